Source: an optimization exercise on an open RTL-to-GDS flow (aim: small area, a short achievable clock period and few clock cycles per item). Production flows keep margins and buffers that such runs may drop. Function was checked by simulation only, so behaviour that the tests miss may differ from the original. Order is by start time. A run may have started before the one above it ended, and the first run may already hold edits. The series may have gaps, and a smaller design here may also do less where the tests do not look.

### flow/design.v
module measureClifford(
    input wire i_clk,
    input wire i_rst_n,
    input wire [1 : 0] i_basis_0,
    input wire [1 : 0] i_basis_1,
    input wire [1 : 0] i_basis_2,
    input wire [1 : 0] i_basis_3,
    input wire [1 : 0] i_basis_4,
    input wire [1 : 0] i_result_0,
    input wire [1 : 0] i_result_1,
    input wire [1 : 0] i_result_2,
    input wire [1 : 0] i_result_3,
    input wire [1 : 0] i_result_4,
    output wire [5+1 : 0] o_value,
    output wire o_ready
);
    reg [0 : 2*5] tableau [0 : 2*5-1];
    reg [0 : 2*5] nxt_tableau [0 : 2*5-1];
    reg [1 : 0] basis [0 : 5-1];
    reg [1 : 0] nxt_basis [0 : 5-1];
    reg [1 : 0] result [0 : 5-1];
    reg [2 : 0] state, nxt_state;
    reg [$clog2(5)-1 : 0] cnt2, nxt_cnt2;
    reg [$clog2(5)-1 : 0] cnt3, nxt_cnt3;
    reg [$clog2(5)-1 : 0] cnt2_j, nxt_cnt2_j;
    reg [$clog2(5) : 0] first_row_idx, nxt_first_row_idx;
    reg [0 : 2*5] first_row, nxt_first_row;
    reg [0 : 2*5] ancilla, nxt_ancilla;
    reg [0 : 2*5] row1_1, row2_1;
    reg [0 : 2*5] row1_2, row2_2;
    reg [5+1 : 0] value, nxt_value;
    reg ready, nxt_ready;
    integer i, j;
    integer ib, it, jt, ip;
    wire [0 : 5-1] wire_0 [0 : 2*5-1];
    wire [0 : 2*5] new_row_1, new_row_2;
    wire [0 : 2*5] obs_row;
    wire [0 : 5-1] wire_1 [0 : 2*5-1];
    wire [0 : 2*5-1] IsCommute;
    function automatic row_bit(input [0 : 2*5] row, input [$clog2(5)-1 : 0] idx);
        integer k;
        begin
            row_bit = 1'b0;
            for(k=0;k<5;k=k+1) if(idx == k) row_bit = row[k];
        end
    endfunction
    row_sum u_row_sum_1(
        .row1(row1_1),
        .row2(row2_1),
        .new_row(new_row_1)
    );
    row_sum u_row_sum_2(
        .row1(row1_2),
        .row2(row2_2),
        .new_row(new_row_2)
    );
    generate
        genvar gi, gj;
        for(gi=0;gi<2*5;gi=gi+1) begin : gen_wire_0
            for(gj=0;gj<5;gj=gj+1) begin : gen_inner_wire_0
                assign wire_0[gi][gj] = (basis[gj][1]) ? ((basis[gj][0]) ? tableau[gi][gj] : (tableau[gi][gj+5] & tableau[gi][gj])) : 1'b0;
            end
        end
    endgenerate
    assign o_value = (ready) ? value : 0;
    assign o_ready = ready;
    generate
        for(gi=0;gi<5;gi=gi+1) begin : gen_obs_row
            assign obs_row[gi] = basis[gi][1];
            assign obs_row[gi+5] = basis[gi][0];
        end
        assign obs_row[2*5] = 0;
    endgenerate
    generate
        for(gi=0;gi<2*5;gi=gi+1) begin : gen_wire_1
            for(gj=0;gj<5;gj=gj+1) begin : gen_inner_wire_0
                assign wire_1[gi][gj] = (obs_row[gj] & tableau[gi][gj+5]) ^ (obs_row[gj+5] & tableau[gi][gj]);
            end
        end
    endgenerate
    generate
        for(gi=0;gi<2*5;gi=gi+1) begin : gen_iscommute
            assign IsCommute[gi] = 1 ^ (^wire_1[gi]);
        end
    endgenerate
    always @(posedge i_clk or negedge i_rst_n) begin
        if(!i_rst_n) begin
            tableau[0] <= 11'b00000100000;
            tableau[1] <= 11'b01000000000;
            tableau[2] <= 11'b00000001000;
            tableau[3] <= 11'b01010000000;
            tableau[4] <= 11'b00001000000;
            tableau[5] <= 11'b10000000000;
            tableau[6] <= 11'b00000011100;
            tableau[7] <= 11'b01100000000;
            tableau[8] <= 11'b00001000101;
            tableau[9] <= 11'b01010000011;
            state <= 0;
            for(i = 0;i < 5;i = i+1) begin
                basis[i] <= 2'b00;
                result[i] <= 2'b00;
            end
            value <= 0;
            ready <= 0;
            cnt2 <= 0;
            cnt2_j <= 0;
            cnt3 <= 0;
            first_row_idx <= 0;
            ancilla <= {11{1'b0}};
            first_row <= {11{1'b0}};
        end else begin
            state <= nxt_state;
            if(state == 0) begin
                basis[0] <= i_basis_0;
                basis[1] <= i_basis_1;
                basis[2] <= i_basis_2;
                basis[3] <= i_basis_3;
                basis[4] <= i_basis_4;
                result[0] <= i_result_0;
                result[1] <= i_result_1;
                result[2] <= i_result_2;
                result[3] <= i_result_3;
                result[4] <= i_result_4;
                value <= 2**5;
            end
            else begin
                for(i=0;i<5;i=i+1) begin
                    basis[i] <= nxt_basis[i];
                end
                value <= nxt_value;
            end
            for(i=0;i<2*5;i=i+1) begin
                tableau[i] <= nxt_tableau[i];
            end
            cnt2 <= nxt_cnt2;
            cnt2_j <= nxt_cnt2_j;
            first_row_idx <= nxt_first_row_idx;
            first_row <= nxt_first_row;
            ready <= nxt_ready;
            ancilla <= nxt_ancilla;
            cnt3 <= nxt_cnt3;
            ready <= nxt_ready;
        end
    end
    always @(*) begin
        if(state==0) begin
            nxt_state = 1;
            nxt_cnt2 = 0;
            nxt_cnt2_j = 0;
            nxt_cnt3 = 0;
            nxt_ready = ready;
        end
        else if(state == 1) begin
            nxt_state = 2;
            nxt_cnt2 = 0;
            nxt_cnt2_j = 0;
            nxt_cnt3 = 0;
            nxt_ready = ready;
        end
        else if(state == 2) begin
            nxt_cnt3 = 0;
            if(!result[cnt2][1]) begin
                if(cnt2 == 5-1) begin
                    nxt_state = 3;
                    nxt_cnt2 = 0;
                    nxt_cnt2_j = 0;
                    nxt_ready = ready;
                end
                else begin
                    nxt_cnt2 = cnt2 + 1;
                    nxt_cnt2_j = 0;
                    nxt_ready = ready;
                    nxt_state = state;
                end
            end
            else begin
                if(cnt2_j >= 5) begin
                    if(cnt2_j == 5 && first_row_idx == 0 && nxt_ancilla[2*5] != result[cnt2][0]) begin
                        nxt_state = 4;
                        nxt_ready = 1;
                        nxt_cnt2 = 0;
                        nxt_cnt2_j = 0;
                    end
                    else if(cnt2 == 5-1) begin
                        nxt_state = 3;
                        nxt_cnt2 = 0;
                        nxt_cnt2_j = 0;
                        nxt_ready = ready;
                    end
                    else begin
                        nxt_cnt2_j = 0;
                        nxt_cnt2 = cnt2 + 1;
                        nxt_ready = ready;
                        nxt_state = state;
                    end
                end
                else begin
                    nxt_cnt2_j = cnt2_j + 1;
                    nxt_cnt2 = cnt2;
                    nxt_state = state;
                    nxt_ready = ready;
                end
            end
        end
        else if(state == 3) begin
            nxt_cnt2 = 0;
            nxt_cnt2_j = 0;
            if(&IsCommute[5:2*5-1] == 0) begin
                nxt_state = 4;
                nxt_ready = 1;
                nxt_cnt3 = 0;
            end
            else begin
                if(cnt3 == 5) begin
                    nxt_state = 4;
                    nxt_ready = 1;
                    nxt_cnt3 = 0;
                end
                else begin
                    nxt_state = state;
                    nxt_ready = 0;
                    nxt_cnt3 = cnt3 + 1;
                end
            end
        end
        else begin
            nxt_state = 0;
            nxt_cnt2 = 0;
            nxt_cnt2_j = 0;
            nxt_cnt3 = 0;
            nxt_ready = 0;
        end
    end
    always @(*) begin
        for(ib = 0;ib<5;ib=ib+1) begin
            nxt_basis[ib] = basis[ib];
        end
        if(state == 1) begin
            for(ib = 0;ib<5;ib=ib+1) begin
                if(basis[ib] >= 2'b10) begin
                    nxt_basis[ib] = 2'b01;
                end
                else nxt_basis[ib] = basis[ib];
            end
        end
        else if(state == 2) begin
            if(cnt2_j == 0 && result[cnt2][1]) nxt_basis[cnt2] = 2'b00;
            else nxt_basis[cnt2] = basis[cnt2];
        end
        else begin
            for(ib = 0;ib<5;ib=ib+1) begin
                nxt_basis[ib] = basis[ib];
            end
        end
    end
    always @(*) begin
        jt = 0;
        for(it=0;it<2*5;it=it+1) nxt_tableau[it] = tableau[it];
        if(state == 1) begin
            nxt_ancilla = 0;
            for(it=0;it<2*5;it=it+1) begin
                for(jt=0;jt<5;jt=jt+1) begin
                    nxt_tableau[it][jt] = (basis[jt][1]) ? ((basis[jt][0]) ? (tableau[it][jt+5] ^ tableau[it][jt]) : tableau[it][jt+5]) : tableau[it][jt];
                    nxt_tableau[it][jt+5] = (basis[jt][1]) ? tableau[it][jt] : tableau[it][jt+5];
                end
                nxt_tableau[it][2*5] = tableau[it][2*5] ^ (^wire_0[it]);
            end
        end
        else if(state == 2) begin
            if(cnt2_j != 0 && first_row_idx != 0) begin
                nxt_ancilla = 0;
                if(cnt2_j-1 == first_row_idx-5) begin
                    nxt_tableau[cnt2_j-1] = new_row_1;
                    nxt_tableau[cnt2_j-1+5] = {11{1'b0}};
                    for(jt=0;jt<5;jt=jt+1) if(jt == cnt2) nxt_tableau[cnt2_j-1+5][jt+5] = 1'b1;
                    nxt_tableau[cnt2_j-1+5][2*5] = result[cnt2][0];
                end
                else begin
                    if(row_bit(tableau[cnt2_j-1], cnt2)) nxt_tableau[cnt2_j-1] = new_row_1;
                    else nxt_tableau[cnt2_j-1] = tableau[cnt2_j-1];
                    if(row_bit(tableau[cnt2_j-1+5], cnt2)) nxt_tableau[cnt2_j-1+5] = new_row_2;
                    else nxt_tableau[cnt2_j-1+5] = tableau[cnt2_j-1+5];
                end
            end
            else if(cnt2_j != 0 && first_row_idx == 0) begin
                if(row_bit(tableau[cnt2_j-1], cnt2)) begin
                    nxt_ancilla = new_row_1;
                end
                else begin
                    nxt_ancilla = ancilla;
                end
            end
            else begin
                for(it=0;it<2*5;it=it+1) begin
                    nxt_tableau[it] = tableau[it];
                end
                nxt_ancilla = {11{1'b0}};
            end
        end
        else if(state == 3) begin
            if(cnt3 == 0) begin
                nxt_ancilla = {11{1'b0}};
            end
            else begin
                if(IsCommute[cnt3-1] == 0) nxt_ancilla = new_row_1;
                else nxt_ancilla = ancilla;
            end
        end
        else nxt_ancilla = ancilla;
    end
    always @(*) begin
        ip = 0;
        nxt_first_row_idx = first_row_idx;
        nxt_first_row = first_row;
        if(state == 2 && cnt2_j == 0 && result[cnt2][1]) begin
            nxt_first_row_idx = 0;
            nxt_value = value;
            for(ip=2*5-1;ip>=5;ip=ip-1) begin
                if(row_bit(tableau[ip], cnt2)) begin
                    nxt_first_row_idx = ip;
                    nxt_value = value >>> 1;
                end
            end
            nxt_first_row = tableau[nxt_first_row_idx];
        end
        else if(state == 2 && cnt2_j == 5 && first_row_idx == 0 && nxt_ancilla[2*5] != result[cnt2][0]) nxt_value = 0;
        else if(state == 3 && &IsCommute[5:2*5-1] == 0) nxt_value = 0;
        else if(state == 3 && cnt3 == 5) begin
            if(nxt_ancilla[2*5]) nxt_value = value * -1;
            else nxt_value = value;
        end
        else nxt_value = value;
    end
    always @(*) begin
        row1_2 = {11{1'b0}};
        row2_2 = {11{1'b0}};
        if(state == 2) begin
            if(first_row_idx != 0 && cnt2_j != 0) begin
                if(cnt2_j-1 == first_row_idx-5) begin
                    row1_1 = {11{1'b0}};
                    row2_1 = first_row;
                    row1_2 = {11{1'b0}};
                    row2_2 = {11{1'b0}};
                end
                else begin
                    row1_1 = first_row;
                    row2_1 = tableau[cnt2_j-1];
                    row1_2 = first_row;
                    row2_2 = tableau[cnt2_j-1+5];
                end
            end
            else if(first_row_idx == 0 && cnt2_j != 0) begin
                row1_1 = tableau[cnt2_j-1+5];
                row2_1 = ancilla;
            end
            else begin
                row1_1 = {11{1'b0}};
                row2_1 = {11{1'b0}};
            end
        end
        else if(state == 3) begin
            if(cnt3 != 0) begin
                row1_1 = tableau[cnt3-1+5];
                row2_1 = ancilla;
            end
            else begin
                row1_1 = {11{1'b0}};
                row2_1 = {11{1'b0}};
            end
        end
        else begin
            row1_1 = {11{1'b0}};
            row2_1 = {11{1'b0}};
        end
    end
endmodule
module row_sum(
    input wire [0 : 2*5] row1,
    input wire [0 : 2*5] row2,
    output reg [0 : 2*5] new_row
);
    wire [1 : 0] phase_i [0 : 5-1];
    wire [0 : 2*5-1] front_row;
    reg [1 : 0] sum;
    reg last_bit;
    integer i;
    generate
        genvar gi;
        for(gi=0;gi<5;gi=gi+1) begin : phase_assign
            assign phase_i[gi] = (row1[gi] & ~row1[gi+5] & row2[gi] & row2[gi+5]) ? 2'b01 :
                                    (row1[gi] & row1[gi+5] & ~row2[gi] & row2[gi+5]) ? 2'b01 :
                                    (~row1[gi] & row1[gi+5] & row2[gi] & ~row2[gi+5]) ? 2'b01 :
                                    (row1[gi] & ~row1[gi+5] & ~row2[gi] & row2[gi+5]) ? 2'b11 :
                                    (~row1[gi] & row1[gi+5] & row2[gi] & row2[gi+5]) ? 2'b11 :
                                    (row1[gi] & row1[gi+5] & row2[gi] & ~row2[gi+5]) ? 2'b11 :
                                    2'b00;
        end
    endgenerate
    assign front_row = row1[0:2*5-1] ^ row2[0:2*5-1];
    always @(*) begin
        sum = 0;
        for(i=0;i<5;i=i+1) begin
            sum = (sum + phase_i[i]) % 4;
        end
        last_bit = row1[2*5] ^ row2[2*5] ^ sum[1];
        new_row = {front_row, last_bit};
    end
endmodule
### flow/run.sh
#!/bin/bash
# synth_recipe.tcl (not shown) runs the flow's synth.tcl, then flattens the netlist and writes it again
# the make line also repeats each setting of config.mk as NAME=value (left out here)
make -C /OpenROAD-flow-scripts/flow DESIGN_CONFIG=/design/flow/config.mk WORK_HOME=/design/flow/orfs CLKGATE_MAP_FILE= SYNTH_SCRIPT=/design/flow/synth_recipe.tcl finish
### flow/config.mk
export PLATFORM = sky130hd
export DESIGN_NAME = measureClifford
export DESIGN_NICKNAME = measureClifford
export VERILOG_FILES = /design/flow/design.v
export SDC_FILE = /design/flow/constraint.sdc
export NUM_CORES = 4
export LEC_CHECK = 0
export CAP_MARGIN = 20
export CORE_MARGIN = 2
export CORE_UTILIZATION = 40
export SLEW_MARGIN = 20
### flow/constraint.sdc
create_clock -name core_clock -period 10.0 [get_ports {i_clk}]
set_input_delay 2.0000 -clock core_clock [delete_from_list [all_inputs] [get_ports {i_clk}]]
set_output_delay 2.0000 -clock core_clock [all_outputs]
set_load 0.01 [all_outputs]
==> results of run 1 <==
per-stage QoR:
stage | hold WS [ps] | area, sq um | worst slack (ps) | cells | util
floorplan | 449 | 20600 | 3530 | 2798 | -
global placement | 471 | 21500 | 1700 | 3341 | 0.420
detailed placement | 477 | 21500 | 1630 | 3343 | 0.421
CTS | 498 | 22100 | 1540 | 3375 | 0.433
global route | 525 | 22200 | 1020 | 3376 | 0.434
finish | 500 | 22200 | 1310 | 3377 | 0.434
flip-flops by register name, indices dropped and copies added, names as in the netlist:
register,cells
ancilla,11
basis,10
cnt2,3
cnt2_j,3
cnt3,3
first_row,11
first_row_idx,4
ready,1
result,10
state,3
tableau,110
value,7
layout by cell type (no fill, tap or decap), types with 22 or more instances in the layout:
cell             Yosys  final
clkdlybuf4s50_1      0     28
o21ai_0            284    284
and2_1              36     36
o31ai_1             31     30
a21oi_1            158    152
xnor2_1            126    126
a211oi_1            65     65
xor2_1              44     44
o211ai_1            27     27
dfrtp_1            157    157
nor3_1              30     30
a22oi_1             66     66
a222oi_1            44     44
ha_1                88     86
mux2i_1             62     61
inv_1              107    107
buf_4                6     94
nand3_1             56     56
nand2_1            496    495
a221oi_1            27     27
and3_1              22     22
nor2_1             171    170
a221o_1             29     29
o22ai_1             32     32
final timing paths:
kind | startpoint | end | slack, ps | depth (start not counted)
max | cnt2_j[0] | tableau[7][10] | 1310 | 21
min | ancilla[6] | ancilla[6] | 500 | 2
max reg2reg | cnt2_j[0] | tableau[7][10] | 1310 | 21
min reg2reg | ancilla[6] | ancilla[6] | 500 | 2
max in group asynchronous | i_rst_n | tableau[0][4] | 7230 | 2
min in group asynchronous | i_rst_n | tableau[3][8] | 1450 | 1
kinds of logic after synthesis:
logic type / count (synthesis) / synth area share
flops: 176 / 0.215
simple gates: 903 / 0.192
mux: 88 / 0.0455
buf+inv: 366 / 0.0705
xor+xnor: 184 / 0.0874
compound gates: 984 / 0.327
fa+ha+maj: 97 / 0.0623
area by class of cell:
cell class                      instances  area, sq um  share of cell area
Clock buffer                           17          425              0.0192
Antenna cell                            1         2.50            0.000113
Tap cell                              680          851              0.0384
Timing Repair Buffer                  124         1030              0.0464
Inverter                              108          405              0.0183
Clock inverter                         15          210             0.00949
Sequential cell                       176         4430               0.200
Multi-Input combinational cell       2256        14800               0.668
worst min-delay path, stage by stage (launching register included):
cell and delay, ps:
dfrtp_1 350, nand2_1 50, o21ai_0 60
routing by layer:
layer | GRT usage | up-vias | share of wire
met5 | 0 | - | 0.000091
met4 | 0.229 | 2 | 0.064
met3 | 0.0936 | 318 | 0.10
met2 | 0.621 | 1325 | 0.43
met1 | 0.535 | 11000 | 0.41
li1 | - | 9967 | -
==> out/qor.csv, run 1 <==
stage,metric,value,unit
detailed_routing,drt_first_iter_violations,3338,
detailed_routing,via_count,22600,
cts,clock_path_buffers,2,
cts,cts_hold_buffers,0,
setup_path,critPathTopFamily,compound AO/OA/AOI/OAI gates,
floorplanning,fp.dieH,231,microns
cts,cts_setup_buffers,0,
yosys,synth_ff_type,dfrtp_1,
cts,cts_made_buffers,17,
cts,cts.sinks,176,
cts,cts_resized,0,
finish,final_nets,2802,
setup_path,crit_required,10410,ps
timing,min_period_over_period,0.869,
global_route,grt.total_usage,0.409,
floorplanning,core-area,51100,sq um
setup_path,cp_num_buf_inv,3,
timing,tightest_slew,1250,ps
cts,cts_tree,done,
yosys,syn-num-nets,2917,
yosys,synth_seq_cells,176,
cts,cts_root_buffer,clkbuf_16,
detailed_routing,wl_per_cell,32.5,microns
yosys,synth-seq-area-share,0.215,
floorplanning,rows,83,
yosys,syn_inst,2798,
yosys,synth_top_area_frac,0.191,
placement,io_buffers,29,
detailed_routing,via_per_inst,6.68,
floorplanning,fp.dieW,231,microns
yosys,yosys_warnings,7,
yosys,synth_top_area_cell,dfrtp_1,
timing,hold_viol,0,
setup_path,endpoint_kind,flop,
setup_path,crit_chain,"inv_1, ha_1, buf_4, mux2i_1, and2_1, a221oi_1, nand2_1, a222oi_1, nand2b_1, xnor2_1, fa_1, inv_1, fa_1, ha_1, nor4b_1, a311oi_1, xor2_1, xor3_1, a21oi_2, o221ai_1, a32o_1",
timing,max_clock_freq,0.115,GHz
timing,rsz0062_at_grt,no,
finish,fillers,5223,
timing,min_period,8690,ps
global_route,grt_pass1_wl,156,mm
hold_path,hp-class,reg2reg,
yosys,yosysMostFrequentCell,nand2_1,
cts,clock_latency,530,ps
global_route,antenna_found_initial,4,
finish,drive_gt1_frac,0.0853,
yosys,yosys-top-cells-count,"nand2_1, o21ai_0, clkbuf_1",
cts,htree_levels,4,
floorplanning,pin_count,30,
detailed_routing,drcViolationCount,0,
setup_path,startpoint_type,flop,
yosys,async_reset_ff_frac,1.00,
setup_path,cp_slowest_cell,a21oi_2,
placement,place_hpwl,83.5,mm
detailed_routing,ant_nets,0,
flow_run,drv_cap,0,
timing,finalSetupViolations,0,
timing,skew,24.6,ps
setup_path,cp.arrival,9090,ps
detailed_routing,dr.pass1.iters,8,
yosys,synth_edf_count,0,
timing,fin_setup_tns,0,ps
yosys,synth_area_per_cell,7.35,sq um
global_route,grt_pass1_vias,20900,
yosys,netlist_area,20600,sq um
floorplanning,die_area,53300,sq um
timing,maxSlewViolCount,0,
timing,max_slew_margin,0.168,
setup_path,cp_max_fo,25,
cts,clkTransAtPathRegs,70,ps
yosys,synthTopCellsByArea,"dfrtp_1, nand2_1, o21ai_0",
detailed_routing,wirelength,110,mm
placement,gp_congestion,1.07,
yosys,synth_cell_types,102,
global_route,overflow,0,
run_status,outcome,"complete, no violations",
setup_path,critPathMaxStageDelay,860,ps
setup_path,worstSetupPathType,reg2reg,
global_route,grt_max_degree,66,
floorplanning,start_util,0.403,
finish,syn_to_final_growth,7.68,%
Power of run 1 is not shown: the default activity estimate is doubtful for this run.
==> inputs of run 2 (changes only) <==
==> flow/design.v (replaced) <==
module measureClifford(
    input wire i_clk,
    input wire i_rst_n,
    input wire [1 : 0] i_basis_0,
    input wire [1 : 0] i_basis_1,
    input wire [1 : 0] i_basis_2,
    input wire [1 : 0] i_basis_3,
    input wire [1 : 0] i_basis_4,
    input wire [1 : 0] i_result_0,
    input wire [1 : 0] i_result_1,
    input wire [1 : 0] i_result_2,
    input wire [1 : 0] i_result_3,
    input wire [1 : 0] i_result_4,
    output wire [6 : 0] o_value,
    output wire o_ready
);
    reg [4:0] tx [0:9];      
    reg [4:0] tz [0:9];      
    reg [4:0] ts;            
    reg       armed;         
    reg       busy;          
    reg [4:0] done;          
    reg [2:0] nrand;         
    wire [1:0] b [0:4];
    assign b[0] = i_basis_0; assign b[1] = i_basis_1; assign b[2] = i_basis_2;
    assign b[3] = i_basis_3; assign b[4] = i_basis_4;
    wire [4:0] meas = {i_result_4[1], i_result_3[1], i_result_2[1], i_result_1[1], i_result_0[1]};
    wire [4:0] outc = {i_result_4[0], i_result_3[0], i_result_2[0], i_result_1[0], i_result_0[0]};
    wire rot_en = armed & ~busy;
    reg [4:0] rx [0:9];
    reg [4:0] rz [0:9];
    reg [4:0] rs;
    integer i, j, q;
    always @(*) begin
        for (i = 0; i < 10; i = i + 1) begin
            for (q = 0; q < 5; q = q + 1) begin
                if (rot_en && b[q][1]) begin
                    rx[i][q] = b[q][0] ? (tx[i][q] ^ tz[i][q]) : tz[i][q];
                    rz[i][q] = tx[i][q];
                end else begin
                    rx[i][q] = tx[i][q];
                    rz[i][q] = tz[i][q];
                end
            end
        end
        for (j = 0; j < 5; j = j + 1) begin
            rs[j] = ts[j];
            for (q = 0; q < 5; q = q + 1)
                if (rot_en && b[q][1])
                    rs[j] = rs[j] ^ (tx[5+j][q] & (b[q][0] | tz[5+j][q]));
        end
    end
    wire [4:0] rem = meas & ~(busy ? done : 5'b0) & {5{armed}};
    wire [4:0] sel = rem & ~{rem[3:0] | {rem[2:0], 1'b0} | {rem[1:0], 2'b0} | {rem[0], 3'b0}, 1'b0};
    wire [4:0] rest = rem & ~sel;
    wire       last = ~|rest;
    wire       outcome = |(sel & outc);
    reg [9:0] c;
    always @(*) begin
        for (i = 0; i < 10; i = i + 1)
            c[i] = |(rx[i] & sel);
    end
    wire [4:0] cs = c[9:5];
    wire [4:0] piv = cs & ~{cs[3:0] | {cs[2:0], 1'b0} | {cs[1:0], 2'b0} | {cs[0], 3'b0}, 1'b0};
    wire       rnd = |cs;
    reg [4:0] px, pz;
    reg       ps;
    always @(*) begin
        px = 5'b0; pz = 5'b0; ps = 1'b0;
        for (j = 0; j < 5; j = j + 1) begin
            px = px | (rx[5+j] & {5{piv[j]}});
            pz = pz | (rz[5+j] & {5{piv[j]}});
            ps = ps | (rs[j] & piv[j]);
        end
    end
    function automatic prod_phase(input [4:0] ax, input [4:0] az, input [4:0] bx, input [4:0] bz);
        reg [4:0] anti, neg;
        reg [2:0] cnt;
        integer k;
        begin
            anti = (ax & bz) ^ (az & bx);
            neg = (ax & ~az & ~bx & bz) | (~ax & az & bx & bz) | (ax & az & bx & ~bz);
            cnt = 3'd0;
            for (k = 0; k < 5; k = k + 1) cnt = cnt + anti[k];
            prod_phase = cnt[1] ^ (^neg);
        end
    endfunction
    reg [4:0] nx [0:9];
    reg [4:0] nz [0:9];
    reg [4:0] ns;
    always @(*) begin
        for (i = 0; i < 5; i = i + 1) begin
            if (piv[i]) begin
                nx[i] = px; nz[i] = pz;
            end else if (c[i] & rnd) begin
                nx[i] = rx[i] ^ px; nz[i] = rz[i] ^ pz;
            end else begin
                nx[i] = rx[i]; nz[i] = rz[i];
            end
            if (piv[i]) begin
                nx[5+i] = 5'b0; nz[5+i] = sel; ns[i] = outcome;
            end else if (c[5+i]) begin
                nx[5+i] = rx[5+i] ^ px; nz[5+i] = rz[5+i] ^ pz;
                ns[i] = rs[i] ^ ps ^ prod_phase(px, pz, rx[5+i], rz[5+i]);
            end else begin
                nx[5+i] = rx[5+i]; nz[5+i] = rz[5+i]; ns[i] = rs[i];
            end
        end
    end
    function automatic zprod_sign(input [24:0] xs, input [24:0] zs, input [4:0] ss, input [4:0] m);
        reg [24:0] y;
        reg [4:0] ycnt;
        reg acc;
        integer a, bb, k;
        begin
            y = xs & zs;
            ycnt = 5'd0;
            acc = ^(ss & m);
            for (a = 0; a < 5; a = a + 1)
                for (k = 0; k < 5; k = k + 1)
                    ycnt = ycnt + (y[5*a+k] & m[a]);
            for (a = 0; a < 5; a = a + 1)
                for (bb = a + 1; bb < 5; bb = bb + 1)
                    acc = acc ^ (m[a] & m[bb] & (^(zs[5*a +: 5] & xs[5*bb +: 5])));
            zprod_sign = acc ^ ycnt[1];
        end
    endfunction
    wire [24:0] rxs = {rx[9], rx[8], rx[7], rx[6], rx[5]};
    wire [24:0] rzs = {rz[9], rz[8], rz[7], rz[6], rz[5]};
    wire det_sign = zprod_sign(rxs, rzs, rs, c[4:0]);
    wire contra = (|sel) & ~rnd & (det_sign ^ outcome);
    reg [4:0] obs;
    always @(*) begin
        for (q = 0; q < 5; q = q + 1)
            obs[q] = (|b[q]) & ~meas[q];
    end
    reg [4:0] dsel;
    reg       anticomm;
    always @(*) begin
        anticomm = 1'b0;
        for (i = 0; i < 5; i = i + 1) begin
            dsel[i] = ^(nx[i] & obs);
            anticomm = anticomm | (^(nx[5+i] & obs));
        end
    end
    wire [24:0] nxs = {nx[9], nx[8], nx[7], nx[6], nx[5]};
    wire [24:0] nzs = {nz[9], nz[8], nz[7], nz[6], nz[5]};
    wire exp_neg = zprod_sign(nxs, nzs, ns, dsel);
    wire [2:0] nr = nrand + rnd;
    wire [5:0] mag = 6'd32 >> nr;
    wire [6:0] val = {1'b0, mag};
    assign o_value = (contra | anticomm) ? 7'd0 : (exp_neg ? (7'd0 - val) : val);
    wire fin = armed & (last | contra);
    assign o_ready = fin;
    always @(posedge i_clk or negedge i_rst_n) begin
        if (!i_rst_n) begin
            tx[0] <= 5'b00000; tz[0] <= 5'b00001;
            tx[1] <= 5'b00010; tz[1] <= 5'b00000;
            tx[2] <= 5'b00000; tz[2] <= 5'b00100;
            tx[3] <= 5'b01010; tz[3] <= 5'b00000;
            tx[4] <= 5'b10000; tz[4] <= 5'b00000;
            tx[5] <= 5'b00001; tz[5] <= 5'b00000;
            tx[6] <= 5'b00000; tz[6] <= 5'b01110;
            tx[7] <= 5'b00110; tz[7] <= 5'b00000;
            tx[8] <= 5'b10000; tz[8] <= 5'b01000;
            tx[9] <= 5'b01010; tz[9] <= 5'b10000;
            ts <= 5'b11000;
            armed <= 1'b0;
            busy <= 1'b0;
            done <= 5'b0;
            nrand <= 3'd0;
        end else begin
            for (i = 0; i < 10; i = i + 1) begin
                tx[i] <= nx[i];
                tz[i] <= nz[i];
            end
            ts <= ns;
            armed <= 1'b1;
            busy <= armed & ~fin;
            done <= (busy ? done : 5'b0) | sel;
            nrand <= fin ? 3'd0 : nr;
        end
    end
endmodule
==> run 2 against run 1 <==
Now fails the layout checks on setup timing. Critical path depth increased by 15. Synthesized cell count shrank 32%. Critical endpoint is now o_value[2]. Synthesized area shrank 30%. Hold slack improved by 99 ps. Largest cell class unchanged. Die area down 29%. Via count shrank 17%. Sequential cell count is 61 lower. Final area up 2.8%. Sequential share of layout area is 7.2 points lower. First-iteration DRC count shrank 40%.
==> out/qor.csv, run 2 <==
stage,metric,value,unit,change
floorplanning,die_area,37800,sq um,-29%
cts,clkTransAtPathRegs,60,ps,about the same
yosys,synth_top_family_by_area,simple AND/OR/NAND/NOR gates,,
detailed_routing,via_per_inst,6.04,,-9.6%
global_route,grt_max_degree,70,,+6.1%
detailed_routing,via_count,18800,,-17%
placement,dpl.cell_count,2991,,-11%
timing,finalSetupViolations,8,,+8
global_route,grt_pass1_wl,122,mm,-22%
timing,maxSlewViolCount,0,,unchanged
detailed_routing,ant_nets,0,,unchanged
finish,final_cells,3112,,-7.8%
floorplanning,fp.dieW,194,microns,-16%
detailed_routing,drcViolationCount,0,,unchanged
timing,hold_viol,0,,unchanged
setup_path,cp.arrival,10720,ps,+1630 ps
flow_run,drv_cap,0,,unchanged
finish,final_common_cell,buf_4,,
yosys,yosys_warnings,7,,unchanged
yosys,synth_xor_area_frac,0.187,,+0.0993
yosys,synth_edf_count,0,,unchanged
yosys,synth-seq-area-share,0.200,,-0.0150
yosys,synth_area_per_cell,7.57,sq um,+2.9%
placement,place_hpwl,70.8,mm,-15%
timing,skew,13.4,ps,-11.3 ps
setup_path,cp_max_fo,5,,-80%
finish,final_nets,2694,,-3.9%
cts,htree_levels,4,,unchanged
yosys,synth_top_area_frac,0.166,,-0.0252
yosys,yosys-top-cells-count,"nand2_1, xnor2_1, nor2_1",,
finish,largestRegisters,"tx: 50 flops, tz: 50 flops",,
timing,min_period_over_period,1.27,,+0.403
timing,max_clock_freq,0.0786,GHz,-32%
global_route,antenna_found_initial,6,,+2
detailed_routing,dr.pass1.iters,6,,-2
setup_path,cp_slowest_cell,xor3_2,,
floorplanning,fp.dieH,194,microns,-16%
yosys,async_reset_ff_frac,1.00,,unchanged
yosys,synth_ff_type,dfrtp_1,,
yosys,synth_mux_area_frac,0.0320,,-0.0135
yosys,synthSimpleGateAreaFrac,0.251,,+0.0586
detailed_routing,wl_per_cell,27.8,microns,-14%
timing,min_period,12720,ps,+4030 ps
placement,io_buffers,29,,unchanged
yosys,synth_seq_cells,115,,-35%
yosys,synthTopCellsByArea,"dfrtp_1, xnor2_1, nand2_1",,
cts,clock_latency,450,ps,-80 ps
timing,fin_ws,-2720,ps,-4030 ps
yosys,syn_inst,1916,,-32%
global_route,grt.total_usage,0.452,,+0.0425
cts,cts.sinks,115,,-35%
yosys,netlist_area,14500,sq um,-30%
setup_path,crit_required,8000,ps,-2410 ps
setup_path,critPathMaxStageDelay,580,ps,-280 ps
setup_path,startpoint_type,input port,,
placement,place_area,20400,sq um,-4.9%
finish,design_area,22800,sq um,+2.8%
run_status,so_faults,setup timing,,
finish,syn_to_final_growth,57.1,%,
run_status,outcome,"complete, but fails checks",,
cts,clock_path_buffers,2,,unchanged
setup_path,endpoint_kind,output pin,,
timing,tightest_slew,957,ps,-291 ps
setup_path,worstSetupPathType,in2out,,
yosys,synth_fa_ha_area_frac,0.0437,,-0.0186
yosys,synth-compound-area-share,0.241,,-0.0861
global_route,overflow,0,,unchanged
global_route,met1_usage,0.556,,+0.0207
floorplanning,pin_count,30,,unchanged
finish,drive_gt1_frac,0.413,,+0.328
cts,cts_root_buffer,clkbuf_16,,
setup_path,critPathMostFrequentCell,fa_1,,
yosys,synth_cell_types,113,,+11%
cts,cts_tree,done,,
yosys,syn-num-nets,1973,,-32%
timing,rsz0062_at_grt,yes,,
timing,max_slew_margin,0.362,,+0.194
global_route,use_met3,0.0987,,+0.00511
cts,cts_made_buffers,17,,unchanged
global_route,gr-usage-met2,0.696,,+0.0747
yosys,yosysMostFrequentCell,nand2_1,,
hold_path,hp-class,reg2reg,,
placement,gp_congestion,1.12,,+4.8%
floorplanning,core-area,35700,sq um,-30%
yosys,synth_top_area_cell,dfrtp_1,,
global_route,grt_pass1_vias,18200,,-13%
global_route,busiest_layer,met2,,
floorplanning,start_util,0.407,,+0.00383
detailed_routing,wirelength,86.6,mm,-21%
floorplanning,rows,69,,-17%
detailed_routing,drt_first_iter_violations,2007,,-40%
finish,mostFrequentLayoutCells,"buf_4, nand2_1, xnor2_1, nor2_1, a21oi_1",,
[run 2: cell count changes after synthesis, moves of 25 or more]
cell      change
o21ai_0     -185
nand2_1     -182
clkbuf_1    -152
xnor2_1      +80
ha_1         -79
inv_1        -71
dfrtp_1      -61
a211oi_1     -58
nand3_1      +53
a22oi_1      -49
a222oi_1     -42
o31ai_1      -27
mux2i_1      -25
[run 2: per-stage QoR]
stage | setup WS [ps] | hold WS (ps) | utilization | setup TNS [ps]
2_1_floorplan | -1800 | 437 | - | -10250
3_3_place_gp | -3560 | 560 | 0.573 | -24930
3_5_place_dp | -3580 | 565 | 0.573 | -25060
4_1_cts | -2940 | 590 | 0.610 | -19670
5_1_grt | -2970 | 664 | 0.639 | -18860
6_report | -2720 | 599 | 0.639 | -16840
[run 2: logic make-up (layout without fill, tap and decap cells)]
logic type / Yosys count / after routing
muxes: 45 / 45
adders and majority gates: 35 / 35
DFF: 115 / 115
and+or+nand+nor: 783 / 783
other: 1 / 2
AOI/OAI and AO/OA: 516 / 516
xor gates and xnor gates: 279 / 279
buffers and inverters: 142 / 876
[run 2: area by class of cell]
type                    instances  area (sq um)
repair buffers                808          6500
clock inverters                14           123
diodes                          1          2.50
well taps                     461           577
inverters                      36           135
fillers                      3104         12900
clock buffers                  18           439
multi-input cells            1659         12100
flip-flops and latches        115          2900
[run 2: worst max-delay path: cells and delay by family]
kind | cells | cell delay (ps)
buffers and inverters | 9 | 1390
XOR/XNOR | 6 | 1640
adder cells (fa/ha/maj) | 6 | 2720
AO/OA/AOI/OAI | 8 | 1780
AND/OR/NAND/NOR | 7 | 1170
[run 2: final timing paths]
path / slack (ps) / end / startpoint / cells past startpoint
setup / recovery: -2720 / o_value[2] / i_result_3[1] / 36
hold / removal: 600 / done[4] / done[4] / 3
setup reg to reg: 2460 / nrand[2] / armed / 37
hold reg to reg: 600 / done[4] / done[4] / 3
max in group asynchronous: 6990 / tz[7][3] / i_rst_n / 2
min in group asynchronous: 1580 / tz[1][0] / i_rst_n / 1
[run 2: layer usage]
| metal | wire (microns) | vias up | share of wire |
|---|---|---|---|
| met2 | 36800 | 1204 | 0.43 |
| met5 | 8 | - | 0.000092 |
| li1 | - | 8192 | - |
| met1 | 32700 | 9027 | 0.38 |
| met3 | 8890 | 368 | 0.10 |
| met4 | 8150 | 2 | 0.094 |
[run 2: timing repair]
action | in CTS | in global routing
pin swaps | 51 | 97
setup buffers | 42 | 57
hold buffers | 0 | 0
endpoints found under the setup margin | 8 | 8
resized for setup | 144 | 197
cloned | 1 | 0
Testbench counts for the RTL of run 2, summed over its fixed seeds: cycles 3,228, items 2,400.
Power of run 2 is not shown: the default activity estimate is doubtful for this run.
==> inputs of run 3 (changes only) <==
==> flow/design.v (replaced) <==
module measureClifford(
    input wire i_clk,
    input wire i_rst_n,
    input wire [1 : 0] i_basis_0,
    input wire [1 : 0] i_basis_1,
    input wire [1 : 0] i_basis_2,
    input wire [1 : 0] i_basis_3,
    input wire [1 : 0] i_basis_4,
    input wire [1 : 0] i_result_0,
    input wire [1 : 0] i_result_1,
    input wire [1 : 0] i_result_2,
    input wire [1 : 0] i_result_3,
    input wire [1 : 0] i_result_4,
    output wire [6 : 0] o_value,
    output wire o_ready
);
    reg [4:0] tx [0:9];      
    reg [4:0] tz [0:9];      
    reg [1:0] tk [0:4];      
    reg       armed;         
    reg       busy;          
    reg [4:0] done;          
    reg [2:0] nrand;         
    wire [1:0] b [0:4];
    assign b[0] = i_basis_0; assign b[1] = i_basis_1; assign b[2] = i_basis_2;
    assign b[3] = i_basis_3; assign b[4] = i_basis_4;
    wire [4:0] meas = {i_result_4[1], i_result_3[1], i_result_2[1], i_result_1[1], i_result_0[1]};
    wire [4:0] outc = {i_result_4[0], i_result_3[0], i_result_2[0], i_result_1[0], i_result_0[0]};
    integer i, j, q;
    wire rot_en = armed & ~busy;
    reg [4:0] roth, roty;
    reg [4:0] rx [0:9];
    reg [4:0] rz [0:9];
    reg [1:0] rk [0:4];
    reg [4:0] yv;
    reg       yn0, yn1, pxz;
    always @(*) begin
        for (q = 0; q < 5; q = q + 1) begin
            roth[q] = rot_en & b[q][1] & ~b[q][0];
            roty[q] = rot_en & b[q][1] & b[q][0];
        end
        for (i = 0; i < 10; i = i + 1) begin
            for (q = 0; q < 5; q = q + 1) begin
                if (roty[q]) begin
                    rx[i][q] = tx[i][q] ^ tz[i][q];
                    rz[i][q] = tx[i][q];
                end else if (roth[q]) begin
                    rx[i][q] = tz[i][q];
                    rz[i][q] = tx[i][q];
                end else begin
                    rx[i][q] = tx[i][q];
                    rz[i][q] = tz[i][q];
                end
            end
        end
        for (j = 0; j < 5; j = j + 1) begin
            yv = roty & tx[5+j];
            yn0 = ^yv;
            yn1 = (yv[0] & yv[1]) ^ (yv[0] & yv[2]) ^ (yv[1] & yv[2]) ^ (yv[3] & yv[4])
                ^ ((yv[0] ^ yv[1] ^ yv[2]) & (yv[3] ^ yv[4]));
            pxz = ^((roth | roty) & tx[5+j] & tz[5+j]);
            rk[j][0] = tk[j][0] ^ yn0;
            rk[j][1] = tk[j][1] ^ yn1 ^ yn0 ^ pxz ^ (tk[j][0] & yn0);
        end
    end
    reg [4:0] Bq [0:4];
    always @(*) begin
        for (i = 0; i < 5; i = i + 1)
            for (j = 0; j < 5; j = j + 1)
                Bq[i][j] = 1'b0;
        for (i = 0; i < 5; i = i + 1)
            for (j = i + 1; j < 5; j = j + 1)
                Bq[i][j] = (^(tz[5+i] & tx[5+j])) ^ (tk[i][0] & tk[j][0]);
    end
    function automatic qform(input [4:0] m, input [9:0] kk1, input [24:0] bb);
        integer a, c;
        begin
            qform = ^(m & kk1[4:0]);
            for (a = 0; a < 5; a = a + 1)
                for (c = a + 1; c < 5; c = c + 1)
                    qform = qform ^ (m[a] & m[c] & bb[5*a+c]);
        end
    endfunction
    wire [4:0]  k1 = {tk[4][1], tk[3][1], tk[2][1], tk[1][1], tk[0][1]};
    wire [24:0] bflat = {Bq[4], Bq[3], Bq[2], Bq[1], Bq[0]};
    wire [4:0] rem = meas & ~(busy ? done : 5'b0) & {5{armed}};
    wire [4:0] sel = rem & ~{rem[3:0] | {rem[2:0], 1'b0} | {rem[1:0], 2'b0} | {rem[0], 3'b0}, 1'b0};
    wire [4:0] rest = rem & ~sel;
    wire       last = ~|rest;
    wire       outcome = |(sel & outc);
    reg [9:0] c;
    always @(*) begin
        for (i = 0; i < 10; i = i + 1)
            c[i] = |(rx[i] & sel);
    end
    wire [4:0] cs = c[9:5];
    wire [4:0] piv = cs & ~{cs[3:0] | {cs[2:0], 1'b0} | {cs[1:0], 2'b0} | {cs[0], 3'b0}, 1'b0};
    wire       rnd = |cs;
    reg [4:0] px, pz;
    reg [1:0] pk;
    always @(*) begin
        px = 5'b0; pz = 5'b0; pk = 2'b0;
        for (j = 0; j < 5; j = j + 1) begin
            px = px | (rx[5+j] & {5{piv[j]}});
            pz = pz | (rz[5+j] & {5{piv[j]}});
            pk = pk | (rk[j] & {2{piv[j]}});
        end
    end
    reg [4:0] nx [0:9];
    reg [4:0] nz [0:9];
    reg [1:0] nk [0:4];
    always @(*) begin
        for (i = 0; i < 5; i = i + 1) begin
            if (piv[i]) begin
                nx[i] = px; nz[i] = pz;
            end else if (c[i] & rnd) begin
                nx[i] = rx[i] ^ px; nz[i] = rz[i] ^ pz;
            end else begin
                nx[i] = rx[i]; nz[i] = rz[i];
            end
            if (piv[i]) begin
                nx[5+i] = 5'b0; nz[5+i] = sel; nk[i] = {outcome, 1'b0};
            end else if (c[5+i]) begin
                nx[5+i] = rx[5+i] ^ px; nz[5+i] = rz[5+i] ^ pz;
                nk[i][0] = rk[i][0] ^ pk[0];
                nk[i][1] = rk[i][1] ^ pk[1] ^ (^(pz & rx[5+i])) ^ (rk[i][0] & pk[0]);
            end else begin
                nx[5+i] = rx[5+i]; nz[5+i] = rz[5+i]; nk[i] = rk[i];
            end
        end
    end
    wire [4:0] isy = roty;           
    wire       ya = |(sel & isy);    
    wire contra = (|sel) & ~rnd & (qform(c[4:0], k1, bflat) ^ ya ^ outcome);
    reg [4:0] obs;
    always @(*) begin
        for (q = 0; q < 5; q = q + 1)
            obs[q] = (|b[q]) & ~meas[q];
    end
    wire [4:0] yo = obs & isy;
    wire ny0 = ^yo;
    wire ny1 = (yo[0] & yo[1]) ^ (yo[0] & yo[2]) ^ (yo[1] & yo[2]) ^ (yo[3] & yo[4])
             ^ ((yo[0] ^ yo[1] ^ yo[2]) & (yo[3] ^ yo[4]));
    wire cor1 = ny0 ^ ny1;
    wire cor2 = ya ? ~ny1 : cor1;    
    reg [9:0] ac;
    always @(*) begin
        for (i = 0; i < 10; i = i + 1)
            ac[i] = ^(rx[i] & obs);
    end
    wire ac1 = |ac[9:5];
    wire ac2 = |(ac[9:5] ^ cs);
    wire neg1 = qform(ac[4:0], k1, bflat) ^ cor1;
    wire neg2 = qform(ac[4:0] ^ c[4:0], k1, bflat) ^ cor2 ^ outcome;
    wire anticomm = ac1 & ac2;
    wire exp_neg = ac1 ? neg2 : neg1;
    reg [5:0] mag0;
    always @(*) begin
        case (nrand)
            3'd0: mag0 = 6'd32;
            3'd1: mag0 = 6'd16;
            3'd2: mag0 = 6'd8;
            3'd3: mag0 = 6'd4;
            3'd4: mag0 = 6'd2;
            default: mag0 = 6'd1;
        endcase
    end
    wire [6:0] pos = {1'b0, rnd ? {1'b0, mag0[5:1]} : mag0};
    wire [6:0] negv = {|pos[5:0], |pos[5:0], |pos[4:0], |pos[3:0], |pos[2:0], |pos[1:0], pos[0]};
    assign o_value = (contra | anticomm) ? 7'd0 : (exp_neg ? negv : pos);
    wire fin = armed & (last | contra);
    assign o_ready = fin;
    always @(posedge i_clk or negedge i_rst_n) begin
        if (!i_rst_n) begin
            tx[0] <= 5'b00000; tz[0] <= 5'b00001;
            tx[1] <= 5'b00010; tz[1] <= 5'b00000;
            tx[2] <= 5'b00000; tz[2] <= 5'b00100;
            tx[3] <= 5'b01010; tz[3] <= 5'b00000;
            tx[4] <= 5'b10000; tz[4] <= 5'b00000;
            tx[5] <= 5'b00001; tz[5] <= 5'b00000;
            tx[6] <= 5'b00000; tz[6] <= 5'b01110;
            tx[7] <= 5'b00110; tz[7] <= 5'b00000;
            tx[8] <= 5'b10000; tz[8] <= 5'b01000;
            tx[9] <= 5'b01010; tz[9] <= 5'b10000;
            tk[0] <= 2'd0; tk[1] <= 2'd0; tk[2] <= 2'd0; tk[3] <= 2'd2; tk[4] <= 2'd2;
            armed <= 1'b0;
            busy <= 1'b0;
            done <= 5'b0;
            nrand <= 3'd0;
        end else begin
            for (i = 0; i < 10; i = i + 1) begin
                tx[i] <= nx[i];
                tz[i] <= nz[i];
            end
            for (j = 0; j < 5; j = j + 1) tk[j] <= nk[j];
            armed <= 1'b1;
            busy <= armed & ~fin;
            done <= (busy ? done : 5'b0) | sel;
            nrand <= fin ? 3'd0 : nrand + rnd;
        end
    end
endmodule
--- a/flow/config.mk
+++ b/flow/config.mk
@@ -7,5 +7,7 @@
 export LEC_CHECK = 0
 export CAP_MARGIN = 20
 export CORE_MARGIN = 2
-export CORE_UTILIZATION = 40
+export CORE_UTILIZATION = 55
+export CTS_BUF_LIST = sky130_fd_sc_hd__clkbuf_8
+export SETUP_SLACK_MARGIN = 3
 export SLEW_MARGIN = 20
==> run 3 against run 2 <==
Global-route usage decreased by 1.5 points. Die area decreased by 38%. Final area decreased by 34%. Non-clock buffer count decreased by 641. Routed wire length decreased by 40%. Critical path depth decreased by 16. The run now finishes clean. Register-to-register slack improved by 1200 ps.
==> out/qor.csv, run 3 <==
stage,metric,value,unit,change
cts,cts.sinks,120,,+4.3%
detailed_routing,dr.pass1.iters,6,,unchanged
finish,mostFrequentLayoutCells,"nand2_1, xnor2_1, nor2_1, buf_4, dfrtp_1",,
detailed_routing,wl_per_cell,25.7,microns,-7.7%
detailed_routing,drcViolationCount,0,,unchanged
global_route,grt_pass1_wl,77.0,mm,-37%
setup_path,endpoint_kind,output pin,,
global_route,grt_max_degree,76,,+8.6%
yosys,syn_inst,1640,,-14%
yosys,synth_ff_type,dfrtp_1,,
yosys,synth_seq_cells,120,,+4.3%
cts,clkTransAtPathRegs,90,ps,+30 ps
yosys,async_reset_ff_frac,1.00,,unchanged
setup_path,cp_num_buf_inv,5,,-4
detailed_routing,drt_first_iter_violations,1874,,-6.6%
setup_path,r2r-end,tk[4][1],,
yosys,synth_cell_types,74,,-35%
finish,syn_to_final_growth,22.3,%,
timing,finalSetupViolations,0,,-8
finish,antennaDiodeCount,0,,-1
finish,final_cells,2026,,-35%
yosys,netlist_area,12300,sq um,-15%
finish,drive_gt1_frac,0.206,,-0.207
yosys,yosysMostFrequentCell,nand2_1,,
yosys,yosys-top-cells-count,"nand2_1, xnor2_1, nor2_1",,
setup_path,crit_chain,"buf_4, and3b_2, buf_12, buf_8, nand3_4, a21oi_2, xnor2_1, xnor3_2, xor2_4, or2_1, or3_1, o21ai_2, nor3_2, xnor2_2, xnor2_2, mux2i_2, buf_4, o211ai_1, a31oi_2, buf_2",,
floorplanning,core-area,21900,sq um,-39%
global_route,grt.total_usage,0.436,,-0.0153
cts,cts_root_buffer,clkbuf_8,,
floorplanning,start_util,0.561,,+0.154
yosys,syn-num-nets,1691,,-14%
placement,gp_congestion,1.03,,-8.5%
timing,maxSlewViolCount,0,,unchanged
global_route,grt_pass1_vias,12300,,-32%
yosys,synthTopCellsByArea,"dfrtp_1, xnor2_1, nand2_1",,
timing,max_slew_margin,0.320,,-0.0416
global_route,overflow,0,,unchanged
setup_path,r2r_slack,3610,ps,+1150 ps
global_route,antenna_found_initial,1,,-5
placement,place_hpwl,36.3,mm,-49%
timing,min_period,7730,ps,-4990 ps
setup_path,critPathMaxStageDelay,570,ps,about the same
setup_path,critPathTopFamily,XOR/XNOR gates,,
yosys,synth_edf_count,0,,unchanged
flow_run,drv_cap,0,,unchanged
cts,cts_hold_buffers,0,,unchanged
setup_path,worstSetupPathType,in2out,,
cts,cts_made_buffers,17,,unchanged
yosys,synth-seq-area-share,0.247,,+0.0464
setup_path,cp_max_fo,6,,+1
yosys,synth_top_area_frac,0.206,,+0.0402
floorplanning,fp.dieW,153,microns,-21%
floorplanning,rows,54,,-22%
setup_path,cp_slowest_cell,xnor3_2,,
finish,final_common_cell,nand2_1,,
cts,clock_path_buffers,2,,unchanged
floorplanning,pin_count,30,,unchanged
cts,clock_latency,490,ps,+40 ps
detailed_routing,ant_nets,0,,unchanged
detailed_routing,via_per_inst,6.51,,+7.9%
finish,largestRegisters,"tx: 50 flops, tz: 50 flops, tk: 10 flops",,
placement,dpl.cell_count,1896,,-37%
placement,place_ws,785,ps,+4370 ps
finish,fillers,1925,,-38%
detailed_routing,wirelength,52.0,mm,-40%
cts,htree_levels,4,,unchanged
timing,skew,25.4,ps,+12.1 ps
timing,max_clock_freq,0.129,GHz,+65%
hold_path,hp-class,reg2reg,,
floorplanning,fp.dieH,153,microns,-21%
timing,tightest_slew,1010,ps,+51.7 ps
hold_path,min_to,done[4],,
setup_path,crit_required,8000,ps,about the same
yosys,synth_top_area_cell,dfrtp_1,,
timing,min_period_over_period,0.773,,-0.499
setup_path,r2r_start,armed,,
setup_path,rr_worst_depth,21,,-43%
timing,fin_ws,2270,ps,+4990 ps
yosys,synth_area_per_cell,7.48,sq um,-1.1%
detailed_routing,via_count,13200,,-30%
timing,fin_setup_tns,0,ps,+16840 ps
run_status,outcome,"complete, no violations",,
timing,rsz0062_at_grt,yes,,
hold_path,hold_depth,2,,-1
floorplanning,die_area,23500,sq um,-38%
setup_path,cp.arrival,5730,ps,-4990 ps
finish,final_nets,1784,,-34%
placement,io_buffers,29,,unchanged
timing,hold_viol,0,,unchanged
yosys,yosys_warnings,11,,+4
cts,cts_tree,done,,
setup_path,startpoint_type,input port,,
hold_path,min_from,done[4],,
run 3: cell type report:
| type | count | area, sq um | share of cell area |
|---|---|---|---|
| inverter | 29 | 114 | 0.00758 |
| clock buffer | 17 | 234 | 0.0156 |
| tap | 280 | 350 | 0.0233 |
| clock inverter | 15 | 170 | 0.0113 |
| sequential | 120 | 3030 | 0.202 |
| multi-input combinational | 1398 | 9600 | 0.639 |
| timing repair buffer | 167 | 1520 | 0.101 |
run 3: worst register-to-register path: stages (launching register included):
cell	delay, ps
dfrtp_1	990
and3b_2	470
buf_4	180
bufbuf_16	280
o21ai_0	120
a32o_1	300
a222oi_1	430
a21boi_4	260
buf_4	220
and3_1	210
buf_4	270
nand2_1	210
nor2_2	530
buf_4	380
a221o_1	320
ha_1	210
xor2_1	240
xnor2_1	170
xnor2_1	160
xnor2_1	140
nand2_1	60
a22oi_1	150
run 3: metrics by stage:
step | util | hold WS, ps | instance area, sq um
after CTS | 0.665 | 526 | 14600
after global routing | 0.686 | 566 | 15000
after floorplan | - | 464 | 12300
final | 0.686 | 536 | 15000
after detailed placement | 0.589 | 506 | 12900
after global placement | 0.589 | 496 | 12900
run 3: worst max path at each step:
stage	slack, ps	cells past startpoint	end	startpoint
floorplan	2820	16	o_value[2]	i_basis_1[1]
global placement	890	17	o_value[2]	i_basis_4[0]
detailed placement	790	17	o_value[2]	i_basis_4[0]
CTS	2310	20	o_value[1]	i_basis_0[1]
global route	2120	19	o_value[1]	i_basis_4[1]
finish	2270	20	o_value[1]	i_basis_3[1]
run 3: logic make-up (layout without fill, tap and decap cells):
family,Yosys count,count (layout),synth area share
AND/OR/NAND/NOR,688,688,0.244
AO/OA/AOI/OAI,341,341,0.175
XOR/XNOR,298,298,0.226
buffers and inverters,123,228,0.0420
flip-flops,120,120,0.247
multiplexers,40,41,0.0337
adder cells (fa/ha/maj),29,29,0.0332
other,1,1,0.000306
run 3: what timing repair did:
action                     in CTS  in global routing
gates cloned                    5                  1
gates resized for setup       244                 58
setup endpoints to repair      13                 12
pin swaps                      66                 41
setup buffers                  71                 21
run 3: routing by layer:
metal	track usage	routed length, microns	vias up	share of wire
met5	0	13	-	0.00025
met4	0.254	3720	2	0.071
met3	0.100	6360	225	0.12
met2	0.667	22600	953	0.44
met1	0.567	19300	6250	0.37
li1	-	-	5768	-
Testbench counts for the RTL of run 3, summed over its fixed seeds: cycles 3,228, items 2,400.
Power of run 3 is not shown: the default activity estimate is doubtful for this run.
==> inputs of run 4 (changes only) <==
--- a/flow/design.v
+++ b/flow/design.v
@@ -83,7 +83,7 @@
     endfunction
     wire [4:0]  k1 = {tk[4][1], tk[3][1], tk[2][1], tk[1][1], tk[0][1]};
     wire [24:0] bflat = {Bq[4], Bq[3], Bq[2], Bq[1], Bq[0]};
-    wire [4:0] rem = meas & ~(busy ? done : 5'b0) & {5{armed}};
+    wire [4:0] rem = meas & ~done & {5{armed}};
     wire [4:0] sel = rem & ~{rem[3:0] | {rem[2:0], 1'b0} | {rem[1:0], 2'b0} | {rem[0], 3'b0}, 1'b0};
     wire [4:0] rest = rem & ~sel;
     wire       last = ~|rest;
@@ -195,7 +195,7 @@
             for (j = 0; j < 5; j = j + 1) tk[j] <= nk[j];
             armed <= 1'b1;
             busy <= armed & ~fin;
-            done <= (busy ? done : 5'b0) | sel;
+            done <= fin ? 5'b0 : (done | sel);
             nrand <= fin ? 3'd0 : nrand + rnd;
         end
     end
==> run 4 against run 3 <==
Still clean on timing, DRC and antenna. Hold slack worse by 37 ps. Cell count grew 4.3%. Routed wire length grew 3.4%. Critical path type unchanged.
==> out/qor.csv, run 4 <==
stage,metric,value,unit,change
timing,fin_setup_tns,0,ps,unchanged
timing,finalSetupViolations,0,,unchanged
yosys,async_reset_ff_frac,1.00,,unchanged
timing,skew,19.7,ps,-5.71 ps
cts,cts.sinks,120,,unchanged
detailed_routing,wl_per_cell,25.4,microns,-0.93%
yosys,synthTopCellsByArea,"dfrtp_1, xnor2_1, nand2_1",,
cts,clkTransAtPathRegs,90,ps,about the same
timing,max_slew_margin,0.223,,-0.0978
global_route,grt_pass1_wl,79.5,mm,+3.2%
yosys,synth_edf_count,0,,unchanged
hold_path,hp-class,reg2reg,,
cts,htree_levels,4,,unchanged
finish,drive_gt1_frac,0.236,,+0.0301
yosys,synth_area_per_cell,7.66,sq um,+2.3%
floorplanning,rows,55,,+1.9%
floorplanning,start_util,0.563,,+0.00255
timing,min_period_over_period,0.783,,+0.00961
setup_path,cp_max_fo,5,,-1
setup_path,startpoint_type,input port,,
setup_path,crit_required,8000,ps,about the same
yosys,synth_top_area_cell,dfrtp_1,,
global_route,overflow,0,,unchanged
floorplanning,fp.dieH,157,microns,+2.2%
timing,hold_viol,0,,unchanged
yosys,synth_ff_type,dfrtp_1,,
cts,cts_tree,done,,
finish,final_nets,1837,,+3.0%
yosys,synth_cell_types,93,,+26%
yosys,syn_inst,1676,,+2.2%
timing,tightest_slew,1160,ps,+153 ps
floorplanning,die_area,24600,sq um,+4.4%
setup_path,worstSetupPathType,in2out,,
detailed_routing,drt_first_iter_violations,2081,,+11%
floorplanning,core-area,22800,sq um,+4.1%
floorplanning,pin_count,30,,unchanged
cts,clock_path_buffers,2,,unchanged
detailed_routing,dr.pass1.iters,7,,+1
detailed_routing,wl_met3,6.99,mm,+10%
cts,cts_made_buffers,17,,unchanged
finish,syn_to_final_growth,23.0,%,
yosys,yosys-top-cells-count,"nand2_1, xnor2_1, nor2_1",,
placement,place_hpwl,37.3,mm,+2.8%
detailed_routing,via_per_inst,6.56,,+0.74%
yosys,synth_top_area_frac,0.197,,-0.00892
yosys,synth_seq_cells,120,,unchanged
yosys,yosys_warnings,11,,unchanged
placement,gp_congestion,1.04,,+1.7%
global_route,grt.total_usage,0.440,,+0.00350
finish,largestRegisters,"tx: 50 flops, tz: 50 flops, tk: 10 flops",,
setup_path,endpoint_kind,output pin,,
timing,rsz0062_at_grt,yes,,
timing,maxSlewViolCount,0,,unchanged
detailed_routing,wirelength,53.8,mm,+3.4%
cts,cts_hold_buffers,0,,unchanged
setup_path,cp.arrival,5830,ps,+100 ps
placement,io_buffers,29,,unchanged
yosys,yosysMostFrequentCell,nand2_1,,
yosys,synth-seq-area-share,0.236,,-0.0107
global_route,grt_pass1_vias,12900,,+4.8%
cts,clock_latency,490,ps,about the same
global_route,antenna_found_initial,1,,unchanged
global_route,grt_max_degree,45,,-41%
detailed_routing,via_count,13900,,+5.1%
detailed_routing,wl_met2,22.5,mm,-0.80%
yosys,netlist_area,12800,sq um,+4.5%
run_status,outcome,"complete, no violations",,
detailed_routing,ant_nets,0,,unchanged
finish,final_common_cell,nand2_1,,
detailed_routing,top_layer_used,met5,,
detailed_routing,wl_met1,21.0,mm,+9.0%
detailed_routing,drcViolationCount,0,,unchanged
finish,mostFrequentLayoutCells,"nand2_1, nor2_1, xnor2_1, buf_4, a21oi_1",,
floorplanning,fp.dieW,157,microns,+2.2%
cts,cts_root_buffer,clkbuf_8,,
yosys,syn-num-nets,1727,,+2.1%
timing,min_period,7830,ps,+96.1 ps
flow_run,drv_cap,0,,unchanged
timing,max_clock_freq,0.128,GHz,-1.2%
run 4: changes by cell type after synthesis, sizes merged, moves of 7 or more:
| cell | change |
|---|---|
| a211oi | +7 |
| xnor3 | +7 |
| nand3 | +20 |
| a21oi | +31 |
| nand2 | -79 |
| or2 | +7 |
| xnor2 | -41 |
| a31oi | +8 |
| buf | +8 |
| and2 | +12 |
run 4: logic make-up (layout without fill, tap and decap cells):
group | after synthesis | in the layout | share of synthesized area
adder cells (fa/ha/maj) | 29 | 29 | 0.0318
flip-flops | 120 | 120 | 0.236
buffers and inverters | 128 | 248 | 0.0448
XOR/XNOR | 271 | 271 | 0.205
other | 1 | 3 | 0.000292
AND/OR/NAND/NOR | 670 | 673 | 0.243
AO/OA/AOI/OAI | 419 | 419 | 0.210
multiplexers | 38 | 38 | 0.0297
run 4: critical path: stages:
cell and delay, ps:
buf_8 100, buf_6 100, buf_6 110, and3b_4 200, buf_6 130, a21oi_4 130
a211oi_2 70, xnor2_2 330, xnor3_2 470, xnor2_2 220, a2bb2oi_2 80, or3_4 380
xnor3_1 420, xor2_2 210, xnor2_2 240, buf_4 150, o211ai_1 90, a211oi_2 240
buf_2 160
run 4: routing by layer:
layer,track usage,vias to the layer above
met1,0.591,6514
met3,0.120,227
met4,0.204,2
li1,-,6085
met2,0.657,1045
met5,0,-
run 4: final timing paths:
check / slack (ps) / cells past startpoint / start / to
worst max-delay path: 2170 / 19 / i_basis_2[1] / o_value[4]
worst min-delay path: 500 / 1 / done[4] / done[4]
worst max register to register: 4400 / 17 / armed / tk[3][1]
worst min register to register: 500 / 1 / done[4] / done[4]
max in group asynchronous: 6830 / 3 / i_rst_n / tx[4][0]
min in group asynchronous: 1460 / 1 / i_rst_n / nrand[2]
run 4: timing repair:
action / in CTS / in global routing
setup buffers: 78 / 29
endpoints found under the setup margin: 37 / 8
gates cloned: 7 / 0
pin swaps: 48 / 41
gates resized for setup: 192 / 99
run 4: cell type report:
cell class                      instances  area, sq um
Clock inverter                         15          168
Clock buffer                           17          234
Multi-Input combinational cell       1431        10200
Antenna cell                            2         5.00
Fill cell                            1892         7000
Inverter                               29          109
Timing Repair Buffer                  187         1640
Sequential cell                       120         3030
Tap cell                              313          392
run 4: stage by stage:
| stage | cell area [sq um] | std cells | utilization | hold WS (ps) | worst slack (ps) |
|---|---|---|---|---|---|
| 3_3_place_gp | 13500 | 1965 | 0.595 | 467 | 883 |
| 4_1_cts | 15200 | 2083 | 0.667 | 496 | 2060 |
| 6_report | 15800 | 2114 | 0.693 | 498 | 2170 |
| 3_5_place_dp | 13600 | 1966 | 0.595 | 476 | 886 |
| 5_1_grt | 15800 | 2112 | 0.693 | 535 | 2080 |
| 2_1_floorplan | 13000 | 1676 | - | 455 | 2840 |
Testbench counts for the RTL of run 4, summed over its fixed seeds: cycles 3,228, items 2,400.
Power of run 4 is not shown: the default activity estimate is doubtful for this run.
==> inputs of run 5 (changes only) <==
--- a/flow/design.v
+++ b/flow/design.v
@@ -83,7 +83,7 @@
     endfunction
     wire [4:0]  k1 = {tk[4][1], tk[3][1], tk[2][1], tk[1][1], tk[0][1]};
     wire [24:0] bflat = {Bq[4], Bq[3], Bq[2], Bq[1], Bq[0]};
-    wire [4:0] rem = meas & ~done & {5{armed}};
+    wire [4:0] rem = meas & ~(busy ? done : 5'b0) & {5{armed}};
     wire [4:0] sel = rem & ~{rem[3:0] | {rem[2:0], 1'b0} | {rem[1:0], 2'b0} | {rem[0], 3'b0}, 1'b0};
     wire [4:0] rest = rem & ~sel;
     wire       last = ~|rest;
@@ -195,7 +195,7 @@
             for (j = 0; j < 5; j = j + 1) tk[j] <= nk[j];
             armed <= 1'b1;
             busy <= armed & ~fin;
-            done <= fin ? 5'b0 : (done | sel);
+            done <= (busy ? done : 5'b0) | sel;
             nrand <= fin ? 3'd0 : nrand + rnd;
         end
     end
--- a/flow/config.mk
+++ b/flow/config.mk
@@ -9,5 +9,5 @@
 export CORE_MARGIN = 2
 export CORE_UTILIZATION = 55
 export CTS_BUF_LIST = sky130_fd_sc_hd__clkbuf_8
-export SETUP_SLACK_MARGIN = 3
+export SETUP_SLACK_MARGIN = 2.5
 export SLEW_MARGIN = 20
==> run 5 against run 4 <==
Sequential share of layout area is 0.56 points higher. Critical endpoint is now nrand[2]. First-iteration DRC count is 0.29% higher. Largest cell class unchanged. Non-clock buffer count is 3 higher. Final area is 2.9% lower. Count of clock-buffer cells in the layout stayed put. Core utilization is 0.72 points higher. Die area is 4.2% lower.
==> out/qor.csv, run 5 <==
stage,metric,value,unit,change
run_status,outcome,"complete, no violations",,
yosys,synth-seq-area-share,0.247,,+0.0107
yosys,synthTopCellsByArea,"dfrtp_1, xnor2_1, nand2_1",,
timing,finalSetupViolations,0,,unchanged
timing,max_clock_freq,0.130,GHz,+1.6%
yosys,yosysMostFrequentCell,nand2_1,,
global_route,use_met3,0.139,,+0.0196
detailed_routing,wirelength,53.1,mm,-1.3%
cts,cts_hold_buffers,0,,unchanged
global_route,gr-usage-met2,0.654,,-0.00335
finish,antennaDiodeCount,0,,-2
timing,fin_setup_tns,0,ps,unchanged
detailed_routing,wl_per_cell,25.9,microns,+1.9%
detailed_routing,via_per_inst,6.53,,-0.55%
setup_path,startpoint_type,input port,,
global_route,antenna_found_initial,0,,-1
setup_path,critPathMaxStageDelay,380,ps,-90 ps
finish,syn_to_final_growth,24.8,%,
setup_path,worstSetupPathType,in2reg,,
cts,htree_levels,4,,unchanged
floorplanning,fp.dieW,153,microns,-2.1%
cts,cts_made_buffers,17,,unchanged
cts,clock_latency,480,ps,about the same
yosys,synth_top_area_frac,0.206,,+0.00892
timing,skew,21.6,ps,+1.91 ps
cts,clock_path_buffers,2,,unchanged
setup_path,critPathMostFrequentCell,buf_4,,
detailed_routing,drt_first_iter_violations,2087,,+0.29%
timing,max_slew_margin,0.159,,-0.0637
setup_path,cp_max_fo,4,,-1
global_route,grt.total_usage,0.444,,+0.00371
cts,cts_tree,done,,
yosys,synth_area_per_cell,7.48,sq um,-2.2%
yosys,syn_inst,1640,,-2.1%
timing,min_period,7700,ps,-123 ps
yosys,async_reset_ff_frac,1.00,,unchanged
finish,largestRegisters,"tx: 50 flops, tz: 50 flops, tk: 10 flops",,
detailed_routing,ant_nets,0,,unchanged
finish,fillers,1785,,-5.7%
floorplanning,fp.dieH,153,microns,-2.1%
setup_path,rr_worst_depth,43,,+26
hold_path,hold_depth,2,,+1
detailed_routing,dr.pass1.iters,9,,+2
flow_run,drv_cap,0,,unchanged
floorplanning,core-area,21900,sq um,-3.9%
global_route,busiest_layer,met2,,
finish,mostFrequentLayoutCells,"nand2_1, xnor2_1, nor2_1, buf_4, dfrtp_1",,
finish,regArea,3030,sq um,about the same
timing,rsz0062_at_grt,yes,,
setup_path,endpoint_kind,flop,,
setup_path,cp_slowest_cell,xnor3_1,,
hold_path,hp-class,reg2reg,,
yosys,synth_cell_types,74,,-20%
yosys,synth_edf_count,0,,unchanged
cts,clkTransAtPathRegs,90,ps,about the same
cts,cts_root_buffer,clkbuf_8,,
yosys,synth_seq_cells,120,,unchanged
yosys,syn-num-nets,1691,,-2.1%
placement,io_buffers,29,,unchanged
setup_path,r2r_start,armed,,
setup_path,cp.arrival,8120,ps,+2290 ps
timing,maxSlewViolCount,0,,unchanged
yosys,yosys-top-cells-count,"nand2_1, xnor2_1, nor2_1",,
yosys,synth_top_area_cell,dfrtp_1,,
timing,min_period_over_period,0.770,,-0.0123
timing,tightest_slew,1250,ps,+86.7 ps
floorplanning,rows,54,,-1.8%
detailed_routing,drcViolationCount,0,,unchanged
placement,place_hpwl,36.7,mm,-1.7%
cts,cts.sinks,120,,unchanged
global_route,grt_pass1_vias,12500,,-3.4%
yosys,yosys_warnings,11,,unchanged
global_route,grt_max_degree,68,,+51%
placement,dpl.cell_count,1900,,-3.4%
yosys,synth_ff_type,dfrtp_1,,
timing,hold_viol,0,,unchanged
finish,multi_input_area,9760,sq um,-4.4%
finish,drive_gt1_frac,0.228,,-0.00843
hold_path,min_from,done[4],,
finish,final_cells,2049,,-3.1%
global_route,overflow,0,,unchanged
finish,final_common_cell,nand2_1,,
timing,holdWs,548,ps,+49.2 ps
floorplanning,start_util,0.561,,-0.00255
finish,final_nets,1807,,-1.6%
finish,utilization,0.700,,+0.00721
global_route,grt_pass1_wl,78.2,mm,-1.6%
yosys,netlist_area,12300,sq um,-4.3%
floorplanning,die_area,23500,sq um,-4.2%
setup_path,cp-startpoint,i_basis_1[1],,
detailed_routing,via_count,13400,,-3.6%
global_route,met1_usage,0.595,,+0.00325
floorplanning,pin_count,30,,unchanged
placement,gp_congestion,1.05,,+0.53%
setup_path,crit_required,10410,ps,+2410 ps
==> run 5: layout make-up <==
type | count | area share
repair buffers | 190 | 0.111
flip-flops and latches | 120 | 0.198
inverters | 29 | 0.00768
clock buffers | 17 | 0.0153
multi-input cells | 1398 | 0.637
clock inverters | 15 | 0.00923
well taps | 280 | 0.0229
==> run 5: stage by stage <==
| stage | instance area, sq um | setup WS [ps] |
|---|---|---|
| after global routing | 15300 | 2100 |
| after floorplan | 12300 | 2540 |
| after global placement | 12900 | 917 |
| after detailed placement | 12900 | 842 |
| after CTS | 14600 | 2310 |
| final | 15300 | 2300 |
==> run 5: metal layers <==
layer / wire length (microns) / vias up / share of wire
li1: - / 5803 / -
met1: 20300 / 6326 / 0.38
met2: 22200 / 1010 / 0.42
met3: 7110 / 234 / 0.13
met4: 3510 / 0 / 0.066
met5: 0 / - / 0
==> run 5: critical path: cells and delay by family <==
| family | cells | cell delay [ps] |
|---|---|---|
| simple gates | 4 | 550 |
| buf+inv | 30 | 3670 |
| xor+xnor | 5 | 1030 |
| compound gates | 4 | 850 |
==> run 5: final timing paths <==
kind	to	slack, ps
worst max-delay path	nrand[2]	2300
worst min-delay path	done[4]	550
worst max register to register	nrand[2]	2670
worst min register to register	done[4]	550
max in group asynchronous	tx[6][1]	6980
min in group asynchronous	tz[0][4]	1550
==> run 5: repair_timing <==
item	CTS	global route
hold endpoints to repair	0	0
setup buffers	76	36
setup endpoints to repair	8	9
pin swaps	56	71
resized for setup	244	113
gates cloned	4	0
==> run 5: kinds of logic (layout without fill, tap and decap cells) <==
group	count (synthesis)	after routing	share of synthesized area
adders and majority gates	29	29	0.0332
AOI/OAI and AO/OA	341	341	0.175
muxes	40	41	0.0337
xor gates and xnor gates	298	298	0.226
DFF	120	120	0.247
buffers and inverters	123	251	0.0420
and+or+nand+nor	688	688	0.244
other	1	1	0.000306
Testbench counts for the RTL of run 5, summed over its fixed seeds: cycles 3,228, items 2,400.
Power of run 5 is not shown: the default activity estimate is doubtful for this run.
==> inputs of run 6 (changes only) <==
--- a/flow/config.mk
+++ b/flow/config.mk
@@ -9,5 +9,5 @@
 export CORE_MARGIN = 2
 export CORE_UTILIZATION = 55
 export CTS_BUF_LIST = sky130_fd_sc_hd__clkbuf_8
-export SETUP_SLACK_MARGIN = 2.5
+export SETUP_SLACK_MARGIN = 3.5
 export SLEW_MARGIN = 20
==> run 6 against run 5 <==
Synthesized area unchanged. Sequential cell count unchanged. Clock skew down 0.52 ps. Synthesized cell count unchanged. Critical path depth down 24. Final area down 2.5%. Critical endpoint is now o_value[1]. Critical path type is now in2out. Fmax down 0.33%. Still clean on timing, DRC and antenna.
==> out/qor.csv, run 6 <==
stage,metric,value,unit,change
run_status,outcome,"complete, no violations",,
detailed_routing,via_count,13000,,-2.8%
floorplanning,start_util,0.561,,unchanged
detailed_routing,drt_first_iter_violations,1683,,-19%
yosys,synth_edf_count,0,,unchanged
finish,multi_input_area,9550,sq um,-2.1%
setup_path,r2r_slack,4000,ps,+1330 ps
detailed_routing,via_per_inst,6.43,,-1.5%
setup_path,r2r_start,armed,,
yosys,syn_inst,1640,,unchanged
timing,maxSlewViolCount,0,,unchanged
setup_path,rr_worst_depth,21,,-51%
placement,place_ws,876,ps,+33.8 ps
timing,hold_viol,0,,unchanged
detailed_routing,ant_nets,0,,unchanged
yosys,synthTopCellsByArea,"dfrtp_1, xnor2_1, nand2_1",,
yosys,yosys_warnings,11,,unchanged
hold_path,hold_depth,2,,unchanged
global_route,antenna_found_initial,0,,unchanged
timing,skew,21.1,ps,-0.519 ps
detailed_routing,wl_per_cell,24.5,microns,-5.6%
setup_path,startpoint_type,input port,,
placement,io_buffers,29,,unchanged
yosys,synth-seq-area-share,0.247,,unchanged
timing,rsz0062_at_grt,yes,,
detailed_routing,drcViolationCount,0,,unchanged
placement,place_hpwl,34.4,mm,-6.3%
global_route,grt_pass1_wl,73.5,mm,-6.0%
yosys,syn-num-nets,1691,,unchanged
cts,clkTransAtPathRegs,90,ps,about the same
finish,drive_gt1_frac,0.210,,-0.0183
finish,final_nets,1780,,-1.5%
timing,max_slew_margin,0.229,,+0.0699
yosys,async_reset_ff_frac,1.00,,unchanged
timing,fin_ws,2270,ps,-25.6 ps
cts,cts_tree,done,,
finish,fillers,1856,,+4.0%
hold_path,hp-class,reg2reg,,
global_route,overflow,0,,unchanged
flow_run,drv_cap,0,,unchanged
timing,tightest_slew,1140,ps,-104 ps
cts,cts_root_buffer,clkbuf_8,,
yosys,synth_top_area_cell,dfrtp_1,,
yosys,synth_seq_cells,120,,unchanged
yosys,synth_area_per_cell,7.48,sq um,unchanged
global_route,grt.total_usage,0.413,,-0.0306
setup_path,crit_required,8000,ps,-2410 ps
hold_path,min_to,done[4],,
setup_path,cp.arrival,5730,ps,-2390 ps
finish,antennaDiodeCount,0,,unchanged
timing,max_clock_freq,0.129,GHz,-0.33%
yosys,netlist_area,12300,sq um,unchanged
timing,finalSetupViolations,0,,unchanged
cts,clock_latency,480,ps,about the same
detailed_routing,wirelength,49.5,mm,-6.8%
global_route,grt_pass1_vias,12000,,-3.8%
setup_path,r2r-end,tk[1][1],,
floorplanning,fp.dieH,153,microns,unchanged
yosys,yosysMostFrequentCell,nand2_1,,
yosys,synth_cell_types,74,,unchanged
yosys,synth_top_area_frac,0.206,,unchanged
yosys,synth_ff_type,dfrtp_1,,
detailed_routing,dr.pass1.iters,9,,unchanged
finish,regArea,3030,sq um,unchanged
setup_path,endpoint_kind,output pin,,
finish,final_common_cell,nand2_1,,
floorplanning,pin_count,30,,unchanged
setup_path,crit_chain,"clkdlybuf4s15_2, o21bai_2, nor2_1, a22oi_2, xnor3_2, xnor2_4, buf_12, xnor2_4, nand2_2, xnor3_1, xnor2_2, xnor2_2, xnor2_2, xnor2_2, mux2i_4, buf_6, o211ai_1, a31oi_2, buf_2",,
setup_path,cp_slowest_cell,xnor3_2,,
timing,fin_setup_tns,0,ps,unchanged
cts,clock_path_buffers,2,,unchanged
floorplanning,die_area,23500,sq um,unchanged
floorplanning,core-area,21900,sq um,unchanged
cts,htree_levels,4,,unchanged
hold_path,min_from,done[4],,
placement,gp_congestion,0.972,,-7.5%
cts,cts_made_buffers,17,,unchanged
timing,min_period,7730,ps,+25.6 ps
setup_path,critPathMostFrequentCell,xnor2_2,,
finish,largestRegisters,"tx: 50 flops, tz: 50 flops, tk: 10 flops",,
yosys,yosys-top-cells-count,"nand2_1, xnor2_1, nor2_1",,
setup_path,critPathMaxStageDelay,430,ps,+50 ps
setup_path,worstSetupPathType,in2out,,
global_route,grt_max_degree,73,,+7.4%
setup_path,cp_max_fo,5,,+1
finish,syn_to_final_growth,21.8,%,
cts,cts.sinks,120,,unchanged
finish,mostFrequentLayoutCells,"nand2_1, xnor2_1, nor2_1, buf_4, dfrtp_1",,
floorplanning,fp.dieW,153,microns,unchanged
floorplanning,rows,54,,unchanged
timing,min_period_over_period,0.773,,+0.00256
run 6: cell types whose count changed in the layout (fill, tap and decap cells not counted), moves of 4 or more:
cell	change
o21ai_0	+4
buf_4	-30
a21oi_2	+4
a21oi_4	-7
run 6: logic make-up after synthesis:
| logic type | count (synthesis) | synth area share |
|---|---|---|
| other | 1 | 0.000306 |
| AOI/OAI and AO/OA | 341 | 0.175 |
| muxes | 40 | 0.0337 |
| and+or+nand+nor | 688 | 0.244 |
| xor gates and xnor gates | 298 | 0.226 |
| DFF | 120 | 0.247 |
| adders and majority gates | 29 | 0.0332 |
| buffers and inverters | 123 | 0.0420 |
run 6: worst max-delay path, delay by kind of cell:
family | cells | cell delay, ps
AOI/OAI and AO/OA | 4 | 680
xor gates and xnor gates | 8 | 1910
buffers and inverters | 4 | 710
muxes | 1 | 140
and+or+nand+nor | 2 | 250
run 6: how the worst max path moves through the flow:
stage             startpoint         end  slack (ps)  cells after the start
2_1_floorplan   i_basis_1[1]  o_value[2]        2820                     16
5_1_grt        i_result_0[1]  o_value[2]        2130                     20
6_report       i_result_4[1]  o_value[1]        2270                     19
3_3_place_gp   i_result_0[1]  o_value[2]        1050                     17
3_5_place_dp   i_result_0[1]  o_value[2]         880                     17
4_1_cts         i_basis_0[1]  o_value[1]        2370                     19
run 6: routing by layer:
layer	share of wire	GRT usage	wire length, microns
met1	0.40	0.563	19600
met5	0	0	0
met3	0.12	0.103	5860
met2	0.43	0.623	21300
met4	0.053	0.183	2650
run 6: area by class of cell:
type	instances	area share
clock inverter	15	0.00879
sequential	120	0.203
clock buffer	17	0.0157
multi-input combinational	1398	0.639
inverter	29	0.00762
tap	280	0.0234
timing repair buffer	163	0.103
run 6: metrics by stage:
| step | instances | util | hold slack [ps] | cell area (sq um) |
|---|---|---|---|---|
| final | 2022 | 0.683 | 534 | 14900 |
| after global routing | 2022 | 0.683 | 563 | 14900 |
| after CTS | 1997 | 0.661 | 530 | 14500 |
| after detailed placement | 1897 | 0.591 | 499 | 12900 |
| after global placement | 1897 | 0.591 | 487 | 12900 |
| after floorplan | 1640 | - | 464 | 12400 |
run 6: what timing repair did:
item | CTS | global route
pin swaps | 66 | 39
buffers inserted | 64 | 24
resized for setup | 244 | 63
endpoints found under the hold margin | 0 | 0
cloned | 4 | 1
hold buffers | 0 | 0
setup endpoints to repair | 32 | 12
Power of run 6 is not shown: the default activity estimate is doubtful for this run.
==> inputs of run 7 (changes only) <==
--- a/flow/config.mk
+++ b/flow/config.mk
@@ -9,5 +9,5 @@
 export CORE_MARGIN = 2
 export CORE_UTILIZATION = 55
 export CTS_BUF_LIST = sky130_fd_sc_hd__clkbuf_8
-export SETUP_SLACK_MARGIN = 3.5
+export SETUP_SLACK_MARGIN = 4
 export SLEW_MARGIN = 20
==> run 7 against run 6 <==
Clock skew fell by 2.9 ps. Global-route usage is essentially flat. Hold slack worse by 0.55 ps. Cell count is 0.59% higher.
==> out/qor.csv, run 7 <==
stage,metric,value,unit,change
run_status,outcome,"complete, no violations",,
setup_path,crit_chain,"buf_2, and3b_2, buf_6, o21ai_1, a32o_2, a222oi_1, buf_4, nand2_4, xnor2_4, nand2_2, xnor3_1, xnor2_2, xnor2_2, xnor2_2, xnor2_2, mux2i_4, buf_6, o211ai_1, a31oi_2, buf_2",,
setup_path,critPathMaxStageDelay,410,ps,-20 ps
yosys,yosys_warnings,11,,unchanged
finish,final_common_cell,nand2_1,,
yosys,synth_top_area_cell,dfrtp_1,,
cts,clkTransAtPathRegs,70,ps,-20 ps
flow_run,drv_cap,0,,unchanged
detailed_routing,drt_first_iter_violations,1798,,+6.8%
timing,maxSlewViolCount,0,,unchanged
timing,skew,18.2,ps,-2.89 ps
finish,final_nets,1792,,+0.67%
setup_path,r2r-end,tk[1][1],,
yosys,synth_top_area_frac,0.206,,unchanged
setup_path,rr_worst_depth,21,,unchanged
floorplanning,fp.dieH,153,microns,unchanged
setup_path,critPathMostFrequentCell,xnor2_2,,
finish,largestRegisters,"tx: 50 flops, tz: 50 flops, tk: 10 flops",,
setup_path,cp.arrival,5750,ps,+20 ps
global_route,met1_usage,0.564,,+0.000898
yosys,yosys-top-cells-count,"nand2_1, xnor2_1, nor2_1",,
timing,rsz0062_at_grt,yes,,
detailed_routing,dr.pass1.iters,8,,-1
setup_path,r2r_slack,4350,ps,+350 ps
detailed_routing,ant_nets,0,,unchanged
hold_path,min_from,done[2],,
setup_path,cp_slowest_cell,a222oi_1,,
cts,cts_tree,done,,
finish,design_area,15300,sq um,+2.7%
finish,drive_gt1_frac,0.230,,+0.0202
placement,gp_congestion,0.972,,unchanged
floorplanning,fp.dieW,153,microns,unchanged
timing,max_clock_freq,0.129,GHz,-0.25%
floorplanning,core-area,21900,sq um,unchanged
finish,antennaDiodeCount,0,,unchanged
hold_path,hp-class,reg2reg,,
detailed_routing,via_per_inst,6.48,,+0.80%
timing,hold_viol,0,,unchanged
timing,min_period,7750,ps,+19.7 ps
cts,cts.sinks,120,,unchanged
yosys,synthTopCellsByArea,"dfrtp_1, xnor2_1, nand2_1",,
detailed_routing,drcViolationCount,0,,unchanged
global_route,busiest_layer,met2,,
setup_path,worstSetupPathType,in2out,,
floorplanning,die_area,23500,sq um,unchanged
yosys,synth_ff_type,dfrtp_1,,
global_route,grt_max_degree,73,,unchanged
placement,io_buffers,29,,unchanged
cts,cts_root_buffer,clkbuf_8,,
cts,clock_path_buffers,2,,unchanged
yosys,synth_seq_cells,120,,unchanged
setup_path,cp_max_fo,6,,+1
cts,cts_made_buffers,17,,unchanged
setup_path,cp_num_buf_inv,5,,+1
detailed_routing,wl_per_cell,24.9,microns,+2.0%
yosys,synth_cell_types,74,,unchanged
global_route,grt.total_usage,0.413,,about the same
hold_path,hold_depth,2,,unchanged
timing,finalSetupViolations,0,,unchanged
hold_path,min_to,done[2],,
setup_path,crit_required,8000,ps,about the same
yosys,syn-num-nets,1691,,unchanged
detailed_routing,via_count,13200,,+1.4%
yosys,synth_edf_count,0,,unchanged
floorplanning,start_util,0.561,,unchanged
global_route,grt_pass1_wl,73.5,mm,about the same
setup_path,cp-startpoint,i_basis_1[1],,
finish,syn_to_final_growth,25.0,%,
setup_path,critPathTopFamily,XOR/XNOR gates,,
global_route,gr-usage-met2,0.623,,about the same
cts,cts_hold_buffers,0,,unchanged
timing,fin_setup_tns,0,ps,unchanged
global_route,grt_pass1_vias,12000,,+0.13%
floorplanning,rows,54,,unchanged
yosys,synth_area_per_cell,7.48,sq um,unchanged
cts,clock_latency,480,ps,about the same
global_route,antenna_found_initial,0,,unchanged
yosys,synth-seq-area-share,0.247,,unchanged
yosys,async_reset_ff_frac,1.00,,unchanged
timing,tightest_slew,1240,ps,+94.3 ps
setup_path,r2r_start,armed,,
placement,place_hpwl,34.4,mm,unchanged
cts,htree_levels,4,,unchanged
placement,place_area,12900,sq um,unchanged
timing,max_slew_margin,0.165,,-0.0635
setup_path,endpoint_kind,output pin,,
yosys,yosysMostFrequentCell,nand2_1,,
floorplanning,pin_count,30,,unchanged
global_route,overflow,0,,unchanged
timing,min_period_over_period,0.775,,+0.00197
yosys,syn_inst,1640,,unchanged
global_route,use_met3,0.102,,-0.00142
yosys,netlist_area,12300,sq um,unchanged
detailed_routing,wirelength,50.7,mm,+2.6%
setup_path,startpoint_type,input port,,
finish,mostFrequentLayoutCells,"nand2_1, xnor2_1, nor2_1, buf_4, dfrtp_1",,
==> run 7: through the flow <==
step	utilization	hold slack, ps	cells	worst slack (ps)
6_report	0.701	533	2034	2250
5_1_grt	0.701	564	2034	2190
4_1_cts	0.661	530	1997	2370
3_5_place_dp	0.591	499	1897	876
3_3_place_gp	0.591	487	1897	1050
2_1_floorplan	-	464	1640	2820
==> run 7: kinds of logic after synthesis <==
| family | after synthesis | share of synthesized area |
|---|---|---|
| AND/OR/NAND/NOR | 688 | 0.244 |
| AO/OA/AOI/OAI | 341 | 0.175 |
| XOR/XNOR | 298 | 0.226 |
| buffers and inverters | 123 | 0.0420 |
| flip-flops | 120 | 0.247 |
| multiplexers | 40 | 0.0337 |
| adder cells (fa/ha/maj) | 29 | 0.0332 |
| other | 1 | 0.000306 |
==> run 7: metal layers <==
metal / part of all wire / wire length [microns]
met5: 0 / 0
met4: 0.053 / 2700
met3: 0.12 / 6070
met2: 0.43 / 22100
met1: 0.39 / 19900
==> run 7: final cells by class <==
type | instances | area (sq um)
clock inverters | 15 | 131
fillers | 1820 | 6550
inverters | 29 | 118
well taps | 280 | 350
clock buffers | 17 | 234
flip-flops and latches | 120 | 3030
multi-input cells | 1398 | 9780
repair buffers | 175 | 1700
==> run 7: how the worst max path moves through the flow <==
stage	endpoint	slack, ps	cells past startpoint
5_1_grt	o_value[2]	2190	18
3_3_place_gp	o_value[2]	1050	17
3_5_place_dp	o_value[2]	880	17
6_report	o_value[1]	2250	20
2_1_floorplan	o_value[2]	2820	16
4_1_cts	o_value[1]	2370	19
==> run 7: tightest hold or removal path, cell delays in order, from the launching register on <==
cell,delay (ps)
dfrtp_1,340
nand2_1,100
nand2_1,70
==> run 7: repair_timing <==
action	4_1_cts	5_1_grt
buffers inserted	64	33
cloned	4	4
setup endpoints to repair	88	46
gates resized for setup	245	117
pin swaps	66	58
Power of run 7 is not shown: the default activity estimate is doubtful for this run.

[what the ideal ports hide]
Ports are ideal in the flow. The routed layouts listed here were re-timed in OpenROAD. Step 1: set_driving_cell puts a clkbuf_16 on i_clk and a buf_2 on each other input, an assumption about the parent block. Step 2 also shifts input and output timing later by t, the mid clock arrival at the registers, as if the neighbouring blocks saw the same clock. Three values: no drivers, after step 1, after step 2; two values: the first two.
run	t (ns)	setup slack, ns	clock arrival spread, ns	slew at the worst register clock pin (ns)	pins driven straight from the clock port
run 1	0.575	1.313 / 1.313 / 1.313	0.025 / 0.025	0.09 / 0.09	1
run 2	0.506	-2.718 / -2.747 / -2.747	0.013 / 0.014	0.07 / 0.07	1
run 3	0.520	2.268 / 2.240 / 2.240	0.025 / 0.026	0.11 / 0.11	1
run 4	0.521	2.172 / 2.134 / 2.134	0.020 / 0.020	0.10 / 0.10	1
run 5	0.512	2.296 / 2.267 / 1.809	0.021 / 0.021	0.10 / 0.10	1
run 6	0.510	2.270 / 2.226 / 2.226	0.021 / 0.021	0.09 / 0.09	1
run 7	0.513	2.250 / 2.230 / 2.230	0.018 / 0.018	0.09 / 0.09	1
For run 5, which loses most, drivers alone change the setup slack by -0.029 ns; drivers and shift together by -0.487 ns.
